This design comes from an exercise in tuning for a short achievable clock period and few clock cycles per item on the open sky130 flow, not from production work. The RTL was checked by simulation tests, not by an equivalence proof against the original design. Runs are listed by start time; runs that overlapped did not see each other's results, and the first one shown may already differ from the original design. Not every run is shown, and edits may drop behaviour that the tests do not exercise. No activity file was given, so power comes from the tool's default toggle rates.

===== flow/run.sh =====
#!/bin/bash
# synth_recipe.tcl (not shown) runs the flow's synth.tcl, then flattens the netlist and writes it again
# the make line also repeats each setting of config.mk as NAME=value (left out here)
make -C /OpenROAD-flow-scripts/flow DESIGN_CONFIG=/design/flow/config.mk WORK_HOME=/design/flow/orfs CLKGATE_MAP_FILE= SYNTH_SCRIPT=/design/flow/synth_recipe.tcl finish

===== flow/config.mk =====
export PLATFORM = sky130hd
export DESIGN_NAME = cross_bar
export DESIGN_NICKNAME = cross_bar
export VERILOG_FILES = /design/flow/design.v
export SDC_FILE = /design/flow/constraint.sdc
export NUM_CORES = 8
export LEC_CHECK = 0
export CAP_MARGIN = 20
export CORE_AREA = 10 10 190 190
export DIE_AREA = 0 0 200 200
export SLEW_MARGIN = 20

===== flow/design.v =====
module arbiter
#(parameter NUM=1'b0) 
(
	input clk, 
	input reset,
	input req0, 
	input req1,
	input ack,
	output reg [1:0] from_num_master  
);
reg [1:0] state;
parameter Idle=0, Master0=2'b01, Master1=2'b10;
reg [1:0] last_num_master;  
always@(posedge clk, posedge reset)
begin
	if(reset) begin
		state<=Idle;
	end
	else
		case(state)
			Idle: begin case ({req0,req1})
				2'b00: state <= Idle;
				2'b01: state <= Master1;
				2'b10: state <= Master0; 
				2'b11: state <= (last_num_master) ? Master0 : Master1;    
				endcase
				end
			Master0: begin case ({req0,req1})
				2'b00: state <= Idle;
				2'b01: state <= Master1;
				2'b10: state <= Master0;
				2'b11: begin if (ack)
						state <= Master1;  
						else state <= Master0;  
						end
				endcase
				end
			Master1: begin case ({req0,req1})
				2'b00: state <= Idle;
				2'b01: state <= Master1;
				2'b10: state <= Master0;
				2'b11: begin if (ack)
						state <= Master0; 
						else state<=Master1; 
						end
				endcase
				end
		endcase
end
always@(state)
begin
	case(state)
		Idle: from_num_master = 2'b0;
		Master0: from_num_master = 2'b01;  
		Master1: from_num_master = 2'b10;  
		default: from_num_master = 2'b0;
	endcase
end
always@(posedge clk, posedge reset)
begin
if (reset)
	last_num_master <= 2'b0;
else last_num_master <= from_num_master;
end
endmodule
module cross_bar
#(parameter N=31) 
(
	input clk, 
	input reset,
	input req0, 
	input [N:0] addr0,
	input cmd0,
	input [N:0] wdata0,
	input req1,
	input [N:0] addr1,
	input cmd1,
	input [N:0] wdata1,
	input slv0_ack,
	input [N:0] slv0_rdata,
	input slv1_ack,
	input [N:0] slv1_rdata,
	output reg slv0_req,
	output reg [N:0] slv0_addr,
	output reg slv0_cmd,
	output reg [N:0] slv0_wdata,
	output reg slv1_req,
	output reg[N:0] slv1_addr,
	output reg slv1_cmd,
	output reg [N:0] slv1_wdata,
	output reg ack0,
	output reg [N:0] rdata0, 
	output reg ack1,
	output reg [N:0] rdata1
);
wire [1:0] arb_num_master0, arb_num_master1;
arbiter #(1'b0)
	a0(clk,(reset),(req0 & (~addr0[N])), (req1 & (~addr1[N])), slv0_ack, arb_num_master0);  
arbiter #(1'b1)
	a1(clk,(reset),(req0 & (addr0[N])), (req1 & (addr1[N])), slv1_ack, arb_num_master1);  
reg req0_tr;
reg [N:0] addr0_tr;
reg cmd0_tr;
reg [N:0] wdata0_tr;
reg req1_tr;
reg [N:0] addr1_tr;
reg cmd1_tr;
reg [N:0] wdata1_tr;
always@(posedge clk,posedge reset)
begin
if (reset) begin
	req0_tr<=1'b0;
	addr0_tr<={(N+1){1'b0}};
	cmd0_tr<=1'b0;
	wdata0_tr<={(N+1){1'b0}};
	req1_tr<=1'b0;
	addr1_tr<={(N+1){1'b0}};
	cmd1_tr<=1'b0;
	wdata1_tr<={(N+1){1'b0}};
end
else begin
	req0_tr<=req0;
	addr0_tr<=addr0;
	cmd0_tr<=cmd0;
	wdata0_tr<=wdata0;
	req1_tr<=req1;
	addr1_tr<=addr1;
	cmd1_tr<=cmd1;
	wdata1_tr<=wdata1;
end
end
always@(posedge clk, posedge reset)
begin
if (reset) begin
	slv0_req <= 1'b0;
	slv0_addr <= {(N+1){1'b0}};
	slv0_cmd <= 1'b0;
	slv0_wdata <= {(N+1){1'b0}};
	slv1_req<=1'b0;
	slv1_addr <= {(N+1){1'b0}};
	slv1_cmd <= 1'b0;
	slv1_wdata <= {(N+1){1'b0}};
	end
else begin
	slv0_req <= (arb_num_master0 == 2'b01) ? req0_tr : ((arb_num_master0 == 2'b10) ? req1_tr : 1'b0);  
	slv0_addr <= (arb_num_master0 == 2'b01) ? addr0_tr : ((arb_num_master0 == 2'b10) ? addr1_tr : slv0_addr);
	slv0_cmd <= (arb_num_master0 == 2'b01) ? cmd0_tr : ((arb_num_master0 == 2'b10) ? cmd1_tr : slv0_cmd);
	slv0_wdata <= (arb_num_master0 == 2'b01) ? wdata0_tr : ((arb_num_master0 == 2'b10) ? wdata1_tr : slv0_wdata);
	slv1_req <= (arb_num_master1 == 2'b01) ? req0_tr : ((arb_num_master1 == 2'b10) ? req1_tr : 1'b0);  
	slv1_addr <= (arb_num_master1 == 2'b01) ? addr0_tr : ((arb_num_master1 == 2'b10) ? addr1_tr : slv1_addr);
	slv1_cmd <= (arb_num_master1 == 2'b01) ? cmd0_tr : ((arb_num_master1 == 2'b10) ? cmd1_tr : slv1_cmd);
	slv1_wdata <= (arb_num_master1 == 2'b01) ? wdata0_tr : ((arb_num_master1 == 2'b10) ? wdata1_tr : slv1_wdata);
	end
end
reg [1:0] arb_num_master0_tr;	
reg [1:0] arb_num_master1_tr;
always@(posedge clk,posedge reset)
begin
if (reset) begin
	arb_num_master0_tr <= 2'b0;
	arb_num_master1_tr <= 2'b0;
	end
else begin
	arb_num_master0_tr<=arb_num_master0;	
	arb_num_master1_tr<=arb_num_master1;
end
end
reg [1:0] arb_num_master0_tr2;	
reg [1:0] arb_num_master1_tr2;
always@(posedge clk,posedge reset)
begin
if (reset) begin
	arb_num_master0_tr2 <= 2'b0;
	arb_num_master1_tr2 <= 2'b0;
	end
else begin
arb_num_master0_tr2<=arb_num_master0_tr;	
arb_num_master1_tr2<=arb_num_master1_tr;
end
end
reg [1:0] arb_num_master0_tr3;	
reg [1:0] arb_num_master1_tr3;
always@(posedge clk,posedge reset)
begin
if (reset) begin
	arb_num_master0_tr3 <= 2'b0;
	arb_num_master1_tr3 <= 2'b0;
	end
else begin
arb_num_master0_tr3<=arb_num_master0_tr2;	
arb_num_master1_tr3<=arb_num_master1_tr2;
end
end
always@(posedge clk,posedge reset)
begin
if (reset) begin
	ack0 <= 1'b0;
	ack1 <= 1'b0;
	end
else begin
	ack0 <= (arb_num_master0_tr2 == 2'b01) ? slv0_ack : ((arb_num_master1_tr2 == 2'b01) ? slv1_ack : 1'b0);
	ack1 <= (arb_num_master0_tr2 == 2'b10) ? slv0_ack : ((arb_num_master1_tr2 == 2'b10) ? slv1_ack : 1'b0);
end
end
always@(posedge clk,posedge reset)
begin
if (reset) begin
	rdata0 <= {(N+1){1'b0}};
	rdata1 <= {(N+1){1'b0}};
	end
else begin
	rdata0 <= (arb_num_master0_tr3  == 2'b01) ? slv0_rdata : ((arb_num_master1_tr3  == 2'b01) ? slv1_rdata : rdata0);
	rdata1 <= (arb_num_master0_tr3 == 2'b10) ? slv0_rdata : ((arb_num_master1_tr3 == 2'b10) ? slv1_rdata : rdata1);
end
end
endmodule

===== flow/constraint.sdc =====
create_clock -name core_clock -period 4.0 [get_ports {clk}]
set_input_delay 0.8000 -clock core_clock [delete_from_list [all_inputs] [get_ports {clk}]]
set_output_delay 0.8000 -clock core_clock [all_outputs]
set_load 0.01 [all_outputs]

==> impl_metrics.py, run 1 <==
metrics = {
    "synthesis": {
        "yosysSeqAreaShare_pct": 66.3,
        "synth_nets": 1267,
        "yosysTopAreaCell": "dfrtp_1",
        "netlist_area_mm2": 0.0131,
        "synth_cell_types": 35,
        "synthCells": 1059,
        "avgSynthCellArea_um2": 12.3,
        "synthTopCellsByArea": "dfrtp_1 66%, mux2i_1 15%, o21ai_0 7.3%",
        "synth_top_area_share_pct": 66.3,
        "ys_warn_count": 3,
        "synth-seq-cells": 346,
    },
    "timing": {
        "final-max-slew-violation-count": 0,
        "fmaxAchievable_ghz": 0.435,
        "hold_viol_final": 0,
        "finalSetupViolations": 0,
        "setup_ws_ns": 1.70,
        "fin_crit_sh_pct": 57.5,
        "grt_setup_unrepaired": "no",
        "finClkSkew_ns": 0.0113,
        "worst_pin_slew_ns": 0.924,
        "slew_headroom_pct": 38.4,
        "min_period_ns": 2.30,
    },
    "clock_tree": {
        "cts_num_sinks": 346,
        "clock_latency_ns": 0.51,
        "hold_buffers": 0,
        "cts_made_buffers": 38,
        "clockRootBuffer": "clkbuf_16",
        "tritoncts": "yes",
        "cts_buffer_depth": 3,
        "post_cts_buffers": 0,
        "clkTransAtPathRegs_ns": 0.06,
        "cts.repair.resized": 0,
        "cts_max_level": 2,
    },
    "place": {
        "place_hpwl_um": 27700,
        "post-place-ws_ns": 1.64,
        "post_dp_cell_area_mm2": 0.0175,
        "io_buffers": 397,
        "gp_congestion": 0.774,
    },
    "final_layout": {
        "area_growth_syn_to_layout_pct": 44.4,
        "final_cell_area_mm2": 0.0189,
        "drive_gt1_share_pct": 6.11,
        "final_cell_mix": "397 x clkdlybuf4s50_1, 346 x dfrtp_1, 204 x nand2_1",
        "fill_cells": 2635,
        "multiInputGateArea_mm2": 0.00414,
        "final_common_cell": "clkdlybuf4s50_1",
        "seq_area_mm2": 0.00866,
        "nNetsFinal": 1652,
    },
    "power": {
        "combPwrFrac_pct": 41.0,
        "power.internal_w": 0.0101,
        "power_frac_clock_pct": 24.0,
        "p_leak_nw": 8.01,
        "max-vdd-ir-drop_uv": 482,
        "pwr-share-seq_pct": 35.0,
        "p_sw_w": 0.00525,
        "p_total_w": 0.0153,
        "switching_share_pct": 34.2,
        "power.density_mw_per_mm2": 813,
    },
    "routing": {
        "drtAntennaViolNets": 0,
        "viasPerCell": 4.79,
        "wl_per_cell_um": 20.3,
        "route.detailed.drc": 0,
        "drt-pass1-iter-count": 4,
        "drt_iter0_drc": 502,
        "vias": 9141,
        "wirelength_um": 38700,
    },
    "setup_path": {
        "cp-start-kind": "register",
        "critPathSlowestCell": "clkdlybuf4s50_1",
        "critPathTopFamily": "buffers and inverters",
        "cp_max_fo": 2,
        "critical_path_class": "register to output port",
        "worstPathRequired_ns": 3.20,
        "end_kind": "output port",
        "path_buf_inv": 1,
        "slowest_delay_ns": 0.61,
        "arrival_ns": 1.50,
        "crit_chain": "clkdlybuf4s50_1",
    },
    "die": {
        "die_y_um": 200,
        "start_util_pct": 41.1,
        "die_area_mm2": 0.0400,
        "die_x_um": 200,
        "pin_count": 398,
        "coreArea_mm2": 0.0318,
        "num_rows": 65,
    },
    "run_status": {
        "status": "complete, no violations",
    },
    "worst_hold_path": {
        "min_path_type": "register to register",
    },
    "grt": {
        "antenna_found_initial": 6,
        "grt_overflow": 0,
        "grt_max_degree": 188,
        "grt_use_total_pct": 18.8,
        "grt_pass1_vias": 9707,
        "grt_first_pass_wirelength_um": 58200,
    },
    "run": {
        "cap_violations": 0,
    },
}
layout make-up:
type                       instances  share of cell area [%]
inverter                           6                   0.139
tap                              435                    2.89
clock buffer                      64                    6.64
clock inverter                     5                   0.551
timing repair buffer             412                    21.9
sequential                       346                    45.9
multi-input combinational        640                    21.9
antenna                            2                  0.0265
cells by family (layout without fill, tap and decap cells):
logic type | Yosys count | count (layout) | share of synthesized area [%]
adders and majority gates | 8 | 8 | 0.766
buffers and inverters | 73 | 487 | 2.63
and+or+nand+nor | 225 | 225 | 6.86
other | 0 | 2 | 0
muxes | 196 | 196 | 15.0
DFF | 346 | 346 | 66.3
AOI/OAI and AO/OA | 211 | 211 | 8.43
cells in the mapped netlist, drive strengths merged:
cell type / count
or2: 1
clkbuf: 29
o41ai: 1
a31o: 1
a22oi: 2
nand3: 3
a2bb2oi: 1
nor2b: 4
a31oi: 1
a21oi: 1
nand2b: 3
a211oi: 1
o311ai: 1
ha: 8
o21ai: 198
mux2: 1
mux2i: 195
and2b: 1
inv: 6
o22ai: 1
buf: 38
o31ai: 1
a21o: 1
nor3b: 1
nor2: 6
dfrtp: 346
nand2: 204
o31a: 1
nand4b: 2
metrics by stage:
stage	instances	TNS [ns]	hold WS [ns]	utilization, %
2_1_floorplan	1059	-494.94	0.354	-
4_1_cts	1907	0	0.377	59.2
3_3_place_gp	1838	0	0.358	54.9
3_5_place_dp	1838	0	0.364	54.9
6_report	1910	0	0.377	59.3
5_1_grt	1909	0	0.382	59.3
state kept, by name (all words and copies together), names as in the netlist, 32 cells and up:
name	count
addr0_tr	32
wdata1_tr	32
slv1_wdata	32
rdata0	32
slv1_addr	32
slv0_wdata	32
rdata1	32
wdata0_tr	32
addr1_tr	32
slv0_addr	32
metal layers:
layer  routed length (µm)  track usage (%)
met4                  700             5.08
met2                19300             32.1
met5                   47                0
met1                15300             22.2
met3                 3340             6.45
power by group through the flow:
stage / combinational [W] / clock, W / sequential [W]
after floorplan: 0.00270 / 0 / 0.00577
after global placement: 0.00636 / 0 / 0.00540
after detailed placement: 0.00644 / 0 / 0.00542
after CTS: 0.00646 / 0.00379 / 0.00538
after global routing: 0.00695 / 0.00391 / 0.00552
final: 0.00629 / 0.00368 / 0.00537
final timing paths:
kind / from / end / slack, ns / cells after the start
min in group asynchronous: reset / rdata0[28] / 0.75 / 3
max: rdata1[23] / rdata1[23] / 1.70 / 1
min reg2reg: a1.last_num_master[1] / arb_num_master1_tr2[1] / 0.38 / 0
max in group asynchronous: reset / wdata0_tr[24] / 2.28 / 4
min: a1.last_num_master[1] / arb_num_master1_tr2[1] / 0.38 / 0
max reg2reg: a0.state[1] / slv0_wdata[9] / 1.73 / 5
Testbench counts, summed over its fixed seeds: cycles 60,007, items 24,000.
==> run 2, diff against run 1 <==
==> flow/design.v (replaced) <==
module arbiter
#(parameter N = 31, parameter HOME_HI = 1'b0)
(
	input clk,
	input reset,
	input hreq, input [N:0] haddr, input hcmd, input [N:0] hwdata,
	input oreq, input [N:0] oaddr, input ocmd, input [N:0] owdata,
	output slv_req,
	output [N:0] slv_addr,
	output slv_cmd,
	output [N:0] slv_wdata,
	output grant_h,    
	output grant_o     
);
reg ovr;  
wire h_want = hreq & (haddr[N] == HOME_HI);
wire o_want = oreq & (oaddr[N] == HOME_HI);
wire sel_o  = ~h_want | ovr;
assign grant_h = h_want & ~ovr;
assign grant_o = o_want & sel_o;
assign slv_req   = grant_h | grant_o;
assign slv_addr  = sel_o ? oaddr  : haddr;
assign slv_cmd   = sel_o ? ocmd   : hcmd;
assign slv_wdata = sel_o ? owdata : hwdata;
always @(posedge clk, posedge reset)
	if (reset) ovr <= 1'b0;
	else       ovr <= o_want & ~sel_o;
endmodule
module cross_bar
#(parameter N=31) 
(
	input clk,
	input reset,
	input req0,
	input [N:0] addr0,
	input cmd0,
	input [N:0] wdata0,
	input req1,
	input [N:0] addr1,
	input cmd1,
	input [N:0] wdata1,
	input slv0_ack,
	input [N:0] slv0_rdata,
	input slv1_ack,
	input [N:0] slv1_rdata,
	output slv0_req,
	output [N:0] slv0_addr,
	output slv0_cmd,
	output [N:0] slv0_wdata,
	output slv1_req,
	output [N:0] slv1_addr,
	output slv1_cmd,
	output [N:0] slv1_wdata,
	output ack0,
	output [N:0] rdata0,
	output ack1,
	output [N:0] rdata1
);
wire g00, g10, g01, g11;
arbiter #(.N(N), .HOME_HI(1'b0)) a0 (
	.clk(clk), .reset(reset),
	.hreq(req0), .haddr(addr0), .hcmd(cmd0), .hwdata(wdata0),
	.oreq(req1), .oaddr(addr1), .ocmd(cmd1), .owdata(wdata1),
	.slv_req(slv0_req), .slv_addr(slv0_addr), .slv_cmd(slv0_cmd), .slv_wdata(slv0_wdata),
	.grant_h(g00), .grant_o(g10));
arbiter #(.N(N), .HOME_HI(1'b1)) a1 (
	.clk(clk), .reset(reset),
	.hreq(req1), .haddr(addr1), .hcmd(cmd1), .hwdata(wdata1),
	.oreq(req0), .oaddr(addr0), .ocmd(cmd0), .owdata(wdata0),
	.slv_req(slv1_req), .slv_addr(slv1_addr), .slv_cmd(slv1_cmd), .slv_wdata(slv1_wdata),
	.grant_h(g11), .grant_o(g01));
reg t00, t10, t01, t11;
reg rs0, rs1;
always @(posedge clk, posedge reset)
begin
if (reset) begin
	t00 <= 1'b0; t10 <= 1'b0; t01 <= 1'b0; t11 <= 1'b0;
	rs0 <= 1'b0; rs1 <= 1'b0;
end
else begin
	t00 <= g00; t10 <= g10; t01 <= g01; t11 <= g11;
	rs0 <= t01; rs1 <= t11;
end
end
assign ack0 = (slv0_ack & t00) | (slv1_ack & t01);
assign ack1 = (slv0_ack & t10) | (slv1_ack & t11);
assign rdata0 = rs0 ? slv1_rdata : slv0_rdata;
assign rdata1 = rs1 ? slv1_rdata : slv0_rdata;
endmodule
==> run 2 against run 1 <==
Still clean. Synthesized cell count shrank 78%. Cell count shrank 44%. Critical path depth grew 5. Total power shrank 92%. Sequential share of layout area shrank 43 points. Flip-flop and latch count shrank 338. Via count shrank 60%. Area after synthesis shrank 80%. Global-route usage shrank 11 points. Clock power shrank 96%. First-iteration DRC count shrank 95%. Largest cell class is now non-clock buffers. Highest routed layer is now met4.
==> impl_metrics.py, run 2 <==
metrics = {
    "place": {
        "io_buffers": 397,
        "gp_congestion": 0.750,
        "place_inst": 1069,
        "post-place-ws_ns": 0.293,
        "place_hpwl_um": 16400,
        "post_dp_cell_area_mm2": 0.00718,
    },
    "power": {
        "power.density_mw_per_mm2": 159,
        "power.internal_w": 0.000803,
        "p_leak_nw": 2.59,
        "max-vdd-ir-drop_uv": 106,
        "switching_share_pct": 30.6,
        "combPwrFrac_pct": 78.0,
        "power_frac_clock_pct": 14.2,
        "p_total_w": 0.00116,
        "p_sw_w": 0.000355,
        "pwr-share-seq_pct": 7.8,
    },
    "timing": {
        "finalSetupTns_ns": 0,
        "finalSetupViolations": 0,
        "fin_crit_sh_pct": 91.9,
        "min_period_ns": 3.68,
        "slew_headroom_pct": 46.2,
        "grt_setup_unrepaired": "no",
        "hold_viol_final": 0,
        "fmaxAchievable_ghz": 0.272,
        "worst_pin_slew_ns": 0.808,
        "final-max-slew-violation-count": 0,
        "finClkSkew_ns": 0.00242,
        "setup_ws_ns": 0.324,
    },
    "setup_path": {
        "cp_max_fo": 31,
        "worstPathRequired_ns": 3.20,
        "cp-start-kind": "input pin",
        "end_kind": "output port",
        "arrival_ns": 2.88,
        "critical_path_class": "input pin to output port",
    },
    "grt": {
        "antenna_found_initial": 0,
        "grt_first_pass_wirelength_um": 25300,
        "grt_max_degree": 33,
        "grt_pass1_vias": 4131,
        "grt_overflow": 0,
        "grt_use_total_pct": 8.13,
    },
    "clock_tree": {
        "cts_buffer_depth": 2,
        "cts.repair.resized": 0,
        "cts_num_sinks": 8,
        "clock_latency_ns": 0.23,
        "hold_buffers": 0,
        "cts_max_level": 1,
        "post_cts_buffers": 0,
        "tritoncts": "yes",
        "clkTransAtPathRegs_ns": 0.04,
        "cts_made_buffers": 3,
        "clockRootBuffer": "clkbuf_16",
    },
    "routing": {
        "route.detailed.drc": 0,
        "viasPerCell": 3.41,
        "drtAntennaViolNets": 0,
        "vias": 3656,
        "wl_per_cell_um": 17.2,
        "drt-pass1-iter-count": 3,
        "drt_iter0_drc": 25,
        "wirelength_um": 18500,
    },
    "synthesis": {
        "synthFlopType": "dfrtp_1",
        "synth_edf_count": 0,
        "ys_warn_count": 3,
        "synth_top_area_share_pct": 78.9,
        "avgSynthCellArea_um2": 11.0,
        "yosysTopAreaCell": "mux2_2",
        "synth_nets": 437,
        "synth_commonest_cells": "183 x mux2_2, 11 x buf_2, 9 x mux2_1",
        "yosysSeqAreaShare_pct": 7.66,
        "synth-seq-cells": 8,
        "synth_cell_types": 17,
        "synthTopCellsByArea": "mux2_2 79%, dfrtp_1 7.7%, mux2_1 3.9%",
        "synthCells": 237,
        "async_reset_ff_share_pct": 100,
        "yosys.cell_count.top_type": "mux2_2",
        "netlist_area_mm2": 0.00261,
    },
    "final_layout": {
        "final_cell_mix": "397 x clkdlybuf4s50_1, 183 x mux2_2, 18 x buf_4",
        "final_cell_area_mm2": 0.00726,
        "stdcell_count": 1072,
        "fill_cells": 3414,
        "final_common_cell": "clkdlybuf4s50_1",
        "drive_gt1_share_pct": 33.0,
        "diodes": 0,
        "nNetsFinal": 839,
        "area_growth_syn_to_layout_pct": 178,
    },
    "die": {
        "die_y_um": 200,
        "start_util_pct": 8.22,
        "pin_count": 398,
        "coreArea_mm2": 0.0318,
        "die_x_um": 200,
        "die_area_mm2": 0.0400,
        "num_rows": 65,
    },
    "run_status": {
        "status": "complete, no violations",
    },
    "run": {
        "cap_violations": 0,
    },
    "worst_hold_path": {
        "min_path_type": "register to register",
    },
}
[run 2: cell type report]
class	instances	area, µm²	area share (%)
clock buffers	3	75.1	1.03
inverters	2	7.51	0.103
multi-input cells	206	2260	31.2
flip-flops and latches	8	200	2.76
well taps	435	544	7.50
repair buffers	418	4170	57.4
[run 2: power groups by stage]
stage	clock network, W	registers (W)	logic [W]
final	0.000164	0.0000902	0.000903
after global routing	0.000177	0.0000908	0.000960
after CTS	0.000167	0.0000902	0.000920
after detailed placement	0	0.0000913	0.000914
after global placement	0	0.0000916	0.000914
after floorplan	0	0.0000870	0.000317
[run 2: logic make-up after synthesis]
group | share of synthesized area [%]
DFF | 7.66
and+or+nand+nor | 2.92
buffers and inverters | 5.99
AOI/OAI and AO/OA | 0.671
muxes | 82.8
[run 2: worst paths after layout]
kind                            startpoint              to  slack [ns]  cells after the start
worst min-delay path                   t01             rs0        0.37                      0
worst max-delay path             addr0[31]  slv0_wdata[25]        0.32                      6
max in group asynchronous            reset             t01        2.93                      2
min in group asynchronous            reset             rs0        0.83                      2
worst min register to register         t01             rs0        0.37                      0
worst max register to register      a0.ovr          a0.ovr        2.83                      4
[run 2: per-layer routing]
layer | vias to the layer above | track usage [%] | share of wire (%)
li1 | 1700 | - | -
met1 | 1677 | 7.97 | 36
met2 | 269 | 15.2 | 48
met3 | 10 | 4.22 | 14
met4 | 0 | 1.18 | 1.1
met5 | - | 0 | 0
[run 2: through the flow]
stage / utilization, % / hold slack (ns)
floorplan: - / 0.355
global route: 22.8 / 0.383
CTS: 22.8 / 0.375
global placement: 22.6 / 0.372
detailed placement: 22.6 / 0.370
finish: 22.8 / 0.372
[run 2: critical path: stages]
cell and delay (ns):
clkdlybuf4s50_1 0.49, nor3b_4 0.26, buf_12 0.18, buf_12 0.21, mux2_2 0.40, clkdlybuf4s50_1 0.49
Testbench counts for the RTL of run 2, summed over its fixed seeds: cycles 24,007, items 24,000.
==> run 3, diff against run 2 <==
--- a/flow/config.mk
+++ b/flow/config.mk
@@ -6,6 +6,7 @@
 export NUM_CORES = 8
 export LEC_CHECK = 0
 export CAP_MARGIN = 20
-export CORE_AREA = 10 10 190 190
-export DIE_AREA = 0 0 200 200
+export CORE_AREA = 5 5 85 85
+export DIE_AREA = 0 0 90 90
+export SETUP_SLACK_MARGIN = 2.5
 export SLEW_MARGIN = 20
==> run 3 against run 2 <==
The flow now stops in I/O pin placement (3_2_place_iop). Area after synthesis did not move. Synthesized cell count did not move.
==> impl_metrics.py, run 3 <==
metrics = {
    "synthesis": {
        "netlist_area_mm2": 0.00261,
        "yosysTopAreaCell": "mux2_2",
        "synth_edf_count": 0,
        "yosysSeqAreaShare_pct": 7.66,
        "avgSynthCellArea_um2": 11.0,
        "synth_top_area_share_pct": 78.9,
        "async_reset_ff_share_pct": 100,
        "synthTopCellsByArea": "mux2_2 79%, dfrtp_1 7.7%, mux2_1 3.9%",
        "synthFlopType": "dfrtp_1",
        "synthCells": 237,
        "synth-seq-cells": 8,
        "synth_commonest_cells": "183 x mux2_2, 11 x buf_2, 9 x mux2_1",
        "ys_warn_count": 3,
        "yosys.cell_count.top_type": "mux2_2",
        "synth_cell_types": 17,
        "synth_nets": 437,
    },
    "run_status": {
        "status": "did not finish",
        "lastStage": "I/O pin placement (3_2_place_iop)",
        "error": "[ERROR PPL-0024] Number of IO pins (398) exceeds maximum number of available positions (316). Increase the die perimeter from 360.00um to 541.28um.",
    },
    "die": {
        "num_rows": 29,
        "die_x_um": 90,
        "die_y_um": 90,
        "start_util_pct": 41.6,
    },
}
## run 3: logic make-up after synthesis
group | synth area share [%]
AND/OR/NAND/NOR | 2.92
multiplexers | 82.8
AO/OA/AOI/OAI | 0.671
flip-flops | 7.66
buffers and inverters | 5.99
==> run 4, diff against run 3 <==
--- a/flow/config.mk
+++ b/flow/config.mk
@@ -6,7 +6,7 @@
 export NUM_CORES = 8
 export LEC_CHECK = 0
 export CAP_MARGIN = 20
-export CORE_AREA = 5 5 85 85
-export DIE_AREA = 0 0 90 90
+export CORE_AREA = 10 10 190 190
+export DIE_AREA = 0 0 200 200
 export SETUP_SLACK_MARGIN = 2.5
 export SLEW_MARGIN = 20
==> run 4 against run 3 <==
Synthesized cell count is the same. Now clean on timing, DRC and antenna. Area after synthesis did not move.
==> impl_metrics.py, run 4 <==
metrics = {
    "setup_path": {
        "cp.depth": 12,
        "critPathTopFamily": "buffers and inverters",
        "slowest_delay_ns": 0.29,
        "crit_end": "slv1_addr[14]",
        "end_kind": "output port",
        "crit_start": "req1",
        "cp-start-kind": "input pin",
        "r2r-start": "a0.ovr",
        "r2r_end": "a0.ovr",
        "arrival_ns": 2.24,
        "cp_common_cell": "buf_6",
        "cp_max_fo": 6,
        "reg2reg_setup_slack_ns": 2.42,
        "worstPathRequired_ns": 3.20,
        "crit_chain": "buf_8 -> nand3b_4 -> buf_12 -> inv_16 -> buf_6 -> buf_6 -> buf_8 -> buf_6 -> buf_6 -> buf_6 -> mux2_4 -> buf_6",
        "rr_worst_depth": 8,
        "critical_path_class": "input pin to output port",
        "path_buf_inv": 10,
        "critPathSlowestCell": "mux2_4",
    },
    "timing": {
        "min_period_ns": 3.04,
        "finalSetupViolations": 0,
        "final-max-slew-violation-count": 0,
        "worst_pin_slew_ns": 0.354,
        "grt_setup_unrepaired": "yes",
        "finalSetupTns_ns": 0,
        "slew_headroom_pct": 76.4,
        "fmaxAchievable_ghz": 0.329,
        "fin_crit_sh_pct": 76.0,
        "finClkSkew_ns": 0.000299,
        "hold_viol_final": 0,
    },
    "routing": {
        "vias": 4330,
        "drt_iter0_drc": 49,
        "drt-pass1-iter-count": 4,
        "viasPerCell": 3.54,
        "drtAntennaViolNets": 0,
        "route.detailed.drc": 0,
        "wl_per_cell_um": 19.8,
        "wirelength_um": 24200,
    },
    "run_status": {
        "status": "complete, no violations",
    },
    "synthesis": {
        "synthFlopType": "dfrtp_1",
        "synth_nets": 437,
        "synth_commonest_cells": "183 x mux2_2, 11 x buf_2, 9 x mux2_1",
        "synth-seq-cells": 8,
        "yosysSeqAreaShare_pct": 7.66,
        "yosysTopAreaCell": "mux2_2",
        "synthTopCellsByArea": "mux2_2 79%, dfrtp_1 7.7%, mux2_1 3.9%",
        "ys_warn_count": 3,
        "async_reset_ff_share_pct": 100,
        "yosys.cell_count.top_type": "mux2_2",
        "synth_top_area_share_pct": 78.9,
        "avgSynthCellArea_um2": 11.0,
        "synth_edf_count": 0,
        "netlist_area_mm2": 0.00261,
        "synthCells": 237,
        "synth_cell_types": 17,
    },
    "clock_tree": {
        "cts_num_sinks": 8,
        "clockRootBuffer": "clkbuf_16",
        "clkTransAtPathRegs_ns": 0.04,
        "cts_buffer_depth": 2,
        "cts_made_buffers": 3,
        "tritoncts": "yes",
        "clock_latency_ns": 0.23,
        "hold_buffers": 0,
        "cts_max_level": 1,
    },
    "final_layout": {
        "final_cell_area_mm2": 0.00998,
        "multiInputGateArea_mm2": 0.00301,
        "drive_gt1_share_pct": 82.0,
        "final_util_pct": 31.4,
        "diodes": 0,
        "area_growth_syn_to_layout_pct": 282,
        "final_common_cell": "buf_6",
        "nNetsFinal": 990,
        "final_cell_mix": "278 x buf_6, 187 x mux2_4, 127 x clkdlybuf4s50_1",
        "seq_area_um2": 205,
        "fill_cells": 3168,
    },
    "grt": {
        "grt_use_total_pct": 10.6,
        "grt_overflow": 0,
        "grt_pass1_vias": 4760,
        "grt_max_degree": 15,
        "antenna_found_initial": 0,
        "grt_first_pass_wirelength_um": 31800,
    },
    "die": {
        "start_util_pct": 8.22,
        "die_y_um": 200,
        "die_x_um": 200,
        "pin_count": 398,
        "die_area_mm2": 0.0400,
        "coreArea_mm2": 0.0318,
        "num_rows": 65,
    },
    "run": {
        "cap_violations": 0,
    },
    "power": {
        "power.density_mw_per_mm2": 156,
        "p_total_w": 0.00156,
        "max-vdd-ir-drop_uv": 159,
        "p_leak_nw": 4.79,
    },
    "place": {
        "gp_congestion": 0.783,
        "io_buffers": 397,
        "post_dp_cell_area_mm2": 0.00766,
        "place_hpwl_um": 16900,
    },
    "worst_hold_path": {
        "min_path_type": "register to register",
    },
}
[run 4: cell counts after synthesis]
No cell type changed its count.
[run 4: layout make-up]
| class | count | share of cell area [%] |
|---|---|---|
| Clock buffer | 4 | 0.789 |
| Inverter | 2 | 0.238 |
| Multi-Input combinational cell | 206 | 30.2 |
| Sequential cell | 8 | 2.06 |
| Tap cell | 435 | 5.45 |
| Timing Repair Buffer | 566 | 60.8 |
| Timing Repair inverter | 3 | 0.476 |
[run 4: layer usage]
layer	vias up	wire length (µm)	global-route usage (%)
li1	2009	-	-
met1	2005	7870	9.89
met2	298	12700	20.7
met3	18	3300	5.22
met4	0	320	1.40
met5	-	0	0
[run 4: where the power goes]
| part | switching (W) | internal [W] |
|---|---|---|
| clock network | 0.0000357 | 0.000132 |
| registers | 0.00000556 | 0.0000857 |
| logic | 0.000444 | 0.000853 |
[run 4: logic make-up (layout without fill, tap and decap cells)]
logic type / count (synthesis) / count (layout) / synth area share [%]
muxes: 192 / 192 / 82.8
buffers and inverters: 23 / 575 / 5.99
and+or+nand+nor: 12 / 12 / 2.92
DFF: 8 / 8 / 7.66
AOI/OAI and AO/OA: 2 / 2 / 0.671
[run 4: how the worst min path moves through the flow]
stage	from	end	slack, ns	depth (start not counted)
2_1_floorplan	t11	rs1	0.35	0
3_3_place_gp	t11	rs1	0.41	0
3_5_place_dp	t11	rs1	0.41	0
4_1_cts	t11	rs1	0.42	0
5_1_grt	t11	rs1	0.44	0
6_report	t11	rs1	0.42	0
[run 4: per-stage QoR]
stage / hold slack (ns) / setup slack (ns) / std cells
floorplan: 0.355 / 1.54 / 237
global placement: 0.408 / 0.325 / 1062
detailed placement: 0.407 / 0.326 / 1062
CTS: 0.422 / 0.927 / 1176
global route: 0.441 / 0.923 / 1224
finish: 0.419 / 0.962 / 1224
[run 4: repair_timing]
action / CTS / global route
resized for setup: 1338 / 200
buffers inserted: 96 / 47
pin swaps: 4 / 3
setup endpoints to repair: 204 / 201
gates cloned: 14 / 1
==> run 5, diff against run 4 <==
--- a/flow/config.mk
+++ b/flow/config.mk
@@ -5,8 +5,9 @@
 export SDC_FILE = /design/flow/constraint.sdc
 export NUM_CORES = 8
 export LEC_CHECK = 0
+export ABC_CLOCK_PERIOD_IN_PS = 500
 export CAP_MARGIN = 20
-export CORE_AREA = 10 10 190 190
-export DIE_AREA = 0 0 200 200
+export CORE_AREA = 4 4 136 136
+export DIE_AREA = 0 0 140 140
 export SETUP_SLACK_MARGIN = 2.5
 export SLEW_MARGIN = 20
==> run 5 against run 4 <==
Clock skew is 0.00078 ns higher. Combinational power decreased by 7%. Sequential share of layout area is 0.23 points higher. First-iteration DRC count grew 41%. Setup slack improved by 0.11 ns. Total power is 5.8% lower. Critical path type unchanged. Critical endpoint is now slv0_wdata[12]. Largest cell class unchanged. Highest routed layer unchanged.
==> impl_metrics.py, run 5 <==
metrics = {
    "final_layout": {
        "final_cell_area_mm2": 0.00910,
        "stdcell_count": 962,
        "final_common_cell": "buf_6",
        "area_growth_syn_to_layout_pct": 248,
        "drive_gt1_share_pct": 79.3,
        "seq_area_um2": 208,
        "multiInputGateArea_mm2": 0.00297,
        "fill_cells": 1499,
        "nNetsFinal": 933,
        "final_cell_mix": "238 x buf_6, 170 x mux2_4, 125 x clkdlybuf4s50_1",
    },
    "synthesis": {
        "synth-seq-cells": 8,
        "avgSynthCellArea_um2": 11.0,
        "synthFlopType": "dfrtp_1",
        "synth_nets": 437,
        "ys_warn_count": 3,
        "yosysTopAreaCell": "mux2_2",
        "synthTopCellsByArea": "mux2_2 79%, dfrtp_1 7.7%, mux2_1 3.9%",
        "yosysSeqAreaShare_pct": 7.66,
        "async_reset_ff_share_pct": 100,
        "synth_commonest_cells": "183 x mux2_2, 11 x buf_2, 9 x mux2_1",
        "synth_top_area_share_pct": 78.9,
        "netlist_area_mm2": 0.00261,
        "synth_edf_count": 0,
        "synth_cell_types": 17,
        "synthCells": 237,
        "yosys.cell_count.top_type": "mux2_2",
    },
    "timing": {
        "worst_pin_slew_ns": 0.313,
        "slew_headroom_pct": 79.1,
        "final-max-slew-violation-count": 0,
        "grt_setup_unrepaired": "yes",
        "min_period_ns": 2.92,
        "finalSetupViolations": 0,
        "fin_crit_sh_pct": 73.1,
        "finClkSkew_ns": 0.00108,
        "finalSetupTns_ns": 0,
        "hold_viol_final": 0,
        "fmaxAchievable_ghz": 0.342,
        "holdWs_ns": 0.413,
    },
    "die": {
        "start_util_pct": 15.2,
        "die_x_um": 140,
        "pin_count": 398,
        "die_area_mm2": 0.0196,
        "coreArea_mm2": 0.0172,
        "num_rows": 48,
        "die_y_um": 140,
    },
    "clock_tree": {
        "hold_buffers": 0,
        "clockRootBuffer": "clkbuf_16",
        "cts_buffer_depth": 2,
        "clkTransAtPathRegs_ns": 0.04,
        "cts_num_sinks": 8,
        "cts_made_buffers": 3,
        "clock_latency_ns": 0.23,
        "tritoncts": "yes",
        "cts_max_level": 1,
    },
    "place": {
        "place_inst": 845,
        "io_buffers": 397,
        "place_hpwl_um": 15300,
        "gp_congestion": 0.863,
        "post_dp_cell_area_mm2": 0.00736,
    },
    "setup_path": {
        "reg2reg_setup_slack_ns": 2.49,
        "cp-start-kind": "input pin",
        "crit_start": "addr0[31]",
        "cp_max_fo": 6,
        "end_kind": "output port",
        "arrival_ns": 2.12,
        "r2r-start": "a0.ovr",
        "critical_path_class": "input pin to output port",
        "worstPathRequired_ns": 3.20,
    },
    "routing": {
        "drt-pass1-iter-count": 4,
        "viasPerCell": 4.28,
        "wl_per_cell_um": 21.9,
        "vias": 4113,
        "drt_iter0_drc": 69,
        "wirelength_um": 21100,
        "route.detailed.drc": 0,
        "drtAntennaViolNets": 0,
    },
    "worst_hold_path": {
        "min_path_type": "register to register",
        "worstHoldStart": "t01",
    },
    "power": {
        "power.density_mw_per_mm2": 161,
        "max-vdd-ir-drop_uv": 133,
        "p_leak_nw": 4.40,
    },
    "grt": {
        "grt_max_degree": 14,
        "grt_overflow": 0,
        "grt_first_pass_wirelength_um": 29100,
        "grt_pass1_vias": 4507,
        "grt_use_total_pct": 19.3,
        "antenna_found_initial": 6,
    },
    "run": {
        "cap_violations": 0,
    },
    "run_status": {
        "status": "complete, no violations",
    },
}
[run 5: cell counts after synthesis]
Identical to the previous run, type by type.
[run 5: logic make-up (layout without fill, tap and decap cells)]
kind of cell | Yosys count | after routing | share of synthesized area, %
simple gates | 12 | 12 | 2.92
mux | 192 | 192 | 82.8
compound gates | 2 | 2 | 0.671
flops | 8 | 8 | 7.66
other cells | 0 | 6 | 0
buf+inv | 23 | 517 | 5.99
[run 5: report_power, final]
group           total, W  internal [W]  switching, W
Clock           0.000166      0.000129     0.0000370
Combinational    0.00121      0.000797      0.000414
Sequential     0.0000896     0.0000859    0.00000370
Total            0.00147       0.00101      0.000454
[run 5: final cells by class]
cell class	count	area share (%)
repair buffers	512	60.9
multi-input cells	206	32.6
well taps	225	3.09
flip-flops and latches	8	2.28
clock buffers	3	0.825
inverters	2	0.165
diodes	6	0.165
[run 5: worst paths after layout]
| kind | cells past startpoint | to |
|---|---|---|
| max reg2reg | 8 | a0.ovr |
| min in group asynchronous | 2 | t01 |
| max in group asynchronous | 2 | rs1 |
| min | 0 | rs0 |
| max | 9 | slv0_wdata[12] |
| min reg2reg | 0 | rs0 |
[run 5: critical path, stage by stage]
cell	delay (ns)
buf_8	0.10
nor3b_4	0.19
buf_6	0.13
buf_12	0.10
buf_6	0.09
buf_12	0.12
buf_16	0.14
mux2_4	0.31
buf_6	0.12
[run 5: per-stage QoR]
| step | setup WS [ns] | utilization (%) | power (W) |
|---|---|---|---|
| floorplan | 1.54 | - | 0.000493 |
| global placement | 0.369 | 42.9 | 0.00106 |
| detailed placement | 0.336 | 42.9 | 0.00107 |
| CTS | 1.09 | 48.7 | 0.00137 |
| global route | 1.02 | 53.0 | 0.00153 |
| finish | 1.08 | 53.0 | 0.00147 |
[run 5: timing repair]
item | 4_1_cts | 5_1_grt
gates resized for setup | 1274 | 142
setup buffers | 64 | 28
pin swaps | 4 | 1
cloned | 15 | 1
setup endpoints to repair | 204 | 201
[run 5: routing by layer]
| metal | part of all wire, % | wire (µm) | GRT usage [%] | up-vias |
|---|---|---|---|---|
| met5 | 0 | 0 | 0 | - |
| met4 | 1.7 | 355 | 3.93 | 0 |
| met3 | 8.5 | 1800 | 5.39 | 21 |
| met2 | 56 | 11800 | 38.5 | 234 |
| met1 | 34 | 7170 | 19.8 | 1958 |
| li1 | - | - | - | 1900 |
==> run 6, diff against run 5 <==
--- a/flow/config.mk
+++ b/flow/config.mk
@@ -5,7 +5,6 @@
 export SDC_FILE = /design/flow/constraint.sdc
 export NUM_CORES = 8
 export LEC_CHECK = 0
-export ABC_CLOCK_PERIOD_IN_PS = 500
 export CAP_MARGIN = 20
 export CORE_AREA = 4 4 136 136
 export DIE_AREA = 0 0 140 140
==> run 6 against run 5 <==
Via count did not move. Die area did not move. Largest cell class unchanged. Clock skew did not move. Hold slack did not move. Clock-buffer cell count did not move. First-iteration DRC count did not move. Clock power barely moved. Largest power group unchanged. Design area did not move. Sequential share of layout area did not move. Total power did not move. Routed wire length did not move. Global-route usage did not move.
==> impl_metrics.py, run 6 <==
metrics = {
    "final_layout": {
        "final_util_pct": 53.0,
        "final_common_cell": "buf_6",
        "multiInputGateArea_mm2": 0.00297,
        "drive_gt1_share_pct": 79.3,
        "final_cell_mix": "238 x buf_6, 170 x mux2_4, 125 x clkdlybuf4s50_1",
        "area_growth_syn_to_layout_pct": 248,
        "stdcell_count": 962,
        "seq_area_um2": 208,
        "fill_cells": 1499,
        "nNetsFinal": 933,
    },
    "place": {
        "place_inst": 845,
        "place_hpwl_um": 15300,
        "io_buffers": 397,
        "gp_congestion": 0.863,
        "post-place-ws_ns": 0.336,
    },
    "grt": {
        "busiest_layer": "met2",
        "grt_util_met1_pct": 19.8,
        "met2_usage_pct": 38.5,
        "met3_usage_pct": 5.39,
        "grt_first_pass_wirelength_um": 29100,
        "grt_use_total_pct": 19.3,
        "grt_overflow": 0,
        "grt_max_degree": 14,
        "antenna_found_initial": 6,
        "grt_pass1_vias": 4507,
    },
    "timing": {
        "worst_pin_slew_ns": 0.313,
        "fmaxAchievable_ghz": 0.342,
        "min_period_ns": 2.92,
        "grt_setup_unrepaired": "yes",
        "finalSetupViolations": 0,
        "finalSetupTns_ns": 0,
        "finClkSkew_ns": 0.00108,
        "final-max-slew-violation-count": 0,
        "hold_viol_final": 0,
        "setup_ws_ns": 1.08,
        "slew_headroom_pct": 79.1,
        "fin_crit_sh_pct": 73.1,
    },
    "die": {
        "die_area_mm2": 0.0196,
        "num_rows": 48,
        "die_x_um": 140,
        "coreArea_mm2": 0.0172,
        "start_util_pct": 15.2,
        "pin_count": 398,
        "die_y_um": 140,
    },
    "synthesis": {
        "synthCells": 237,
        "synth-seq-cells": 8,
        "netlist_area_mm2": 0.00261,
        "yosys.cell_count.top_type": "mux2_2",
        "yosysSeqAreaShare_pct": 7.66,
        "synth_edf_count": 0,
        "avgSynthCellArea_um2": 11.0,
        "synth_top_area_share_pct": 78.9,
        "async_reset_ff_share_pct": 100,
        "yosysTopAreaCell": "mux2_2",
        "synth_nets": 437,
        "ys_warn_count": 3,
        "synth_cell_types": 17,
        "synthFlopType": "dfrtp_1",
        "synthTopCellsByArea": "mux2_2 79%, dfrtp_1 7.7%, mux2_1 3.9%",
        "synth_commonest_cells": "183 x mux2_2, 11 x buf_2, 9 x mux2_1",
    },
    "setup_path": {
        "cp_max_fo": 6,
        "path_buf_inv": 7,
        "critical_path_class": "input pin to output port",
        "crit_chain": "buf_8 -> nor3b_4 -> buf_6 -> buf_12 -> buf_6 -> buf_12 -> buf_16 -> mux2_4 -> buf_6",
        "end_kind": "output port",
        "cp_common_cell": "buf_6",
        "slowest_delay_ns": 0.31,
        "arrival_ns": 2.12,
        "critPathSlowestCell": "mux2_4",
        "critPathTopFamily": "buffers and inverters",
        "worstPathRequired_ns": 3.20,
        "cp-start-kind": "input pin",
    },
    "routing": {
        "viasPerCell": 4.28,
        "vias": 4113,
        "wl_per_cell_um": 21.9,
        "drtAntennaViolNets": 0,
        "drt-pass1-iter-count": 4,
        "route.detailed.drc": 0,
        "drt_iter0_drc": 69,
        "wirelength_um": 21100,
    },
    "clock_tree": {
        "clock_latency_ns": 0.23,
        "clkTransAtPathRegs_ns": 0.04,
        "cts_max_level": 1,
        "tritoncts": "yes",
        "cts_buffer_depth": 2,
        "cts_made_buffers": 3,
        "cts_num_sinks": 8,
        "clockRootBuffer": "clkbuf_16",
    },
    "run": {
        "cap_violations": 0,
    },
    "power": {
        "max-vdd-ir-drop_uv": 133,
        "power.density_mw_per_mm2": 161,
        "p_leak_nw": 4.40,
    },
    "run_status": {
        "status": "complete, no violations",
    },
    "worst_hold_path": {
        "min_path_type": "register to register",
    },
}
[run 6: cell counts in the layout (fill, tap and decap cells not counted)]
Identical to the previous run, type by type.
[run 6: logic make-up (layout without fill, tap and decap cells)]
logic type,after synthesis,in the layout,share of synthesized area (%)
flops,8,8,7.66
mux,192,192,82.8
buf+inv,23,517,5.99
simple gates,12,12,2.92
compound gates,2,2,0.671
other cells,0,6,0
[run 6: repair_timing]
action                      CTS  global route
setup endpoints to repair   204           201
hold buffers                  0             0
pin swaps                     4             1
buffers inserted             64            28
cloned                       15             1
resized for setup          1274           142
[run 6: through the flow]
stage,hold WS (ns),total power (W),instance area (µm²)
5_1_grt,0.425,0.00153,9100
3_5_place_dp,0.374,0.00107,7360
3_3_place_gp,0.363,0.00106,7360
6_report,0.413,0.00147,9100
4_1_cts,0.388,0.00137,8360
2_1_floorplan,0.355,0.000493,3220
[run 6: layout make-up]
cell class	instances	share of cell area, %
timing repair buffer	512	60.9
multi-input combinational	206	32.6
tap	225	3.09
sequential	8	2.28
clock buffer	3	0.825
inverter	2	0.165
antenna	6	0.165
[run 6: layer usage]
metal / routed length [µm] / vias up
li1: - / 1900
met1: 7170 / 1958
met2: 11800 / 234
met3: 1800 / 21
met4: 355 / 0
met5: 0 / -
[run 6: report_power, final]
part | switching [W] | leakage, nW | internal [W]
registers | 0.00000370 | 0.103 | 0.0000859
logic | 0.000414 | 4.26 | 0.000797
clock network | 0.0000370 | 0.0370 | 0.000129
[run 6: path summary, 6_finish.rpt]
| kind | startpoint | end | slack, ns | depth (start not counted) |
|---|---|---|---|---|
| max in group asynchronous | reset | rs1 | 2.91 | 2 |
| hold reg to reg | t01 | rs0 | 0.41 | 0 |
| min in group asynchronous | reset | t01 | 0.82 | 2 |
| hold / removal | t01 | rs0 | 0.41 | 0 |
| setup reg to reg | a0.ovr | a0.ovr | 2.49 | 8 |
| setup / recovery | addr0[31] | slv0_wdata[12] | 1.08 | 9 |
==> run 7, diff against run 6 <==
--- a/flow/design.v
+++ b/flow/design.v
@@ -13,18 +13,17 @@
 	output grant_o     
 );
 reg ovr;  
-wire h_want = hreq & (haddr[N] == HOME_HI);
+wire home   = (haddr[N] == HOME_HI) & ~ovr;
 wire o_want = oreq & (oaddr[N] == HOME_HI);
-wire sel_o  = ~h_want | ovr;
-assign grant_h = h_want & ~ovr;
-assign grant_o = o_want & sel_o;
-assign slv_req   = grant_h | grant_o;
-assign slv_addr  = sel_o ? oaddr  : haddr;
-assign slv_cmd   = sel_o ? ocmd   : hcmd;
-assign slv_wdata = sel_o ? owdata : hwdata;
+assign grant_h   = hreq & home;
+assign grant_o   = o_want & ~home;
+assign slv_req   = home ? hreq   : o_want;
+assign slv_addr  = home ? haddr  : oaddr;
+assign slv_cmd   = home ? hcmd   : ocmd;
+assign slv_wdata = home ? hwdata : owdata;
 always @(posedge clk, posedge reset)
 	if (reset) ovr <= 1'b0;
-	else       ovr <= o_want & ~sel_o;
+	else       ovr <= o_want & home;
 endmodule
 module cross_bar
 #(parameter N=31) 
==> flow/flow/run.sh (new file) <==
#!/bin/bash
set -euo pipefail
W=$(pwd)
FL=$W/flow
R=$W/orfs/results/$FLOW_PLATFORM/cross_bar/base

bash standard.sh synth > $W/log_synth_standard.log 2>&1
cp $R/1_2_yosys.v $W/netlist_standard.v

python3 $FL/gen3.py $W/netlist_hand.v $(cat $FL/gen_params.txt) > $W/log_gen.log 2>&1
python3 $FL/check_regs.py $W/netlist_standard.v $W/netlist_hand.v > $W/log_check_regs.log 2>&1

cp $W/netlist_hand.v $R/1_2_yosys.v
rm -f $R/1_synth.odb $R/1_synth.sdc
# the hand netlist already buffers every port
export DONT_BUFFER_PORTS=1
bash standard.sh finish > $W/log_layout.log 2>&1
==> flow/flow/check_regs.py (new file) <==
#!/usr/bin/env python3
"""check_regs.py STD.v HAND.v: the hand netlist must hold the standard synthesis's registers,
same names, same cell types up to drive strength."""
import re, sys

def regs(path):
    out = {}
    for m in re.finditer(r'sky130_fd_sc_hd__(\w+)\s+(\\\S+\s|\S+)\s*\(', open(path).read()):
        typ, name = m.group(1), m.group(2).strip()
        if typ.startswith(('df', 'sdf', 'dl', 'edf')):
            out[name] = re.sub(r'_\d+$', '', typ)
    return out

a, b = regs(sys.argv[1]), regs(sys.argv[2])
print('standard:', sorted(a.items()))
print('hand:    ', sorted(b.items()))
if a != b:
    print('MISMATCH')
    sys.exit(1)
print('registers match:', len(a))
==> flow/flow/gen3.py (new file) <==
#!/usr/bin/env python3
"""Gate-level netlist of cross_bar (sky130_fd_sc_hd), equivalent to the RTL in rtl/.
Register instance names and cell types follow the standard synthesis.
usage: gen3.py OUT.v [key=value ...]   (cell choices)"""
import sys

P = dict(ibuf='buf_2', ibuf_sel='buf_16', ibuf_ctl='buf_4', obuf='buf_4',
         inv='inv_2', mux='mux2i_1', K=4, t0='nor2_4', t1='nand2_4',
         ff='dfrtp_1', ff_rs='dfrtp_4', ff_ovr='dfrtp_1', rs_buf='buf_8', KR=2,
         tr0='nor2_2', tr1='nand2_2', m0='inv', m1='gate', tinv='inv_4', muxo='mux2i_1', ovrinv='inv_8', KO=4, obuf_ovr='buf_8')
for a in sys.argv[2:]:
    k, v = a.split('=')
    P[k] = int(v) if v.isdigit() else v

L = []
cnt = [0]
def cell(typ, pins, name=None):
    if name is None:
        cnt[0] += 1
        name = 'u%d' % cnt[0]
    pl = ', '.join('.%s(%s)' % (p, n) for p, n in pins.items())
    L.append('  sky130_fd_sc_hd__%s %s (%s);' % (typ, name, pl))
wires = set()
def w(n):
    wires.add(n)
    return n

N = 32
def ib(port, i=None, typ=None):
    src = port if i is None else '%s[%d]' % (port, i)
    dst = w('i_%s' % port if i is None else 'i_%s_%d' % (port, i))
    cell(typ or P['ibuf'], {'A': src, 'X': dst})
    return dst
def ob(port, src, i=None):
    dst = port if i is None else '%s[%d]' % (port, i)
    cell(P['obuf'], {'A': src, 'X': dst})
def ff(name, q, d, typ=None):
    cell(typ or P['ff'], {'CLK': 'clk', 'D': d, 'Q': w(q), 'RESET_B': 'rstn'},
         name='\\%s$_DFF_PP0_ ' % name)

rst = ib('reset', typ=P['ibuf_ctl'])
cell('inv_4', {'A': rst, 'Y': w('rstn')})
r0 = ib('req0', typ=P['ibuf_ctl']); r1 = ib('req1', typ=P['ibuf_ctl'])
a0 = ib('addr0', 31, typ=P['ibuf_sel']); a1 = ib('addr1', 31, typ=P['ibuf_sel'])
ovr0 = w('\\a0.ovr '); ovr1 = w('\\a1.ovr ')
ovr1n = w('ovr1n'); cell(P['ovrinv'], {'A': ovr1, 'Y': ovr1n})

# slave 0 listens to master 0 when home0 = ~a0 & ~ovr0, else to master 1
# slave 1 listens to master 1 when home1 = a1 & ~ovr1, else to master 0 (T1 = ~home1)
K = P['K']
T0 = [w('T0_%d' % b) for b in range(K)]
T1 = [w('T1_%d' % b) for b in range(K)]
# slave 0 select: 'gate': T0 = home0 = nor2(a0, ovr0); 'inv': T0 = ~a0 and the override
# is applied to the data (x0 = ovr0 ? m1 : m0) before the select
for b in range(K):
    if P['m0'] == 'gate':
        cell(P['t0'], {'A': a0, 'B': ovr0, 'Y': T0[b]})
    else:
        cell(P['tinv'], {'A': a0, 'Y': T0[b]})
    if P['m1'] == 'gate':
        cell(P['t1'], {'A': a1, 'B': ovr1n, 'Y': T1[b]})   # ~home1
    else:
        cell(P['tinv'], {'A': a1, 'Y': T1[b]})             # ~a1
NI = 2 * N + 1
KO = P['KO']
OV0 = [w('ov0_%d' % b) for b in range(KO)]
OV1 = [w('ov1_%d' % b) for b in range(KO)]
if P['m0'] != 'gate':
    for b in range(KO): cell(P['obuf_ovr'], {'A': ovr0, 'X': OV0[b]})
if P['m1'] != 'gate':
    for b in range(KO): cell(P['obuf_ovr'], {'A': ovr1, 'X': OV1[b]})
oblk = lambda j: j * KO // NI
blk = lambda j: j * K // NI

# ---- control
w10n = w('w10n'); cell('nand2b_2', {'A_N': a1, 'B': r1, 'Y': w10n})   # ~(r1 & ~a1)
w10 = w('w10'); cell('nor2b_1', {'A': a1, 'B_N': r1, 'Y': w10})       # r1 & ~a1
w01n = w('w01n'); cell('nand2_2', {'A': r0, 'B': a0, 'Y': w01n})      # ~(r0 & a0)
w01 = w('w01'); cell('and2_1', {'A': r0, 'B': a0, 'X': w01})
h0 = w('h0'); cell('nor2_1', {'A': a0, 'B': ovr0, 'Y': h0})           # home0
h1n = w('h1n'); cell('nand2_1', {'A': a1, 'B': ovr1n, 'Y': h1n})      # ~home1
g00 = w('g00'); cell('and2_1', {'A': r0, 'B': h0, 'X': g00})
g10 = w('g10'); cell('nor2b_1', {'A': h0, 'B_N': w10, 'Y': g10})      # w10 & ~home0
v0 = w('ovr0_next'); cell('and2_1', {'A': w10, 'B': h0, 'X': v0})
g11 = w('g11'); cell('nor2b_1', {'A': h1n, 'B_N': r1, 'Y': g11})      # r1 & home1
g01 = w('g01'); cell('and2_1', {'A': w01, 'B': h1n, 'X': g01})
v1 = w('ovr1_next'); cell('nor2b_1', {'A': h1n, 'B_N': w01, 'Y': v1})
ff('a0.ovr', ovr0, v0, P['ff_ovr'])
ff('a1.ovr', ovr1, v1, P['ff_ovr'])
ff('t00', 't00', g00); ff('t10', 't10', g10); ff('t01', 't01', g01); ff('t11', 't11', g11)
ff('rs0', 'rs0', 't01', P['ff_rs']); ff('rs1', 'rs1', 't11', P['ff_rs'])

# ---- request data
items = [('addr0', 'addr1', 'slv0_addr', 'slv1_addr', i) for i in range(N)]
items += [('wdata0', 'wdata1', 'slv0_wdata', 'slv1_wdata', i) for i in range(N)]
items += [('cmd0', 'cmd1', 'slv0_cmd', 'slv1_cmd', None)]
for j, (m0p, m1p, s0p, s1p, i) in enumerate(items):
    tag = m0p if i is None else '%s_%d' % (m0p[:-1], i)
    if m0p == 'addr0' and i == 31:
        p0, p1 = a0, a1
    else:
        p0 = ib(m0p, i); p1 = ib(m1p, i)
    n0 = w('n0_' + tag); cell(P['inv'], {'A': p0, 'Y': n0})
    n1 = w('n1_' + tag); cell(P['inv'], {'A': p1, 'Y': n1})
    if P['m0'] == 'gate':   # home0 ? m0 : m1
        y0 = w('y0_' + tag); cell(P['mux'], {'A0': n1, 'A1': n0, 'S': T0[blk(j)], 'Y': y0})
    else:                   # a0 ? m1 : (ovr0 ? m1 : m0);  T0 = ~a0
        x0 = w('x0n_' + tag); cell(P['muxo'], {'A0': p0, 'A1': p1, 'S': OV0[oblk(j)], 'Y': x0})
        y0 = w('y0_' + tag); cell(P['mux'], {'A0': n1, 'A1': x0, 'S': T0[blk(j)], 'Y': y0})
    if P['m1'] == 'gate':   # T1 = ~home1: T1 ? m0 : m1
        y1 = w('y1_' + tag); cell(P['mux'], {'A0': n1, 'A1': n0, 'S': T1[blk(j)], 'Y': y1})
    else:                   # a1 ? (ovr1 ? m0 : m1) : m0;  T1 = ~a1
        x1 = w('x1n_' + tag); cell(P['muxo'], {'A0': p1, 'A1': p0, 'S': OV1[oblk(j)], 'Y': x1})
        y1 = w('y1_' + tag); cell(P['mux'], {'A0': x1, 'A1': n0, 'S': T1[blk(j)], 'Y': y1})
    ob(s0p, y0, i); ob(s1p, y1, i)
# req: slave 0 = home0 ? r0 : w10 ; slave 1 = home1 ? r1 : w01
r0n = w('r0n'); cell('inv_1', {'A': r0, 'Y': r0n})
r1n = w('r1n'); cell('inv_1', {'A': r1, 'Y': r1n})
T0r = w('T0r'); cell(P['tr0'], {'A': a0, 'B': ovr0, 'Y': T0r})
T1r = w('T1r'); cell(P['tr1'], {'A': a1, 'B': ovr1n, 'Y': T1r})
y0 = w('y0_req'); cell(P['mux'], {'A0': w10n, 'A1': r0n, 'S': T0r, 'Y': y0})
y1 = w('y1_req'); cell(P['mux'], {'A0': r1n, 'A1': w01n, 'S': T1r, 'Y': y1})
ob('slv0_req', y0); ob('slv1_req', y1)

# ---- acks
s0a = ib('slv0_ack', typ=P['ibuf_ctl']); s1a = ib('slv1_ack', typ=P['ibuf_ctl'])
for m in (0, 1):
    na = w('ka%d' % m); cell('nand2_1', {'A': s0a, 'B': 't%d0' % m, 'Y': na})
    nb = w('kb%d' % m); cell('nand2_1', {'A': s1a, 'B': 't%d1' % m, 'Y': nb})
    ak = w('ack%d_i' % m); cell('nand2_2', {'A': na, 'B': nb, 'Y': ak})
    ob('ack%d' % m, ak)

# ---- read data: rdata_m = rs_m ? slv1_rdata : slv0_rdata
KR = P['KR']
RS = {}
for m in (0, 1):
    RS[m] = [w('rs%d_b%d' % (m, b)) for b in range(KR)]
    for b in range(KR):
        cell(P['rs_buf'], {'A': 'rs%d' % m, 'X': RS[m][b]})
for i in range(N):
    q0 = ib('slv0_rdata', i); q1 = ib('slv1_rdata', i)
    q0n = w('q0n_%d' % i); cell(P['inv'], {'A': q0, 'Y': q0n})
    q1n = w('q1n_%d' % i); cell(P['inv'], {'A': q1, 'Y': q1n})
    for m in (0, 1):
        y = w('rd%d_%d' % (m, i))
        cell(P['mux'], {'A0': q0n, 'A1': q1n, 'S': RS[m][i * KR // N], 'Y': y})
        ob('rdata%d' % m, y, i)

hdr = '''module cross_bar (clk, reset, req0, addr0, cmd0, wdata0, req1, addr1, cmd1, wdata1,
  slv0_ack, slv0_rdata, slv1_ack, slv1_rdata, slv0_req, slv0_addr, slv0_cmd, slv0_wdata,
  slv1_req, slv1_addr, slv1_cmd, slv1_wdata, ack0, rdata0, ack1, rdata1);
  input clk; input reset;
  input req0; input [31:0] addr0; input cmd0; input [31:0] wdata0;
  input req1; input [31:0] addr1; input cmd1; input [31:0] wdata1;
  input slv0_ack; input [31:0] slv0_rdata; input slv1_ack; input [31:0] slv1_rdata;
  output slv0_req; output [31:0] slv0_addr; output slv0_cmd; output [31:0] slv0_wdata;
  output slv1_req; output [31:0] slv1_addr; output slv1_cmd; output [31:0] slv1_wdata;
  output ack0; output [31:0] rdata0; output ack1; output [31:0] rdata1;
'''
with open(sys.argv[1], 'w') as f:
    f.write(hdr)
    for n in sorted(wires):
        f.write('  wire %s;\n' % n)
    f.write('\n'.join(L) + '\nendmodule\n')
print('cells', len(L))
==> flow/flow/gen_params.txt (new file) <==
K=8 tinv=inv_8 t1=nand2_8 ff_ovr=dfrtp_2
==> flow/standard.sh (new file) <==
#!/bin/bash
# synth_recipe.tcl (not shown) runs the flow's synth.tcl, then flattens the netlist and writes it again
# the make line also repeats each setting of config.mk as NAME=value (left out here)
make -C /OpenROAD-flow-scripts/flow DESIGN_CONFIG=/design/flow/config.mk WORK_HOME=/design/flow/orfs CLKGATE_MAP_FILE= SYNTH_SCRIPT=/design/flow/synth_recipe.tcl "${@:-finish}"
--- a/flow/config.mk
+++ b/flow/config.mk
@@ -8,5 +8,5 @@
 export CAP_MARGIN = 20
 export CORE_AREA = 4 4 136 136
 export DIE_AREA = 0 0 140 140
-export SETUP_SLACK_MARGIN = 2.5
+export GPL_TIMING_DRIVEN = 0
 export SLEW_MARGIN = 20
removed: flow/run.sh
==> run 7 against run 6 <==
Utilization is 12 points lower. Via count is 15% higher. Maximum frequency is 23% higher. First-iteration DRC count is 5.8% higher. Routed wire length is 22% lower. Still clean on timing, DRC and antenna. Clock-buffer cell count stayed put. Hold slack worse by 0.040 ns. Register-to-register slack better by 0.44 ns. Clock power hardly changed. Total power is 25% lower.
==> impl_metrics.py, run 7 <==
metrics = {
    "run_status": {
        "status": "complete, no violations",
    },
    "routing": {
        "route.detailed.drc": 0,
        "wl_per_cell_um": 14.4,
        "drtAntennaViolNets": 0,
        "vias": 4711,
        "drt-pass1-iter-count": 4,
        "drt_iter0_drc": 73,
        "viasPerCell": 4.14,
        "wirelength_um": 16400,
    },
    "grt": {
        "grt_first_pass_wirelength_um": 24900,
        "antenna_found_initial": 2,
        "grt_pass1_vias": 4818,
        "grt_max_degree": 18,
        "grt_overflow": 0,
        "grt_use_total_pct": 15.5,
    },
    "setup_path": {
        "rr_worst_depth": 3,
        "r2r-start": "a1.ovr",
        "cp_max_fo": 14,
        "crit_end": "slv1_wdata[2]",
        "r2r_end": "t01",
        "slowest_delay_ns": 0.29,
        "reg2reg_setup_slack_ns": 2.93,
        "critical_path_class": "input pin to output port",
        "arrival_ns": 1.57,
        "critPathTopFamily": "buffers and inverters",
        "worstPathRequired_ns": 3.20,
        "cp-start-kind": "input pin",
        "crit_chain": "buf_16 -> nand2_8 -> mux2i_1 -> buf_4",
        "path_buf_inv": 2,
        "critPathSlowestCell": "mux2i_1",
        "end_kind": "output port",
        "crit_start": "addr1[31]",
        "cp.depth": 4,
    },
    "power": {
        "power_frac_clock_pct": 14.7,
        "p_leak_nw": 4.13,
        "power.internal_w": 0.000650,
        "switching_share_pct": 41.0,
        "max-vdd-ir-drop_uv": 119,
        "combPwrFrac_pct": 77.1,
        "p_sw_w": 0.000452,
        "pwr-share-seq_pct": 8.2,
        "power.density_mw_per_mm2": 158,
    },
    "final_layout": {
        "nNetsFinal": 1113,
        "fill_cells": 1843,
        "multiInputGateArea_mm2": 0.00289,
        "final_cell_area_mm2": 0.00696,
        "final_util_pct": 40.5,
        "seq_area_um2": 210,
        "final_common_cell": "mux2i_1",
        "drive_gt1_share_pct": 69.2,
        "final_cell_mix": "261 x mux2i_1, 203 x buf_4, 194 x inv_2",
        "area_growth_syn_to_layout_pct": 5.44,
    },
    "timing": {
        "final-max-slew-violation-count": 0,
        "worst_pin_slew_ns": 0.258,
        "min_period_ns": 2.37,
        "finalSetupTns_ns": 0,
        "grt_setup_unrepaired": "no",
        "hold_viol_final": 0,
        "finalSetupViolations": 0,
        "fmaxAchievable_ghz": 0.421,
        "finClkSkew_ns": 0.00106,
        "fin_crit_sh_pct": 59.3,
        "slew_headroom_pct": 82.3,
        "holdWs_ns": 0.373,
    },
    "clock_tree": {
        "cts.repair.resized": 0,
        "clock_latency_ns": 0.23,
        "cts_max_level": 1,
        "cts_num_sinks": 8,
        "hold_buffers": 0,
        "cts_made_buffers": 3,
        "clockRootBuffer": "clkbuf_16",
        "tritoncts": "yes",
        "post_cts_buffers": 0,
        "clkTransAtPathRegs_ns": 0.04,
        "cts_buffer_depth": 2,
    },
    "die": {
        "die_area_mm2": 0.0196,
        "die_x_um": 140,
        "start_util_pct": 38.4,
        "num_rows": 48,
        "pin_count": 398,
        "die_y_um": 140,
        "coreArea_mm2": 0.0172,
    },
    "synthesis": {
        "synthCells": 908,
        "netlist_area_mm2": 0.00660,
        "ys_warn_count": 3,
        "avgSynthCellArea_um2": 7.27,
        "synth_nets": 1108,
    },
    "place": {
        "io_buffers": 0,
        "gp_congestion": 0.830,
        "post_dp_cell_area_mm2": 0.00688,
        "place_hpwl_um": 14500,
    },
    "worst_hold_path": {
        "min_path_type": "register to register",
    },
    "run": {
        "cap_violations": 0,
    },
}
[run 7: layout make-up]
cell class	count	area share, %
Sequential cell	8	3.02
Buffer	405	38.2
Tap cell	225	4.05
Antenna cell	1	0.0360
Clock buffer	3	1.08
Inverter	206	12.1
Multi-Input combinational cell	289	41.5
[run 7: power by group through the flow]
| stage | Sequential, W | Combinational (W) | Clock (W) |
|---|---|---|---|
| global placement | 0.0000919 | 0.000856 | 0 |
| floorplan | 0.0000905 | 0.000755 | 0 |
| finish | 0.0000905 | 0.000850 | 0.000163 |
| detailed placement | 0.0000920 | 0.000860 | 0 |
| CTS | 0.0000909 | 0.000864 | 0.000167 |
| global route | 0.0000914 | 0.000924 | 0.000173 |
[run 7: metrics by stage]
stage	power, W	worst slack, ns	std cells
floorplan	0.000845	1.80	908
global placement	0.000948	1.62	1133
detailed placement	0.000952	1.62	1133
CTS	0.00112	1.61	1136
global route	0.00119	1.59	1137
finish	0.00110	1.63	1137
[run 7: metal layers]
metal  wire (µm)  share of wire, %  vias to the layer above  global-route usage (%)
li1            -                 -                     2422                       -
met3        1610               9.8                        8                    5.12
met2        8700                53                      208                    29.7
met5          13             0.079                        -                       0
met1        5990                36                     2071                    16.8
met4         111              0.68                        2                    2.60
[run 7: worst min-delay path by stage]
| stage | start | to | depth (start not counted) |
|---|---|---|---|
| floorplan | t01 | rs0 | 0 |
| global placement | t11 | rs1 | 0 |
| detailed placement | t11 | rs1 | 0 |
| CTS | t11 | rs1 | 0 |
| global route | t11 | rs1 | 0 |
| finish | t11 | rs1 | 0 |
Testbench counts for the RTL of run 7, summed over its fixed seeds: cycles 24,007, items 24,000.
==> run 8, diff against run 7 <==
==> flow/flow/run.sh (replaced) <==
#!/bin/bash
set -euo pipefail
W=$(pwd)
FL=$W/flow
R=$W/orfs/results/$FLOW_PLATFORM/cross_bar/base

bash standard.sh synth > $W/log_synth_standard.log 2>&1
cp $R/1_2_yosys.v $W/netlist_standard.v

python3 $FL/gen4.py $W/netlist_hand.v $(cat $FL/gen_params.txt) > $W/log_gen.log 2>&1
python3 $FL/check_regs.py $W/netlist_standard.v $W/netlist_hand.v > $W/log_check_regs.log 2>&1

cp $W/netlist_hand.v $R/1_2_yosys.v
rm -f $R/1_synth.odb $R/1_synth.sdc
# the hand netlist already buffers every port; pins.tcl places every port at floorplan
export DONT_BUFFER_PORTS=1
export FOOTPRINT_TCL=$FL/pins.tcl
bash standard.sh finish > $W/log_layout.log 2>&1
==> flow/flow/gen4.py (new file) <==
#!/usr/bin/env python3
"""Gate-level netlist of cross_bar (sky130_fd_sc_hd), equivalent to the RTL in rtl/.
NAND-NAND data selection. Register instance names and cell types follow the standard synthesis.
usage: gen4.py OUT.v [key=value ...]   (cell choices)"""
import sys

P = dict(ibuf='buf_2', ibuf_sel='buf_16', ibuf_ctl='buf_4', obuf='buf_4',
         nx='nand3_1', ny='nand2_1', nz='nand2_1', nf='nand3_1',
         K=8, tinv='inv_4', tdir=1, tbuf='buf_4',
         KO=4, obuf_ovr='buf_6', oinv='inv_4',
         ff='dfrtp_1', ff_ovr='dfrtp_2', ff_rs='dfrtp_2', KR=4, rbuf='buf_6', rinv='inv_4',
         rn='nand2_1', rf='nand2_1')
for a in sys.argv[2:]:
    k, v = a.split('=')
    P[k] = int(v) if v.isdigit() else v

L = []
cnt = [0]
def cell(typ, pins, name=None):
    if name is None:
        cnt[0] += 1
        name = 'u%d' % cnt[0]
    pl = ', '.join('.%s(%s)' % (p, n) for p, n in pins.items())
    L.append('  sky130_fd_sc_hd__%s %s (%s);' % (typ, name, pl))
wires = set()
def w(n):
    wires.add(n)
    return n

N = 32
def ib(port, i=None, typ=None):
    src = port if i is None else '%s[%d]' % (port, i)
    dst = w('i_%s' % port if i is None else 'i_%s_%d' % (port, i))
    cell(typ or P['ibuf'], {'A': src, 'X': dst})
    return dst
def ob(port, src, i=None):
    dst = port if i is None else '%s[%d]' % (port, i)
    cell(P['obuf'], {'A': src, 'X': dst})
def ff(name, q, d, typ=None):
    cell(typ or P['ff'], {'CLK': 'clk', 'D': d, 'Q': w(q), 'RESET_B': 'rstn'},
         name='\\%s$_DFF_PP0_ ' % name)
def nand(typ, ins, out):
    pins = dict(zip('ABC', ins)); pins['Y'] = w(out)
    cell(typ, pins)
    return out
def fan(src, typ, tag, n, pin='X'):
    outs = [w('%s_%d' % (tag, b)) for b in range(n)]
    for o in outs:
        cell(typ, {'A': src, pin: o})
    return outs

rst = ib('reset', typ=P['ibuf_ctl'])
cell('inv_4', {'A': rst, 'Y': w('rstn')})
r0 = ib('req0', typ=P['ibuf_ctl']); r1 = ib('req1', typ=P['ibuf_ctl'])
a0 = ib('addr0', 31, typ=P['ibuf_sel']); a1 = ib('addr1', 31, typ=P['ibuf_sel'])
ovr0 = w('\\a0.ovr '); ovr1 = w('\\a1.ovr ')

K = P['K']; KO = P['KO']
NI = 2 * N + 1 + 1          # addr, wdata, cmd, req
blk = lambda j: j * K // NI
oblk = lambda j: j * KO // NI
# address bit trees: inverted copies through K inverters; true polarity from the root
# (tdir=1) or through K buffers
A0N = fan(a0, P['tinv'], 'a0n', K, 'Y'); A1N = fan(a1, P['tinv'], 'a1n', K, 'Y')
A0T = [a0] * K if P['tdir'] else fan(a0, P['tbuf'], 'a0t', K)
A1T = [a1] * K if P['tdir'] else fan(a1, P['tbuf'], 'a1t', K)
# override registers: both polarities through KO buffers / inverters
OV0 = fan(ovr0, P['obuf_ovr'], 'ov0', KO); OV0N = fan(ovr0, P['oinv'], 'ov0n', KO, 'Y')
OV1 = fan(ovr1, P['obuf_ovr'], 'ov1', KO); OV1N = fan(ovr1, P['oinv'], 'ov1n', KO, 'Y')

# ---- control (registers' next state)
a0n_c = A0N[0]; a1n_c = A1N[0]
h0 = w('h0'); cell('nor2_1', {'A': a0, 'B': ovr0, 'Y': h0})              # home0 = ~a0 & ~ovr0
h1n = w('h1n'); cell('nand2b_1', {'A_N': ovr1, 'B': a1, 'Y': h1n})       # ~home1 = ~a1 | ovr1
w10 = w('w10'); cell('nor2b_1', {'A': a1, 'B_N': r1, 'Y': w10})          # r1 & ~a1
w01 = w('w01'); cell('and2_1', {'A': r0, 'B': a0, 'X': w01})             # r0 & a0
g00 = w('g00'); cell('and2_1', {'A': r0, 'B': h0, 'X': g00})
g10 = w('g10'); cell('nor2b_1', {'A': h0, 'B_N': w10, 'Y': g10})         # w10 & ~home0
v0 = w('ovr0_next'); cell('and2_1', {'A': w10, 'B': h0, 'X': v0})
g11 = w('g11'); cell('nor2b_1', {'A': h1n, 'B_N': r1, 'Y': g11})         # r1 & home1
g01 = w('g01'); cell('and2_1', {'A': w01, 'B': h1n, 'X': g01})
v1 = w('ovr1_next'); cell('nor2b_1', {'A': h1n, 'B_N': w01, 'Y': v1})
ff('a0.ovr', ovr0, v0, P['ff_ovr'])
ff('a1.ovr', ovr1, v1, P['ff_ovr'])
ff('t00', 't00', g00); ff('t10', 't10', g10); ff('t01', 't01', g01); ff('t11', 't11', g11)
ff('rs0', 'rs0', 't01', P['ff_rs']); ff('rs1', 'rs1', 't11', P['ff_rs'])

# ---- request data
# slave 0 = home0 ? m0 : m1 = (m0 & ~a0 & ~ovr0) | (m1 & a0) | (m1 & ovr0)
# slave 1 = home1 ? m1 : m0 = (m1 & a1 & ~ovr1) | (m0 & ~a1) | (m0 & ovr1)
items = [('addr0', 'addr1', 'slv0_addr', 'slv1_addr', i) for i in range(N)]
items += [('wdata0', 'wdata1', 'slv0_wdata', 'slv1_wdata', i) for i in range(N)]
items += [('cmd0', 'cmd1', 'slv0_cmd', 'slv1_cmd', None)]
for j, (m0p, m1p, s0p, s1p, i) in enumerate(items):
    tag = m0p if i is None else '%s_%d' % (m0p[:-1], i)
    if m0p == 'addr0' and i == 31:
        p0, p1 = a0, a1
    else:
        p0 = ib(m0p, i); p1 = ib(m1p, i)
    b, o = blk(j), oblk(j)
    x = nand(P['nx'], [p0, A0N[b], OV0N[o]], 'x0_' + tag)
    y = nand(P['ny'], [p1, A0T[b]], 'y0_' + tag)
    z = nand(P['nz'], [p1, OV0[o]], 'z0_' + tag)
    ob(s0p, nand(P['nf'], [x, y, z], 'o0_' + tag), i)
    x = nand(P['nx'], [p1, A1T[b], OV1N[o]], 'x1_' + tag)
    y = nand(P['ny'], [p0, A1N[b]], 'y1_' + tag)
    z = nand(P['nz'], [p0, OV1[o]], 'z1_' + tag)
    ob(s1p, nand(P['nf'], [x, y, z], 'o1_' + tag), i)
# req: slave 0 = home0 ? r0 : (r1 & ~a1) ; slave 1 = home1 ? r1 : (r0 & a0)
j = NI - 1; b, o = blk(j), oblk(j)
x = nand('nand3_1', [r0, A0N[b], OV0N[o]], 'x0_req')
y = nand('nand3_1', [r1, A1N[b], A0T[b]], 'y0_req')
z = nand('nand3_1', [r1, A1N[b], OV0[o]], 'z0_req')
ob('slv0_req', nand(P['nf'], [x, y, z], 'o0_req'))
x = nand('nand3_1', [r1, A1T[b], OV1N[o]], 'x1_req')
y = nand('nand3_1', [r0, A0T[b], A1N[b]], 'y1_req')
z = nand('nand3_1', [r0, A0T[b], OV1[o]], 'z1_req')
ob('slv1_req', nand(P['nf'], [x, y, z], 'o1_req'))

# ---- acks
s0a = ib('slv0_ack', typ=P['ibuf_ctl']); s1a = ib('slv1_ack', typ=P['ibuf_ctl'])
for m in (0, 1):
    na = nand('nand2_1', [s0a, 't%d0' % m], 'ka%d' % m)
    nb = nand('nand2_1', [s1a, 't%d1' % m], 'kb%d' % m)
    ob('ack%d' % m, nand('nand2_2', [na, nb], 'ack%d_i' % m))

# ---- read data: rdata_m = rs_m ? slv1_rdata : slv0_rdata
KR = P['KR']
RS = {m: fan('rs%d' % m, P['rbuf'], 'rs%d_b' % m, KR) for m in (0, 1)}
RSN = {m: fan('rs%d' % m, P['rinv'], 'rs%d_n' % m, KR, 'Y') for m in (0, 1)}
for i in range(N):
    q0 = ib('slv0_rdata', i); q1 = ib('slv1_rdata', i)
    for m in (0, 1):
        b = i * KR // N
        u = nand(P['rn'], [q1, RS[m][b]], 'ra%d_%d' % (m, i))
        v = nand(P['rn'], [q0, RSN[m][b]], 'rb%d_%d' % (m, i))
        ob('rdata%d' % m, nand(P['rf'], [u, v], 'rd%d_%d' % (m, i)), i)

hdr = '''module cross_bar (clk, reset, req0, addr0, cmd0, wdata0, req1, addr1, cmd1, wdata1,
  slv0_ack, slv0_rdata, slv1_ack, slv1_rdata, slv0_req, slv0_addr, slv0_cmd, slv0_wdata,
  slv1_req, slv1_addr, slv1_cmd, slv1_wdata, ack0, rdata0, ack1, rdata1);
  input clk; input reset;
  input req0; input [31:0] addr0; input cmd0; input [31:0] wdata0;
  input req1; input [31:0] addr1; input cmd1; input [31:0] wdata1;
  input slv0_ack; input [31:0] slv0_rdata; input slv1_ack; input [31:0] slv1_rdata;
  output slv0_req; output [31:0] slv0_addr; output slv0_cmd; output [31:0] slv0_wdata;
  output slv1_req; output [31:0] slv1_addr; output slv1_cmd; output [31:0] slv1_wdata;
  output ack0; output [31:0] rdata0; output ack1; output [31:0] rdata1;
'''
with open(sys.argv[1], 'w') as f:
    f.write(hdr)
    for n in sorted(wires):
        f.write('  wire %s;\n' % n)
    f.write('\n'.join(L) + '\nendmodule\n')
print('cells', len(L))
==> flow/flow/gen_params.txt (replaced) <==
tdir=0 K=4 tbuf=buf_8
==> flow/flow/pins.tcl (new file) <==
# Places every port on the die edge, in an order that keeps each bit's pins together:
# for bit k: master 0 input, master 1 input, slave 0 output, slave 1 output (and likewise
# for the read data). Pins go clockwise around the die, spread evenly over the slots.
set block [ord::get_db_block]
set die [$block getDieArea]
set W [expr {[$die xMax] / 1000.0}]
set H [expr {[$die yMax] / 1000.0}]
set corner 3.0
set step2 [expr {0.46 * 2}]
set step3 [expr {0.68 * 2}]
# slots clockwise: top (met2) left->right, right (met3) top->bottom, bottom (met2) right->left,
# left (met3) bottom->top
set slots {}
for {set x [expr {0.23 + 0.46 * ceil(($corner - 0.23) / 0.46)}]} {$x < $W - $corner} {set x [expr {$x + $step2}]} {
  lappend slots [list met2 $x [expr {$H - 0.24}] 0.14 0.48]
}
set ys {}
for {set y [expr {0.34 + 0.68 * ceil(($corner - 0.34) / 0.68)}]} {$y < $H - $corner} {set y [expr {$y + $step3}]} { lappend ys $y }
foreach y [lreverse $ys] { lappend slots [list met3 [expr {$W - 0.4}] $y 0.8 0.3] }
set xs {}
for {set x [expr {0.23 + 0.46 * ceil(($corner - 0.23) / 0.46)}]} {$x < $W - $corner} {set x [expr {$x + $step2}]} { lappend xs $x }
foreach x [lreverse $xs] { lappend slots [list met2 $x 0.24 0.14 0.48] }
foreach y $ys { lappend slots [list met3 0.4 $y 0.8 0.3] }

set order {}
foreach {m0 m1 s0 s1} {addr0 addr1 slv0_addr slv1_addr} {
  for {set k 0} {$k < 32} {incr k} { lappend order "$m0\[$k\]" "$m1\[$k\]" "$s0\[$k\]" "$s1\[$k\]" }
}
for {set k 0} {$k < 32} {incr k} { lappend order "wdata0\[$k\]" "wdata1\[$k\]" "slv0_wdata\[$k\]" "slv1_wdata\[$k\]" }
lappend order cmd0 cmd1 slv0_cmd slv1_cmd req0 req1 slv0_req slv1_req
lappend order slv0_ack slv1_ack ack0 ack1
for {set k 0} {$k < 32} {incr k} { lappend order "slv0_rdata\[$k\]" "slv1_rdata\[$k\]" "rdata0\[$k\]" "rdata1\[$k\]" }
lappend order reset clk

set n [llength $order]
set S [llength $slots]
if {$S < $n} { error "pins.tcl: $n pins but only $S slots" }
# rotate so the middle of the request bits (addr bit 31) sits at the middle of the top edge
set ntop [llength $xs]
set shift [expr {int($ntop / 2) - int(31 * 4 * $S / double($n))}]
for {set i 0} {$i < $n} {incr i} {
  set s [expr {(int($i * $S / double($n)) + $shift + $S) % $S}]
  lassign [lindex $slots $s] layer x y w h
  place_pin -pin_name [lindex $order $i] -layer $layer -location [list $x $y] -pin_size [list $w $h]
}
puts "pins.tcl: placed $n pins on $S slots"
removed: flow/flow/gen3.py
==> run 8 against run 7 <==
Still clean on timing, DRC and antenna. Sequential power up 7.5%. Die area unchanged. Total power rose by 3.3%. Combinational power increased by 3.2%. Sequential share of layout area is essentially flat. Design area shrank 3.9%. Clock power about the same. Setup slack gained 0.11 ns. Critical path depth increased by 1. Flip-flop and latch count is the same. Routed wire length increased by 27%. Maximum frequency increased by 4.9%.
==> impl_metrics.py, run 8 <==
metrics = {
    "final_layout": {
        "area_growth_syn_to_layout_pct": 5.64,
        "drive_gt1_share_pct": 38.1,
        "final_common_cell": "nand2_1",
        "final_cell_mix": "456 x nand2_1, 268 x nand3_1, 203 x buf_4",
        "stdcell_count": 1418,
        "nNetsFinal": 1395,
        "final_cell_area_mm2": 0.00668,
        "diodes": 0,
    },
    "die": {
        "coreArea_mm2": 0.0172,
        "start_util_pct": 36.8,
        "pin_count": 0,
        "die_area_mm2": 0.0196,
        "die_x_um": 140,
        "num_rows": 48,
        "die_y_um": 140,
    },
    "routing": {
        "drt-pass1-iter-count": 5,
        "wirelength_um": 20900,
        "drtAntennaViolNets": 0,
        "wl_per_cell_um": 14.7,
        "vias": 6759,
        "viasPerCell": 4.77,
        "drt_iter0_drc": 323,
        "route.detailed.drc": 0,
    },
    "grt": {
        "grt_pass1_vias": 6193,
        "grt_first_pass_wirelength_um": 32100,
        "grt_use_total_pct": 19.2,
        "grt_max_degree": 19,
        "antenna_found_initial": 1,
        "grt_overflow": 0,
    },
    "synthesis": {
        "netlist_area_mm2": 0.00633,
        "ys_warn_count": 3,
        "avgSynthCellArea_um2": 5.32,
        "synthCells": 1190,
        "synth_nets": 1390,
    },
    "setup_path": {
        "cp-start-kind": "input pin",
        "r2r-start": "a1.ovr",
        "cp_max_fo": 18,
        "r2r_end": "t01",
        "reg2reg_setup_slack_ns": 2.93,
        "arrival_ns": 1.46,
        "critical_path_class": "input pin to output port",
        "end_kind": "output port",
        "rr_worst_depth": 2,
        "worstPathRequired_ns": 3.20,
    },
    "place": {
        "post_dp_cell_area_mm2": 0.00661,
        "io_buffers": 0,
        "place_inst": 1415,
        "post-place-ws_ns": 1.74,
        "place_hpwl_um": 16300,
        "gp_congestion": 0.804,
    },
    "clock_tree": {
        "clock_latency_ns": 0.23,
        "cts_buffer_depth": 2,
        "clkTransAtPathRegs_ns": 0.03,
        "cts_num_sinks": 8,
        "cts_max_level": 1,
        "post_cts_buffers": 0,
        "hold_buffers": 0,
        "cts_made_buffers": 3,
        "cts.repair.resized": 0,
        "tritoncts": "yes",
        "clockRootBuffer": "clkbuf_16",
    },
    "worst_hold_path": {
        "worstHoldStart": "t11",
        "hold_path_end": "rs1",
        "min_path_cells": 0,
        "min_path_type": "register to register",
    },
    "timing": {
        "holdWs_ns": 0.372,
        "finClkSkew_ns": 0.00154,
        "grt_setup_unrepaired": "no",
        "setup_ws_ns": 1.74,
        "hold_viol_final": 0,
        "final-max-slew-violation-count": 0,
        "worst_pin_slew_ns": 0.423,
        "fmaxAchievable_ghz": 0.442,
        "finalSetupViolations": 0,
        "min_period_ns": 2.26,
        "fin_crit_sh_pct": 56.6,
        "slew_headroom_pct": 71.8,
        "finalSetupTns_ns": 0,
    },
    "run": {
        "cap_violations": 0,
    },
    "power": {
        "power.density_mw_per_mm2": 170,
        "max-vdd-ir-drop_uv": 85.4,
        "p_leak_nw": 3.86,
    },
    "run_status": {
        "status": "complete, no violations",
    },
}
-- run 8: layout make-up --
type | instances | area [µm²]
inverters | 25 | 156
fillers | 1944 | 10500
multi-input cells | 736 | 3130
flip-flops and latches | 8 | 205
clock buffers | 3 | 75.1
well taps | 225 | 282
plain buffers | 421 | 2840
-- run 8: worst max-delay path by stage --
stage / start / to / slack (ns) / cells past startpoint
6_report: addr1[31] / slv1_req / 1.74 / 5
5_1_grt: addr1[31] / slv1_req / 1.66 / 5
4_1_cts: addr1[31] / slv0_req / 1.74 / 5
3_5_place_dp: addr1[31] / slv1_req / 1.74 / 5
3_3_place_gp: addr1[31] / slv0_req / 1.74 / 5
2_1_floorplan: addr0[31] / slv1_req / 1.84 / 5
-- run 8: worst max-delay path, stage by stage --
cell and delay, ns:
buf_16 0.14, inv_4 0.18, nand3_1 0.11, nand3_1 0.09
buf_4 0.13
-- run 8: per-layer routing --
metal / wire [µm] / global-route usage [%] / up-vias
met4: 398 / 3.67 / 2
li1: - / - / 3413
met2: 10500 / 34.4 / 286
met5: 13 / 0 / -
met3: 1590 / 4.23 / 32
met1: 8390 / 23.8 / 3026
-- run 8: per-stage QoR --
| stage | total power, W | util [%] |
|---|---|---|
| 2_1_floorplan | 0.000846 | - |
| 3_3_place_gp | 0.000977 | 38.5 |
| 3_5_place_dp | 0.000981 | 38.5 |
| 4_1_cts | 0.00115 | 38.9 |
| 5_1_grt | 0.00123 | 38.9 |
| 6_report | 0.00114 | 38.9 |
-- run 8: power breakdown --
| part | switching, W | internal, W |
|---|---|---|
| clock | 0.0000360 | 0.000129 |
| combinational | 0.000459 | 0.000418 |
| sequential | 0.0000119 | 0.0000854 |
| total | 0.000507 | 0.000632 |
==> run 9, diff against run 8 <==
==> flow/flow/run.sh (replaced) <==
#!/bin/bash
set -euo pipefail
W=$(pwd)
FL=$W/flow
R=$W/orfs/results/$FLOW_PLATFORM/cross_bar/base

bash standard.sh synth > $W/log_synth_standard.log 2>&1
cp $R/1_2_yosys.v $W/netlist_standard.v

python3 $FL/gen5.py $W/netlist_hand.v $(cat $FL/gen_params.txt) > $W/log_gen.log 2>&1
python3 $FL/check_regs.py $W/netlist_standard.v $W/netlist_hand.v > $W/log_check_regs.log 2>&1

cp $W/netlist_hand.v $R/1_2_yosys.v
rm -f $R/1_synth.odb $R/1_synth.sdc
# the hand netlist already buffers every port; pins.tcl places every port at floorplan
export DONT_BUFFER_PORTS=1
export FOOTPRINT_TCL=$FL/pins.tcl
export PIN_TRACKS_MET2=1
bash standard.sh finish > $W/log_layout.log 2>&1
==> flow/flow/gen5.py (new file) <==
#!/usr/bin/env python3
"""Gate-level netlist of cross_bar (sky130_fd_sc_hd), equivalent to the RTL in rtl/.
NAND-NAND data selection. Register instance names and cell types follow the standard synthesis.
usage: gen4.py OUT.v [key=value ...]   (cell choices)"""
import sys

P = dict(ibuf='buf_2', ibuf_sel='buf_16', ibuf_ctl='buf_4', obuf='buf_4',
         nx='nand2_1', ny='nand2_1', nz='nand2_1', nf='nand2_1',
         K=8, tinv='inv_4', tdir=1, tbuf='buf_4',
         KO=4, obuf_ovr='buf_6', oinv='inv_4',
         ff='dfrtp_1', ff_ovr='dfrtp_2', ff_rs='dfrtp_2', KR=4, rbuf='buf_6', rinv='inv_4',
         rn='nand2_1', rf='nand2_1', omode='pre', np='nand2_1', rq='nand3_1', rqf='nand3_1', rinvq='inv_2')
for a in sys.argv[2:]:
    k, v = a.split('=')
    P[k] = int(v) if v.isdigit() else v

L = []
cnt = [0]
def cell(typ, pins, name=None):
    if name is None:
        cnt[0] += 1
        name = 'u%d' % cnt[0]
    pl = ', '.join('.%s(%s)' % (p, n) for p, n in pins.items())
    L.append('  sky130_fd_sc_hd__%s %s (%s);' % (typ, name, pl))
wires = set()
def w(n):
    wires.add(n)
    return n

N = 32
def ib(port, i=None, typ=None):
    src = port if i is None else '%s[%d]' % (port, i)
    dst = w('i_%s' % port if i is None else 'i_%s_%d' % (port, i))
    cell(typ or P['ibuf'], {'A': src, 'X': dst})
    return dst
def ob(port, src, i=None):
    dst = port if i is None else '%s[%d]' % (port, i)
    cell(P['obuf'], {'A': src, 'X': dst})
def ff(name, q, d, typ=None):
    cell(typ or P['ff'], {'CLK': 'clk', 'D': d, 'Q': w(q), 'RESET_B': 'rstn'},
         name='\\%s$_DFF_PP0_ ' % name)
def nand(typ, ins, out):
    pins = dict(zip('ABC', ins)); pins['Y'] = w(out)
    cell(typ, pins)
    return out
def fan(src, typ, tag, n, pin='X'):
    outs = [w('%s_%d' % (tag, b)) for b in range(n)]
    for o in outs:
        cell(typ, {'A': src, pin: o})
    return outs

rst = ib('reset', typ=P['ibuf_ctl'])
cell('inv_4', {'A': rst, 'Y': w('rstn')})
r0 = ib('req0', typ=P['ibuf_ctl']); r1 = ib('req1', typ=P['ibuf_ctl'])
a0 = ib('addr0', 31, typ=P['ibuf_sel']); a1 = ib('addr1', 31, typ=P['ibuf_sel'])
ovr0 = w('\\a0.ovr '); ovr1 = w('\\a1.ovr ')

K = P['K']; KO = P['KO']
NI = 2 * N + 1 + 1          # addr, wdata, cmd, req
blk = lambda j: j * K // NI
oblk = lambda j: j * KO // NI
# address bit trees: inverted copies through K inverters; true polarity from the root
# (tdir=1) or through K buffers
A0N = fan(a0, P['tinv'], 'a0n', K, 'Y'); A1N = fan(a1, P['tinv'], 'a1n', K, 'Y')
A0T = [a0] * K if P['tdir'] else fan(a0, P['tbuf'], 'a0t', K)
A1T = [a1] * K if P['tdir'] else fan(a1, P['tbuf'], 'a1t', K)
# override registers: both polarities through KO buffers / inverters
OV0 = fan(ovr0, P['obuf_ovr'], 'ov0', KO); OV0N = fan(ovr0, P['oinv'], 'ov0n', KO, 'Y')
OV1 = fan(ovr1, P['obuf_ovr'], 'ov1', KO); OV1N = fan(ovr1, P['oinv'], 'ov1n', KO, 'Y')

# ---- control (registers' next state)
a0n_c = A0N[0]; a1n_c = A1N[0]
h0 = w('h0'); cell('nor2_1', {'A': a0, 'B': ovr0, 'Y': h0})              # home0 = ~a0 & ~ovr0
h1n = w('h1n'); cell('nand2b_1', {'A_N': ovr1, 'B': a1, 'Y': h1n})       # ~home1 = ~a1 | ovr1
w10 = w('w10'); cell('nor2b_1', {'A': a1, 'B_N': r1, 'Y': w10})          # r1 & ~a1
w01 = w('w01'); cell('and2_1', {'A': r0, 'B': a0, 'X': w01})             # r0 & a0
g00 = w('g00'); cell('and2_1', {'A': r0, 'B': h0, 'X': g00})
g10 = w('g10'); cell('nor2b_1', {'A': h0, 'B_N': w10, 'Y': g10})         # w10 & ~home0
v0 = w('ovr0_next'); cell('and2_1', {'A': w10, 'B': h0, 'X': v0})
g11 = w('g11'); cell('nor2b_1', {'A': h1n, 'B_N': r1, 'Y': g11})         # r1 & home1
g01 = w('g01'); cell('and2_1', {'A': w01, 'B': h1n, 'X': g01})
v1 = w('ovr1_next'); cell('nor2b_1', {'A': h1n, 'B_N': w01, 'Y': v1})
ff('a0.ovr', ovr0, v0, P['ff_ovr'])
ff('a1.ovr', ovr1, v1, P['ff_ovr'])
ff('t00', 't00', g00); ff('t10', 't10', g10); ff('t01', 't01', g01); ff('t11', 't11', g11)
ff('rs0', 'rs0', 't01', P['ff_rs']); ff('rs1', 'rs1', 't11', P['ff_rs'])

# ---- request data
# slave 0 = home0 ? m0 : m1 = (m0 & ~a0 & ~ovr0) | (m1 & a0) | (m1 & ovr0)
# slave 1 = home1 ? m1 : m0 = (m1 & a1 & ~ovr1) | (m0 & ~a1) | (m0 & ovr1)
items = [('addr0', 'addr1', 'slv0_addr', 'slv1_addr', i) for i in range(N)]
items += [('wdata0', 'wdata1', 'slv0_wdata', 'slv1_wdata', i) for i in range(N)]
items += [('cmd0', 'cmd1', 'slv0_cmd', 'slv1_cmd', None)]
for j, (m0p, m1p, s0p, s1p, i) in enumerate(items):
    tag = m0p if i is None else '%s_%d' % (m0p[:-1], i)
    if m0p == 'addr0' and i == 31:
        p0, p1 = a0, a1
    else:
        p0 = ib(m0p, i); p1 = ib(m1p, i)
    b, o = blk(j), oblk(j)
    if P['omode'] == 'term':
        x = nand(P['nx'], [p0, A0N[b], OV0N[o]], 'x0_' + tag)
        y = nand(P['ny'], [p1, A0T[b]], 'y0_' + tag)
        z = nand(P['nz'], [p1, OV0[o]], 'z0_' + tag)
        ob(s0p, nand(P['nf'], [x, y, z], 'o0_' + tag), i)
        x = nand(P['nx'], [p1, A1T[b], OV1N[o]], 'x1_' + tag)
        y = nand(P['ny'], [p0, A1N[b]], 'y1_' + tag)
        z = nand(P['nz'], [p0, OV1[o]], 'z1_' + tag)
        ob(s1p, nand(P['nf'], [x, y, z], 'o1_' + tag), i)
    else:
        # the override applied to the data first: q0 = ovr0 ? m1 : m0, q1 = ovr1 ? m0 : m1
        q0 = nand(P['np'], [nand(P['np'], [p0, OV0N[o]], 'e0_' + tag), nand(P['np'], [p1, OV0[o]], 'f0_' + tag)], 'q0_' + tag)
        q1 = nand(P['np'], [nand(P['np'], [p1, OV1N[o]], 'e1_' + tag), nand(P['np'], [p0, OV1[o]], 'f1_' + tag)], 'q1_' + tag)
        # slave 0 = a0 ? m1 : q0 ; slave 1 = a1 ? q1 : m0
        x = nand(P['nx'], [q0, A0N[b]], 'x0_' + tag)
        y = nand(P['ny'], [p1, A0T[b]], 'y0_' + tag)
        ob(s0p, nand(P['nf'], [x, y], 'o0_' + tag), i)
        x = nand(P['nx'], [q1, A1T[b]], 'x1_' + tag)
        y = nand(P['ny'], [p0, A1N[b]], 'y1_' + tag)
        ob(s1p, nand(P['nf'], [x, y], 'o1_' + tag), i)
# req: slave 0 = home0 ? r0 : (r1 & ~a1) ; slave 1 = home1 ? r1 : (r0 & a0)
j = NI - 1; b, o = blk(j), oblk(j)
# dedicated copies of the address bits for the request outputs
RA0N = w('ra0n'); cell(P['rinvq'], {'A': a0, 'Y': RA0N})
RA1N = w('ra1n'); cell(P['rinvq'], {'A': a1, 'Y': RA1N})
x = nand(P['rq'], [r0, RA0N, OV0N[o]], 'x0_req')
y = nand(P['rq'], [r1, RA1N, a0], 'y0_req')
z = nand(P['rq'], [r1, RA1N, OV0[o]], 'z0_req')
ob('slv0_req', nand(P['rqf'], [x, y, z], 'o0_req'))
x = nand(P['rq'], [r1, a1, OV1N[o]], 'x1_req')
y = nand(P['rq'], [r0, a0, RA1N], 'y1_req')
z = nand(P['rq'], [r0, a0, OV1[o]], 'z1_req')
ob('slv1_req', nand(P['rqf'], [x, y, z], 'o1_req'))

# ---- acks
s0a = ib('slv0_ack', typ=P['ibuf_ctl']); s1a = ib('slv1_ack', typ=P['ibuf_ctl'])
for m in (0, 1):
    na = nand('nand2_1', [s0a, 't%d0' % m], 'ka%d' % m)
    nb = nand('nand2_1', [s1a, 't%d1' % m], 'kb%d' % m)
    ob('ack%d' % m, nand('nand2_2', [na, nb], 'ack%d_i' % m))

# ---- read data: rdata_m = rs_m ? slv1_rdata : slv0_rdata
KR = P['KR']
RS = {m: fan('rs%d' % m, P['rbuf'], 'rs%d_b' % m, KR) for m in (0, 1)}
RSN = {m: fan('rs%d' % m, P['rinv'], 'rs%d_n' % m, KR, 'Y') for m in (0, 1)}
for i in range(N):
    q0 = ib('slv0_rdata', i); q1 = ib('slv1_rdata', i)
    for m in (0, 1):
        b = i * KR // N
        u = nand(P['rn'], [q1, RS[m][b]], 'ra%d_%d' % (m, i))
        v = nand(P['rn'], [q0, RSN[m][b]], 'rb%d_%d' % (m, i))
        ob('rdata%d' % m, nand(P['rf'], [u, v], 'rd%d_%d' % (m, i)), i)

hdr = '''module cross_bar (clk, reset, req0, addr0, cmd0, wdata0, req1, addr1, cmd1, wdata1,
  slv0_ack, slv0_rdata, slv1_ack, slv1_rdata, slv0_req, slv0_addr, slv0_cmd, slv0_wdata,
  slv1_req, slv1_addr, slv1_cmd, slv1_wdata, ack0, rdata0, ack1, rdata1);
  input clk; input reset;
  input req0; input [31:0] addr0; input cmd0; input [31:0] wdata0;
  input req1; input [31:0] addr1; input cmd1; input [31:0] wdata1;
  input slv0_ack; input [31:0] slv0_rdata; input slv1_ack; input [31:0] slv1_rdata;
  output slv0_req; output [31:0] slv0_addr; output slv0_cmd; output [31:0] slv0_wdata;
  output slv1_req; output [31:0] slv1_addr; output slv1_cmd; output [31:0] slv1_wdata;
  output ack0; output [31:0] rdata0; output ack1; output [31:0] rdata1;
'''
with open(sys.argv[1], 'w') as f:
    f.write(hdr)
    for n in sorted(wires):
        f.write('  wire %s;\n' % n)
    f.write('\n'.join(L) + '\nendmodule\n')
print('cells', len(L))
==> flow/flow/gen_params.txt (replaced) <==
tdir=0 K=4 tbuf=buf_8 rq=nand3_2 rqf=nand3_2 obuf=buf_6 ff_ovr=dfrtp_4
--- a/flow/flow/pins.tcl
+++ b/flow/flow/pins.tcl
@@ -6,7 +6,9 @@
 set W [expr {[$die xMax] / 1000.0}]
 set H [expr {[$die yMax] / 1000.0}]
 set corner 3.0
-set step2 [expr {0.46 * 2}]
+set t2 2
+if {[info exists ::env(PIN_TRACKS_MET2)]} { set t2 $::env(PIN_TRACKS_MET2) }
+set step2 [expr {0.46 * $t2}]
 set step3 [expr {0.68 * 2}]
 # slots clockwise: top (met2) left->right, right (met3) top->bottom, bottom (met2) right->left,
 # left (met3) bottom->top
--- a/flow/config.mk
+++ b/flow/config.mk
@@ -6,7 +6,8 @@
 export NUM_CORES = 8
 export LEC_CHECK = 0
 export CAP_MARGIN = 20
-export CORE_AREA = 4 4 136 136
-export DIE_AREA = 0 0 140 140
+export CORE_AREA = 4 4 106 106
+export DIE_AREA = 0 0 110 110
 export GPL_TIMING_DRIVEN = 0
+export PLACE_DENSITY = 0.8
 export SLEW_MARGIN = 20
removed: flow/flow/gen4.py
==> run 9 against run 8 <==
Design area up 20%. Die area decreased by 38%. Total power is 11% higher. First-iteration DRC count grew to 2.7 times the previous value. Register-to-register slack improved by 0.03 ns. Utilization grew 42 points. Synthesized cell count grew 22%. Cell count increased by 13%. Flip-flop and latch count unchanged. Global-route usage increased by 17 points. Setup slack improved by 0.052 ns.
==> impl_metrics.py, run 9 <==
metrics = {
    "final_layout": {
        "area_growth_syn_to_layout_pct": 2.99,
        "final_cell_area_mm2": 0.00801,
        "drive_gt1_share_pct": 32.0,
        "final_common_cell": "nand2_1",
        "final_cell_mix": "976 x nand2_1, 214 x buf_6, 192 x buf_2",
        "fill_cells": 847,
        "nNetsFinal": 1657,
    },
    "timing": {
        "fmaxAchievable_ghz": 0.452,
        "finalSetupTns_ns": 0,
        "slew_headroom_pct": 77.3,
        "finClkSkew_ns": 0.00462,
        "worst_pin_slew_ns": 0.341,
        "hold_viol_final": 0,
        "grt_setup_unrepaired": "no",
        "fin_crit_sh_pct": 55.3,
        "final-max-slew-violation-count": 0,
        "min_period_ns": 2.21,
        "finalSetupViolations": 0,
    },
    "grt": {
        "grt_pass1_vias": 7213,
        "grt_use_total_pct": 36.1,
        "grt_max_degree": 18,
        "grt_overflow": 0,
        "antenna_found_initial": 5,
        "grt_first_pass_wirelength_um": 35300,
    },
    "clock_tree": {
        "cts.repair.resized": 0,
        "cts_made_buffers": 3,
        "cts_max_level": 1,
        "tritoncts": "yes",
        "hold_buffers": 0,
        "cts_buffer_depth": 2,
        "clkTransAtPathRegs_ns": 0.04,
        "cts_num_sinks": 8,
        "clock_latency_ns": 0.23,
        "post_cts_buffers": 0,
        "clockRootBuffer": "clkbuf_8",
    },
    "routing": {
        "wirelength_um": 23300,
        "viasPerCell": 5.02,
        "vias": 8029,
        "route.detailed.drc": 0,
        "drtAntennaViolNets": 0,
        "wl_per_cell_um": 14.6,
        "drt_iter0_drc": 858,
        "drt-pass1-iter-count": 5,
    },
    "setup_path": {
        "cp_max_fo": 16,
        "cp_common_cell": "nand2_1",
        "worstPathRequired_ns": 3.20,
        "critical_path_class": "input pin to output port",
        "end_kind": "output port",
        "critPathSlowestCell": "inv_4",
        "cp-start-kind": "input pin",
        "arrival_ns": 1.41,
        "slowest_delay_ns": 0.17,
        "crit_chain": "buf_16 -> inv_4 -> nand2_1 -> nand2_1 -> buf_6",
    },
    "die": {
        "start_util_pct": 78.1,
        "pin_count": 0,
        "coreArea_mm2": 0.00995,
        "die_x_um": 110,
        "die_y_um": 110,
        "die_area_mm2": 0.0121,
        "num_rows": 36,
    },
    "synthesis": {
        "avgSynthCellArea_um2": 5.35,
        "netlist_area_mm2": 0.00777,
        "ys_warn_count": 3,
        "synth_nets": 1652,
        "synthCells": 1452,
    },
    "power": {
        "combPwrFrac_pct": 84.8,
        "max-vdd-ir-drop_uv": 106,
        "pwr-share-seq_pct": 7.7,
        "p_sw_w": 0.000584,
        "power_frac_clock_pct": 7.5,
        "power.internal_w": 0.000677,
        "power.density_mw_per_mm2": 158,
        "p_leak_nw": 5.24,
        "switching_share_pct": 46.3,
    },
    "run": {
        "cap_violations": 0,
    },
    "place": {
        "gp_congestion": 0.963,
        "post_dp_cell_area_mm2": 0.00794,
        "io_buffers": 0,
        "place_hpwl_um": 18800,
    },
    "worst_hold_path": {
        "min_path_type": "register to register",
    },
    "run_status": {
        "status": "complete, no violations",
    },
}
[run 9: worst max-delay path, delay by kind of cell]
family	cells	cell delay, ns
buffers and inverters	3	0.43
AND/OR/NAND/NOR	2	0.18
[run 9: cell type report]
cell class / instances / area [µm²] / area share, %
buffer: 421 / 3580 / 44.8
multi-input combinational: 996 / 3820 / 47.7
sequential: 8 / 210 / 2.63
tap: 133 / 166 / 2.08
antenna: 10 / 25.0 / 0.313
clock buffer: 3 / 41.3 / 0.516
inverter: 27 / 164 / 2.05
[run 9: power by group through the flow]
stage | Combinational, W | Clock (W) | Sequential [W]
after floorplan | 0.000918 | 0 | 0.0000957
after global placement | 0.00105 | 0 | 0.0000973
after global routing | 0.00116 | 0.000102 | 0.0000974
after CTS | 0.00107 | 0.0000966 | 0.0000966
after detailed placement | 0.00106 | 0 | 0.0000978
final | 0.00107 | 0.0000948 | 0.0000965
[run 9: worst paths after layout]
| path | cells past startpoint | slack (ns) | startpoint | to |
|---|---|---|---|---|
| max reg2reg | 2 | 2.96 | a1.ovr | t01 |
| min in group asynchronous | 2 | 0.45 | reset | t00 |
| min | 0 | 0.38 | t11 | rs1 |
| max in group asynchronous | 2 | 3.41 | reset | a0.ovr |
| max | 5 | 1.79 | addr1[31] | slv1_addr[31] |
| min reg2reg | 0 | 0.38 | t11 | rs1 |
[run 9: layer usage]
| layer | vias up | wire length (µm) | GRT usage (%) |
|---|---|---|---|
| li1 | 3955 | - | - |
| met5 | - | 0 | 0 |
| met3 | 160 | 1830 | 9.96 |
| met4 | 0 | 2210 | 29.3 |
| met1 | 3510 | 7560 | 36.3 |
| met2 | 404 | 11700 | 62.2 |
[run 9: metrics by stage]
step / total power, W / setup WS [ns] / util, % / hold WS (ns) / cells
2_1_floorplan: 0.00101 / 1.89 / - / 0.354 / 1452
3_3_place_gp: 0.00114 / 1.81 / 79.8 / 0.369 / 1585
3_5_place_dp: 0.00116 / 1.79 / 79.8 / 0.373 / 1585
4_1_cts: 0.00126 / 1.79 / 80.2 / 0.379 / 1588
5_1_grt: 0.00136 / 1.72 / 80.3 / 0.394 / 1593
6_report: 0.00126 / 1.79 / 80.4 / 0.376 / 1598
==> run 10, diff against run 9 <==
--- a/flow/flow/gen5.py
+++ b/flow/flow/gen5.py
@@ -9,7 +9,7 @@
          K=8, tinv='inv_4', tdir=1, tbuf='buf_4',
          KO=4, obuf_ovr='buf_6', oinv='inv_4',
          ff='dfrtp_1', ff_ovr='dfrtp_2', ff_rs='dfrtp_2', KR=4, rbuf='buf_6', rinv='inv_4',
-         rn='nand2_1', rf='nand2_1', omode='pre', np='nand2_1', rq='nand3_1', rqf='nand3_1', rinvq='inv_2')
+         rn='nand2_1', rf='nand2_1', omode='pre', np='nand2_1', rq='nand3_1', rqf='nand3_1', rinvq='inv_2', tmain='inv_8', ttinv='inv_4')
 for a in sys.argv[2:]:
     k, v = a.split('=')
     P[k] = int(v) if v.isdigit() else v
@@ -62,8 +62,13 @@
 # address bit trees: inverted copies through K inverters; true polarity from the root
 # (tdir=1) or through K buffers
 A0N = fan(a0, P['tinv'], 'a0n', K, 'Y'); A1N = fan(a1, P['tinv'], 'a1n', K, 'Y')
-A0T = [a0] * K if P['tdir'] else fan(a0, P['tbuf'], 'a0t', K)
-A1T = [a1] * K if P['tdir'] else fan(a1, P['tbuf'], 'a1t', K)
+if P['tdir'] == 1:
+    A0T = [a0] * K; A1T = [a1] * K
+elif P['tdir'] == 2:   # two inverter levels: root -> one inverter -> K inverters
+    A0T = fan(fan(a0, P['tmain'], 'a0m', 1, 'Y')[0], P['ttinv'], 'a0t', K, 'Y')
+    A1T = fan(fan(a1, P['tmain'], 'a1m', 1, 'Y')[0], P['ttinv'], 'a1t', K, 'Y')
+else:
+    A0T = fan(a0, P['tbuf'], 'a0t', K); A1T = fan(a1, P['tbuf'], 'a1t', K)
 # override registers: both polarities through KO buffers / inverters
 OV0 = fan(ovr0, P['obuf_ovr'], 'ov0', KO); OV0N = fan(ovr0, P['oinv'], 'ov0n', KO, 'Y')
 OV1 = fan(ovr1, P['obuf_ovr'], 'ov1', KO); OV1N = fan(ovr1, P['oinv'], 'ov1n', KO, 'Y')
==> flow/flow/gen_params.txt (replaced) <==
tdir=0 K=5 tbuf=buf_8 rq=nand3_2 rqf=nand3_2 obuf=buf_6 ff_ovr=dfrtp_4
==> run 10 against run 9 <==
Via count is 0.30% lower. Non-clock buffer count is 2 higher. Cell count about the same. Hold slack gained 0.011 ns. Die area is the same. Clock skew hardly changed. Sequential share of layout area about the same. Maximum frequency up 0.32%. Design area grew 0.38%. Still clean on timing, DRC and antenna.
==> impl_metrics.py, run 10 <==
metrics = {
    "timing": {
        "grt_setup_unrepaired": "no",
        "fin_crit_sh_pct": 55.1,
        "finalSetupTns_ns": 0,
        "finClkSkew_ns": 0.00434,
        "setup_ws_ns": 1.80,
        "worst_pin_slew_ns": 0.347,
        "finalSetupViolations": 0,
        "holdWs_ns": 0.387,
        "slew_headroom_pct": 76.9,
        "final-max-slew-violation-count": 0,
        "hold_viol_final": 0,
        "min_period_ns": 2.20,
        "fmaxAchievable_ghz": 0.454,
    },
    "clock_tree": {
        "clkTransAtPathRegs_ns": 0.04,
        "cts_num_sinks": 8,
        "clockRootBuffer": "clkbuf_8",
        "cts_buffer_depth": 2,
        "hold_buffers": 0,
        "cts.repair.resized": 0,
        "post_cts_buffers": 0,
        "clock_latency_ns": 0.23,
        "cts_made_buffers": 3,
        "tritoncts": "yes",
        "cts_max_level": 1,
    },
    "setup_path": {
        "worstPathRequired_ns": 3.20,
        "critical_path_class": "input pin to output port",
        "cp_max_fo": 19,
        "arrival_ns": 1.40,
        "end_kind": "output port",
        "cp-start-kind": "input pin",
    },
    "die": {
        "num_rows": 36,
        "die_area_mm2": 0.0121,
        "die_x_um": 110,
        "pin_count": 0,
        "start_util_pct": 78.5,
        "die_y_um": 110,
        "coreArea_mm2": 0.00995,
    },
    "grt": {
        "grt_max_degree": 20,
        "grt_first_pass_wirelength_um": 34800,
        "grt_overflow": 0,
        "grt_pass1_vias": 7129,
        "grt_use_total_pct": 35.6,
        "antenna_found_initial": 2,
    },
    "run_status": {
        "status": "complete, no violations",
    },
    "routing": {
        "wl_per_cell_um": 14.4,
        "drt_iter0_drc": 655,
        "drt-pass1-iter-count": 5,
        "viasPerCell": 5.01,
        "drtAntennaViolNets": 0,
        "route.detailed.drc": 0,
        "vias": 8005,
        "wirelength_um": 23000,
    },
    "final_layout": {
        "area_growth_syn_to_layout_pct": 2.82,
        "drive_gt1_share_pct": 32.1,
        "nNetsFinal": 1661,
        "final_common_cell": "nand2_1",
        "final_cell_mix": "976 x nand2_1, 214 x buf_6, 192 x buf_2",
        "final_cell_area_mm2": 0.00804,
    },
    "place": {
        "io_buffers": 0,
        "place_hpwl_um": 18700,
        "gp_congestion": 0.949,
        "post-place-ws_ns": 1.81,
        "post_dp_cell_area_mm2": 0.00798,
    },
    "power": {
        "max-vdd-ir-drop_uv": 105,
        "p_leak_nw": 5.26,
        "power.density_mw_per_mm2": 157,
        "p_total_w": 0.00126,
    },
    "synthesis": {
        "netlist_area_mm2": 0.00782,
        "ys_warn_count": 3,
        "synthCells": 1456,
        "avgSynthCellArea_um2": 5.37,
        "synth_nets": 1656,
    },
    "run": {
        "cap_violations": 0,
    },
    "worst_hold_path": {
        "min_path_type": "register to register",
    },
}
==> run 10: per-layer routing <==
metal	share of wire [%]	vias up	track usage, %
met5	0	-	0
met4	8.6	0	26.8
met3	7.4	128	9.32
met2	51	391	62.6
met1	32	3526	35.9
li1	-	3960	-
==> run 10: final cells by class <==
type	instances	area, µm²
Tap cell	133	166
Fill cell	824	1920
Antenna cell	5	12.5
Multi-Input combinational cell	996	3820
Sequential cell	8	210
Inverter	29	176
Clock buffer	3	41.3
Buffer	423	3610
==> run 10: report_power, final <==
| part | internal (W) | total, W | switching (W) |
|---|---|---|---|
| combinational | 0.000530 | 0.00107 | 0.000542 |
| sequential | 0.0000858 | 0.0000966 | 0.0000108 |
| clock | 0.0000651 | 0.0000958 | 0.0000307 |
| total | 0.000680 | 0.00126 | 0.000584 |
==> run 10: path summary, 6_finish.rpt <==
check	end	cells after the start	slack (ns)	startpoint
hold / removal	rs1	0	0.39	t11
max in group asynchronous	rs0	2	3.40	reset
hold reg to reg	rs1	0	0.39	t11
setup reg to reg	t01	2	2.95	a1.ovr
setup / recovery	slv0_wdata[7]	5	1.80	addr0[31]
min in group asynchronous	a0.ovr	2	0.46	reset
==> run 10: through the flow <==
step           utilization (%)  cells
4_1_cts                   80.6   1592
5_1_grt                   80.7   1594
2_1_floorplan                -   1456
3_3_place_gp              80.2   1589
3_5_place_dp              80.2   1589
6_report                  80.7   1597
==> run 10: critical path, cell delays in order <==
cell	delay, ns
buf_16	0.17
buf_8	0.17
nand2_1	0.08
nand2_1	0.08
buf_6	0.10
==> run 11, diff against run 10 <==
==> flow/run.sh (new file) <==
#!/bin/bash
# synth_recipe.tcl (not shown) runs the flow's synth.tcl, then flattens the netlist and writes it again
# the make line also repeats each setting of config.mk as NAME=value (left out here)
make -C /OpenROAD-flow-scripts/flow DESIGN_CONFIG=/design/flow/config.mk WORK_HOME=/design/flow/orfs CLKGATE_MAP_FILE= SYNTH_SCRIPT=/design/flow/synth_recipe.tcl finish
==> flow/config.mk (replaced) <==
export PLATFORM = sky130hd
export DESIGN_NAME = cross_bar
export DESIGN_NICKNAME = cross_bar
export VERILOG_FILES = /design/flow/design.v
export SDC_FILE = /design/flow/constraint.sdc
export NUM_CORES = 8
export LEC_CHECK = 0
export CAP_MARGIN = 20
export CORE_AREA = 4 4 136 136
export DIE_AREA = 0 0 140 140
export SETUP_SLACK_MARGIN = 2.5
export SLEW_MARGIN = 20
removed: flow/flow/run.sh
removed: flow/flow/check_regs.py
removed: flow/flow/gen5.py
removed: flow/flow/gen_params.txt
removed: flow/flow/pins.tcl
removed: flow/standard.sh
==> run 11 against run 10 <==
Still clean. Critical path depth rose by 3. Flip-flop and latch count unchanged. Routed wire length up 3.2%. Synthesized cell count shrank 83%. Clock power is 78% higher. Total power grew 29%. Via count down 47%. Maximum frequency is 20% lower. Area after synthesis is 66% lower.
==> impl_metrics.py, run 11 <==
metrics = {
    "place": {
        "place_hpwl_um": 16000,
        "gp_congestion": 0.935,
        "post_dp_cell_area_mm2": 0.00719,
        "io_buffers": 397,
        "post-place-ws_ns": 0.421,
    },
    "setup_path": {
        "slowest_delay_ns": 0.31,
        "arrival_ns": 1.94,
        "cp_common_cell": "buf_12",
        "crit_chain": "buf_8 -> nor2_4 -> buf_12 -> buf_12 -> buf_12 -> buf_16 -> mux2_4 -> buf_6",
        "critPathTopFamily": "buffers and inverters",
        "worstPathRequired_ns": 3.20,
        "critPathSlowestCell": "mux2_4",
        "end_kind": "output port",
        "critical_path_class": "input pin to output port",
        "cp_max_fo": 7,
        "cp-start-kind": "input pin",
        "path_buf_inv": 6,
    },
    "grt": {
        "grt_overflow": 0,
        "grt_pass1_vias": 4773,
        "grt_use_total_pct": 21.5,
        "grt_first_pass_wirelength_um": 31900,
        "antenna_found_initial": 3,
        "grt_max_degree": 11,
    },
    "clock_tree": {
        "tritoncts": "yes",
        "cts_num_sinks": 8,
        "cts_max_level": 1,
        "clockRootBuffer": "clkbuf_16",
        "cts_made_buffers": 3,
        "cts_buffer_depth": 2,
        "clock_latency_ns": 0.23,
        "clkTransAtPathRegs_ns": 0.04,
    },
    "timing": {
        "slew_headroom_pct": 80.7,
        "hold_viol_final": 0,
        "finalSetupTns_ns": 0,
        "finClkSkew_ns": 0.00508,
        "grt_setup_unrepaired": "yes",
        "fin_crit_sh_pct": 68.5,
        "setup_ws_ns": 1.26,
        "final-max-slew-violation-count": 0,
        "finalSetupViolations": 0,
        "worst_pin_slew_ns": 0.289,
        "holdWs_ns": 0.378,
        "min_period_ns": 2.74,
        "fmaxAchievable_ghz": 0.365,
    },
    "final_layout": {
        "drive_gt1_share_pct": 78.9,
        "final_cell_mix": "259 x buf_6, 192 x mux2_4, 130 x clkdlybuf4s50_1",
        "nNetsFinal": 946,
        "area_growth_syn_to_layout_pct": 260,
        "fill_cells": 1408,
        "final_common_cell": "buf_6",
        "final_cell_area_mm2": 0.00954,
        "final_util_pct": 55.6,
    },
    "power": {
        "power.density_mw_per_mm2": 170,
        "max-vdd-ir-drop_uv": 122,
        "p_leak_nw": 4.70,
    },
    "routing": {
        "viasPerCell": 4.39,
        "drt_iter0_drc": 65,
        "drtAntennaViolNets": 0,
        "route.detailed.drc": 0,
        "wirelength_um": 23800,
        "wl_per_cell_um": 24.4,
        "vias": 4275,
        "drt-pass1-iter-count": 4,
    },
    "synthesis": {
        "synth_commonest_cells": "156 x mux2_2, 31 x mux2_1, 14 x buf_2",
        "yosys.cell_count.top_type": "mux2_2",
        "synth-seq-cells": 8,
        "synth_xor_area_share_pct": 0,
        "synth-compound-area-share_pct": 0.661,
        "async_reset_ff_share_pct": 100,
        "avgSynthCellArea_um2": 10.9,
        "synth_cell_types": 16,
        "synthFlopType": "dfrtp_1",
        "synth_top_area_share_pct": 66.3,
        "synthSimpleGateAreaFrac_pct": 2.36,
        "synth_top_family_by_area": "multiplexers",
        "netlist_area_mm2": 0.00265,
        "yosys.area_share.adder_pct": 0,
        "synthTopCellsByArea": "mux2_2 66%, mux2_1 13%, dfrtp_1 7.6%",
        "synthCells": 242,
        "synth_nets": 442,
        "muxShareOfSynthArea_pct": 83.1,
        "yosysSeqAreaShare_pct": 7.56,
        "synth_edf_count": 0,
        "yosysTopAreaCell": "mux2_2",
        "ys_warn_count": 3,
    },
    "die": {
        "num_rows": 48,
        "die_x_um": 140,
        "pin_count": 398,
        "start_util_pct": 15.4,
        "die_y_um": 140,
        "coreArea_mm2": 0.0172,
        "die_area_mm2": 0.0196,
    },
    "run_status": {
        "status": "complete, no violations",
    },
    "worst_hold_path": {
        "min_path_type": "register to register",
    },
    "run": {
        "cap_violations": 0,
    },
}
[run 11: metal layers]
metal  share of wire (%)  global-route usage (%)
met5                   0                       0
met4                 2.9                    6.63
met3                 6.9                    4.13
met2                  54                    42.8
met1                  36                    22.5
[run 11: worst register-to-register path: stages, from the launching register on]
cell and delay (ns):
dfrtp_1 0.36, nand2b_4 0.17, buf_6 0.12, buf_6 0.10
buf_12 0.12, buf_16 0.14, buf_6 0.11, buf_6 0.11
buf_6 0.11, nor2b_1 0.12
[run 11: kinds of logic after synthesis]
family / Yosys count
mux: 194
buf+inv: 26
simple gates: 12
flops: 8
compound gates: 2
[run 11: cell type report]
cell class	count	area (µm²)	area share [%]
Antenna cell	3	7.51	0.0787
Clock buffer	4	78.8	0.826
Sequential cell	8	208	2.18
Tap cell	225	282	2.95
Timing Repair Buffer	522	5920	62.0
Inverter	3	11.3	0.118
Multi-Input combinational cell	208	3040	31.9
[run 11: path summary, 6_finish.rpt]
check                               start            end  slack (ns)  cells past startpoint
worst max register to register     a1.ovr            t01        2.41                      9
worst min-delay path                  t11            rs1        0.38                      0
worst min register to register        t11            rs1        0.38                      0
min in group asynchronous           reset            rs1        0.84                      2
worst max-delay path            addr0[31]  slv0_addr[21]        1.26                      8
max in group asynchronous           reset            rs0        2.91                      2
[run 11: power by group]
| part | switching (W) | internal (W) | leakage (nW) | total [W] |
|---|---|---|---|---|
| Combinational | 0.000470 | 0.000895 | 4.56 | 0.00137 |
| Clock | 0.0000379 | 0.000133 | 0.0382 | 0.000171 |
| Sequential | 0.00000449 | 0.0000859 | 0.103 | 0.0000904 |
| Total | 0.000513 | 0.00111 | 4.70 | 0.00163 |
[run 11: timing repair]
action | in CTS | in global routing
cloned | 19 | 1
endpoints found under the setup margin | 203 | 202
pin swaps | 3 | 2
hold buffers | 0 | 0
resized for setup | 1331 | 180
setup buffers | 73 | 28
[run 11: metrics by stage]
step	cells	total power, W
detailed placement	845	0.00108
global placement	845	0.00108
finish	973	0.00163
floorplan	242	0.000488
global route	973	0.00169
CTS	941	0.00148

-- what the ideal ports hide --
No port has a modelled driver above. Below, the same layouts with a new extraction and two added sets of constraints. Step 1 sets driving cells, clkbuf_16 on the clock port and buf_2 on the other inputs (assumed; they add their load-dependent delay and slew). Step 2, shift: input delay + t, output delay - t, t = (earliest + latest rising clock arrival at the registers) / 2. This alone moves slack from input paths to output paths. a / b / c = ideal ports / drivers / drivers and shift; a / b = the first two.
run	t (ns)	setup slack, ns	worst setup path at the end
run 1	0.559	1.702 / 1.650 / 1.589	input to register
run 2	0.257	0.324 / 0.286 / 0.286	input to output
run 4	0.260	0.962 / 0.919 / 0.919	input to output
run 5	0.262	1.075 / 1.030 / 1.030	input to output
run 6	0.262	1.075 / 1.030 / 1.030	input to output
run 7	0.266	1.627 / 1.545 / 1.545	input to output
run 8	0.267	1.737 / 1.643 / 1.643	input to output
run 9	0.256	1.789 / 1.675 / 1.675	input to output
run 10	0.259	1.796 / 1.663 / 1.663	input to output
run 11	0.258	1.260 / 1.219 / 1.219	input to output
After both steps every run listed still meets setup and hold. For run 10, which loses most, drivers alone change the setup slack by -0.133 ns; drivers and shift together by -0.133 ns.
